Context: an optimization exercise on an open-source flow, tuned for small area, a short achievable clock period and few clock cycles per item. The choices shown serve that exercise and are no tape-out recipe. The RTL was checked by simulation tests, not by an equivalence proof against the original design. The runs stand in the order in which they began. Some may have run side by side, so a run need not build on the results above it, and the first need not be the original design. Some runs may be left out. An edit can pass the tests and still lose a function that they never use. Power and IR drop assume default switching activity.

### flow/design.v
module insertion_sort
  (
   clk,
   rst,
   src_tvalid,
   src_tready,
   src_tdata,
   src_tlast,
   dest_tvalid,
   dest_tready,
   dest_tdata,
   dest_tlast,
   tlast_err
   );
   parameter DATA_WIDTH = 8;
   parameter ADDR_WIDTH = 6;
   input clk;
   input rst;
   input  src_tvalid;
   output src_tready;
   input  [DATA_WIDTH-1:0] src_tdata;
   input  src_tlast;
   output dest_tvalid;
   input  dest_tready;
   output [DATA_WIDTH-1:0] dest_tdata;
   output dest_tlast;
   output tlast_err;
   localparam SM_SORT = 1'b0;
   localparam SM_EJECT = 1'b1;
   reg [DATA_WIDTH-1:0] data_buf [2**ADDR_WIDTH-1:0];
   reg 	  sm;
   reg [ADDR_WIDTH:0] cnt;
   wire 	      tlast;
   integer 	      i;
   assign tlast = ((cnt == 2**ADDR_WIDTH-1) && (sm == SM_SORT))?src_tvalid : src_tlast;
   assign tlast_err = tlast && !src_tlast && src_tvalid && src_tready;
   assign src_tready = (sm == SM_SORT) && !rst ;
   assign dest_tvalid = (sm == SM_EJECT) && !rst;
   assign dest_tdata = data_buf[0];
   assign dest_tlast = (sm == SM_EJECT) && cnt == 1 && dest_tvalid;
   always @(posedge clk) begin
      if (src_tvalid && src_tready) begin
	 case (sm)
	   SM_SORT: begin
 	      data_buf[0] <= (cnt == 0)?src_tdata:
			    (data_buf[0] > src_tdata)?src_tdata : data_buf[0];
	      for (i = 1; i < 2**ADDR_WIDTH; i = i + 1) begin
		 if (i < cnt) begin
		    data_buf[i] <= (data_buf[i - 1] >= src_tdata)?data_buf[i-1]:
				   (data_buf[i] >= src_tdata)?src_tdata:
				   data_buf[i];
		 end else if (i == cnt) begin
		    data_buf[i] <= (data_buf[i - 1] >= src_tdata)?data_buf[i-1]:
				   src_tdata;
		 end else begin
		    data_buf[i] <= data_buf[i - 1];
		 end
	      end 
	   end 
	   SM_EJECT: begin
	      for (i = 1; i < 2**ADDR_WIDTH; i = i + 1) begin
		 data_buf[i] <= data_buf[i];
	      end
	   end    
	 endcase  
      end else if (dest_tvalid && dest_tready) begin
	 for (i = 0; i < 2**ADDR_WIDTH-1; i = i + 1) begin
	    data_buf[i] <= data_buf[i + 1];
	 end
      end else begin
	 for (i = 0; i < 2**ADDR_WIDTH; i = i + 1) begin
	    data_buf[i] <= data_buf[i];	 
	 end
      end
      if (src_tvalid && src_tready && !(dest_tvalid && dest_tready)) begin
	 cnt <= cnt + 1;
      end else if (!(src_tvalid && src_tready)
		   && dest_tvalid && dest_tready) begin
	 cnt <= (cnt == 0)?0:cnt - 1;
      end else begin
	 cnt <= cnt;
      end
      case (sm)
	SM_SORT: sm <= (src_tvalid && src_tready && tlast)? SM_EJECT:SM_SORT;
	SM_EJECT: sm <= (dest_tvalid && dest_tready && dest_tlast)? SM_SORT:
			SM_EJECT;
      endcase
      if (rst) begin
	 cnt <= 0;
	 sm <= SM_SORT;
      end
   end  
endmodule  
### flow/run.sh
#!/bin/bash
# synth_recipe.tcl (not shown) runs the flow's synth.tcl, then flattens the netlist and writes it again
# the make line also repeats each setting of config.mk as NAME=value (left out here)
make -C /OpenROAD-flow-scripts/flow DESIGN_CONFIG=/design/flow/config.mk WORK_HOME=/design/flow/orfs CLKGATE_MAP_FILE= SYNTH_SCRIPT=/design/flow/synth_recipe.tcl finish
### flow/config.mk
export PLATFORM = sky130hd
export DESIGN_NAME = insertion_sort
export DESIGN_NICKNAME = insertion_sort
export VERILOG_FILES = /design/flow/design.v
export SDC_FILE = /design/flow/constraint.sdc
export NUM_CORES = 4
export LEC_CHECK = 0
export CAP_MARGIN = 20
export CORE_MARGIN = 2
export CORE_UTILIZATION = 40
export SLEW_MARGIN = 20
### flow/constraint.sdc
create_clock -name core_clock -period 10.0 [get_ports {clk}]
set_input_delay 2.0000 -clock core_clock [delete_from_list [all_inputs] [get_ports {clk}]]
set_output_delay 2.0000 -clock core_clock [all_outputs]
set_load 0.01 [all_outputs]
==> impl_metrics.json, run 1 <==
{
  "std_cell_rows": 115,
  "setup_viol": 0,
  "ys_async_sr_fraction": 0,
  "use_met3": 0.0467,
  "grt_use_met1": 0.391,
  "critPathArrivalTime_ns": 5.00,
  "synth_flop_cell": "edfxtp_1",
  "timing.max_slew.rel_slack": 0.211,
  "cts_hold_buf": 0,
  "p_leak_uw": 0.0167,
  "hp-class": "reg2reg",
  "cts_tree": "built",
  "initial_core_util": 0.404,
  "viasPerCell": 6.67,
  "yosysUniqueCellTypes": 81,
  "wl_per_cell_um": 27.3,
  "htreeDepth": 3,
  "cp_slowest_cell": "or3b_4",
  "met2_usage": 0.418,
  "reg2reg_from": "sm",
  "place_hpwl_mm": 94.9,
  "power.internal_uw": 4480,
  "worst_r2r_endpoint": "data_buf[30][2]",
  "path_buf_inv": 2,
  "seq_power_share": 0.411,
  "tightest_slew_ns": 1.18,
  "avgSynthCellArea_um2": 9.58,
  "path_clk_slew_ns": 0.06,
  "synth_largest_area_cell": "edfxtp_1",
  "powerDensity_nw_per_um2": 159,
  "coreArea_um2": 98600,
  "cpPeakStageDelay_ns": 0.82,
  "whs_endpoint": "data_buf[7][0]",
  "synth_area_um2": 39800,
  "antenna_left": 0,
  "pwr-share-comb": 0.259,
  "required_ns": 8.00,
  "finalHoldViolations": 0,
  "layout_common_cells": "ha_1 (518), edfxtp_1 (512), a21oi_1 (500)",
  "r2r_cells": 5,
  "fin_crit_ns": 7.00,
  "layout_commonest_cell": "ha_1",
  "post-route-util": 0.437,
  "die_h_um": 319,
  "drive_above_1_share": 0.0508,
  "clkLatencyLatePin_ns": 0.62,
  "regArea_um2": 15500,
  "hold_depth": 1,
  "crit_chain": "clkdlybuf4s50_1 > or3b_4 > nor3_1 > clkdlybuf4s50_1",
  "nFillCells": 9388,
  "critPathCaptureType": "output pin",
  "crit_type": "in2out",
  "cts_buffers": 66,
  "die_area_um2": 102000,
  "drc": 0,
  "area_growth_pct": 8.23,
  "rsz0062_at_grt": "false",
  "cp-start-kind": "input pin",
  "maxCapViolCount": 0,
  "slew_violations": 0,
  "power_frac_clock": 0.330,
  "dr.pass1.iters": 8,
  "gp_congestion": 0.947,
  "irDropWorstVdd_uv": 114,
  "die_x_um": 319,
  "grt_pass1_wl_mm": 217,
  "yosysWarningCount": 2,
  "cp_max_fo": 39,
  "routed_wl_mm": 146,
  "fin_nets": 4542,
  "path_delay_family": "buffers and inverters",
  "multi_input_area_um2": 22900,
  "place_inst": 5230,
  "drt_iter0_drc": 4569,
  "grt_pass1_vias": 33600,
  "hp-start": "data_buf[8][0]",
  "clockBufferDepth": 3,
  "fin_skew_ns": 0.0248,
  "gr-usage-all-layers": 0.277,
  "ys_seq_area_frac": 0.390,
  "min_period_over_period": 0.700,
  "synth-edff-count": 512,
  "post-cts-setup-buffers": 0,
  "ys_ff_latch": 520,
  "fin_cells": 5342,
  "synthCells": 4155,
  "r2r_slack_ns": 5.93,
  "root_buffer": "clkbuf_16",
  "dr_total_vias": 35700,
  "io_pins": 25,
  "synthesis.nets": 4686,
  "outcome": "finished clean",
  "clock.fmax_mhz": 143,
  "grt_max_degree": 190,
  "clock-sinks": 520,
  "final.setup.tns_ns": 0,
  "switching_share": 0.346,
  "synth_area_leaders": "edfxtp_1 (39%), ha_1 (16%), a21oi_1 (6.3%)",
  "cts_resized": 0,
  "hold_ws_ns": 0.585,
  "synth_top_area_frac": 0.386,
  "fin_area_um2": 43100,
  "antenna_found_initial": 1,
  "critical_path.most_common_cell": "clkdlybuf4s50_1",
  "p_sw_uw": 2370,
  "overflow": 0,
  "portBuffers": 24,
  "place_area_um2": 41100,
  "grt.busiest_layer": "met2"
}
[worst max path at each step]
stage | depth (start not counted) | slack (ns) | to | startpoint
4_1_cts | 4 | 3.07 | tlast_err | rst
5_1_grt | 4 | 2.95 | tlast_err | rst
3_3_place_gp | 4 | 3.10 | tlast_err | rst
3_5_place_dp | 4 | 3.09 | tlast_err | rst
2_1_floorplan | 6 | 4.44 | tlast_err | rst
6_report | 4 | 3.00 | tlast_err | rst
[per-stage QoR]
step           total power (µW)  worst slack (ns)
5_1_grt                    7110              2.95
3_3_place_gp               4540              3.10
4_1_cts                    6800              3.07
3_5_place_dp               4570              3.09
6_report                   6850              3.00
2_1_floorplan              3980              4.44
[layout make-up]
type	count	share of cell area
Antenna cell	2	0.000116
Clock inverter	34	0.00471
Timing Repair Buffer	84	0.0166
Clock buffer	76	0.0397
Multi-Input combinational cell	3253	0.533
Inverter	86	0.00790
Tap cell	1287	0.0374
Sequential cell	520	0.361
[metal layers]
layer | share of wire | vias to the layer above
met5 | 0 | -
met4 | 0.042 | 0
met3 | 0.10 | 353
met2 | 0.43 | 1989
met1 | 0.42 | 17300
li1 | - | 16000
[power by group through the flow]
stage | logic [µW] | clock network (µW) | registers (µW)
2_1_floorplan | 1220 | 0 | 2760
3_5_place_dp | 1720 | 0 | 2850
3_3_place_gp | 1690 | 0 | 2850
6_report | 1770 | 2260 | 2820
4_1_cts | 1730 | 2260 | 2810
5_1_grt | 1940 | 2340 | 2830
[synthesized netlist by cell type (8+ instances only)]
master,count
a2111oi_0,14
dfxtp_1,8
and2_1,30
a21oi_1,500
o31a_1,47
nor3_1,32
nor4_1,9
o21ai_1,15
buf_1,15
o21ai_0,173
and3_1,12
nand3_1,171
or4_1,31
a31oi_1,167
nor2b_1,11
o211ai_1,96
or3_1,39
a2111o_1,11
a21o_1,60
a22oi_1,16
a311oi_1,8
mux2i_1,60
inv_1,86
a221o_1,217
a41oi_1,12
edfxtp_1,512
o31ai_1,24
nand2b_1,68
clkbuf_1,248
nand4_1,23
buf_2,31
o21a_1,52
o311ai_0,8
nand2_1,418
ha_1,518
a211oi_1,30
o211a_1,9
nor2_1,286
[kinds of logic (layout without fill, tap and decap cells)]
logic type | Yosys count | in the layout | synth area share
other cells | 0 | 2 | 0
flops | 520 | 520 | 0.390
buf+inv | 382 | 280 | 0.0371
mux | 67 | 67 | 0.0171
compound gates | 1511 | 1511 | 0.259
simple gates | 1155 | 1155 | 0.133
xor+xnor | 2 | 2 | 0.000440
fa+ha+maj | 518 | 518 | 0.163
[sequential cells by signal, summed over array words and instances, names as in the netlist]
name,flops
cnt,7
data_buf,512
sm,1
Testbench counts, summed over its fixed seeds: cycles 20,714, items 10,357.
==> run 2, diff against run 1 <==
==> flow/design.v (replaced) <==
module insertion_sort
  (
   clk,
   rst,
   src_tvalid,
   src_tready,
   src_tdata,
   src_tlast,
   dest_tvalid,
   dest_tready,
   dest_tdata,
   dest_tlast,
   tlast_err
   );
   parameter DATA_WIDTH = 8;
   parameter ADDR_WIDTH = 6;
   localparam N = 2**ADDR_WIDTH;
   input clk;
   input rst;
   input  src_tvalid;
   output src_tready;
   input  [DATA_WIDTH-1:0] src_tdata;
   input  src_tlast;
   output dest_tvalid;
   input  dest_tready;
   output [DATA_WIDTH-1:0] dest_tdata;
   output dest_tlast;
   output tlast_err;
   reg [DATA_WIDTH-1:0] data [0:N-1];   
   reg [N-1:0]          mark;           
   reg [ADDR_WIDTH:0]   n;              
   reg [ADDR_WIDTH:0]   nc;             
   reg [ADDR_WIDTH-1:0] pos;            
   reg                  full;           
   reg                  have;           
   wire out = have && dest_tready && !rst;
   assign src_tready = !rst && (!full || (have && dest_tready));
   assign dest_tvalid = have && !rst;
   assign dest_tdata = data[0];
   assign dest_tlast = mark[0];
   wire ins = src_tvalid && src_tready;
   wire pos_max = &pos;
   assign tlast_err = ins && pos_max && !src_tlast;
   wire done = ins && (src_tlast || pos_max);
   function lt8;
      input [DATA_WIDTH-1:0] a, b;
      integer j;
      begin
         lt8 = 1'b0;
         for (j = 0; j < DATA_WIDTH; j = j + 1)
           lt8 = (!a[j] && b[j]) || (!a[j] && lt8) || (b[j] && lt8);
      end
   endfunction
   reg [N+1:0] L;
   reg [N:0]   V;
   reg [N-1:0] s_dn, s_up, s_x, s_h;
   reg [DATA_WIDTH-1:0] d_dn, d_up, d_next [0:N-1];
   function [N-1:0] therm;
      input [ADDR_WIDTH:0] v;
      reg [N-1:0] t;
      integer k, j;
      begin
         t = {N{1'b0}};
         t[0] = v[0];
         for (k = 1; k < ADDR_WIDTH; k = k + 1)
           for (j = 0; j < N/2; j = j + 1)
             if (j < (1 << k)) begin
                t[j+(1<<k)] = v[k] & t[j];
                t[j]        = v[k] | t[j];
             end
         therm = {N{v[ADDR_WIDTH]}} | t;
      end
   endfunction
   wire [N-1:0] Tn = therm(n);
   wire [N-1:0] Tc = therm(nc);
   integer i;
   always @* begin
      L[0] = 1'b1;
      L[N+1] = 1'b0;
      for (i = 0; i < N; i = i + 1)
        L[i+1] = !ins || Tc[i] || (Tn[i] && lt8(data[i], src_tdata));
      for (i = 0; i < N; i = i + 1)
        V[i] = Tn[i];
      V[N] = 1'b0;
      for (i = 0; i < N; i = i + 1) begin
         s_dn[i] = out && L[i+2];
         s_up[i] = !out && !L[i];
         s_x[i]  = out ? (L[i+1] && !L[i+2]) : (L[i] && !L[i+1]);
         s_h[i]  = out ? !L[i+1] : L[i+1];
         d_dn = (i < N-1) ? data[(i+1)%N] : {DATA_WIDTH{1'b0}};
         d_up = (i > 0) ? data[(i+N-1)%N] : {DATA_WIDTH{1'b0}};
         d_next[i] = ({DATA_WIDTH{s_dn[i]}} & d_dn)
                   | ({DATA_WIDTH{s_up[i]}} & d_up)
                   | ({DATA_WIDTH{s_x[i]}}  & src_tdata)
                   | ({DATA_WIDTH{s_h[i]}}  & data[i]);
      end
   end
   wire [ADDR_WIDTH:0] n_next = n + ins - out;
   always @(posedge clk) begin
      for (i = 0; i < N; i = i + 1)
        data[i] <= d_next[i];
      for (i = 0; i < N; i = i + 1) begin
         if (rst)
           mark[i] <= 1'b0;
         else if (done && (out ? (V[i] && !V[i+1]) : ((i == 0 || V[(i+N-1)%N]) && !V[i])))
           mark[i] <= 1'b1;
         else if (out)
           mark[i] <= (i < N-1) ? mark[(i+1)%N] : 1'b0;
      end
      n <= n_next;
      full <= (n_next == N);
      if (done) begin
         nc <= n_next;
         have <= 1'b1;
      end else if (out) begin
         nc <= nc - 1'b1;
         have <= (nc != 1);
      end
      if (done)     pos <= 0;
      else if (ins) pos <= pos + 1'b1;
      if (rst) begin
         n <= 0;
         nc <= 0;
         pos <= 0;
         full <= 1'b0;
         have <= 1'b0;
      end
   end
endmodule
==> impl_metrics.json, run 2 <==
{
  "hp-class": "reg2reg",
  "timing.max_slew.rel_slack": 0.296,
  "final.setup.tns_ns": 0,
  "synth_area_leaders": "dfxtp_1 (35%), a222oi_1 (15%), o21ai_0 (7.0%)",
  "die_h_um": 298,
  "grt_pass1_vias": 32000,
  "drt_iter0_drc": 6486,
  "pwr-share-comb": 0.380,
  "place_hpwl_mm": 90.0,
  "p_sw_uw": 5550,
  "tightest_slew_ns": 1.05,
  "cts_resized": 0,
  "antenna_left": 0,
  "overflow": 0,
  "viasPerCell": 7.02,
  "cp_max_fo": 20,
  "min_period_over_period": 0.657,
  "clock-sinks": 598,
  "setup_viol": 0,
  "multi_input_area_um2": 20400,
  "synth-edff-count": 0,
  "std_cell_rows": 107,
  "drive_above_1_share": 0.0794,
  "cts_hold_buf": 0,
  "maxCapViolCount": 0,
  "area_growth_pct": 8.34,
  "antenna_found_initial": 3,
  "fin_skew_ns": 0.0280,
  "avgSynthCellArea_um2": 8.64,
  "fin_nets": 3908,
  "cts_tree": "built",
  "synth_flop_cell": "dfxtp_1",
  "yosysWarningCount": 3,
  "path_clk_slew_ns": 0.06,
  "initial_core_util": 0.405,
  "crit_type": "in2out",
  "hold_ws_ns": 0.499,
  "routed_wl_mm": 133,
  "synth_top_area_frac": 0.346,
  "cts_buffers": 71,
  "synthCells": 4008,
  "p_leak_uw": 0.0137,
  "powerDensity_nw_per_um2": 344,
  "required_ns": 8.00,
  "power.internal_uw": 7370,
  "nFillCells": 8358,
  "die_area_um2": 89000,
  "htreeDepth": 3,
  "rsz0062_at_grt": "false",
  "coreArea_um2": 85500,
  "regMostFlops": "data",
  "irDropWorstVdd_uv": 152,
  "wl_per_cell_um": 26.9,
  "hold_depth": 2,
  "critPathCaptureType": "output pin",
  "post-route-util": 0.439,
  "largest_register_ffs": 512,
  "synth_area_um2": 34600,
  "yosysMostFrequentCell": "dfxtp_1",
  "switching_share": 0.429,
  "cp-start-kind": "input pin",
  "post-cts-setup-buffers": 0,
  "grt_max_degree": 110,
  "root_buffer": "clkbuf_16",
  "largestRegisters": "data x512, mark x64",
  "seq_power_share": 0.407,
  "drc": 0,
  "clock.fmax_mhz": 152,
  "die_x_um": 298,
  "critPathArrivalTime_ns": 4.57,
  "grt_pass1_wl_mm": 203,
  "synthesis.nets": 4170,
  "synth_largest_area_cell": "dfxtp_1",
  "r2r_slack_ns": 5.78,
  "slew_violations": 0,
  "clockBufferDepth": 3,
  "dr_total_vias": 34700,
  "r2r_cells": 9,
  "portBuffers": 24,
  "finalHoldViolations": 0,
  "gp_congestion": 0.930,
  "clkLatencyLatePin_ns": 0.65,
  "gr-usage-all-layers": 0.287,
  "power_frac_clock": 0.213,
  "yosysUniqueCellTypes": 100,
  "regArea_um2": 12000,
  "outcome": "finished clean",
  "ys_async_sr_fraction": 0,
  "dr.pass1.iters": 11,
  "fin_crit_ns": 6.57,
  "ys_ff_latch": 598,
  "io_pins": 25,
  "synth_commonest_cells": "dfxtp_1 (598), a222oi_1 (523), o21ai_0 (485)",
  "ys_seq_area_frac": 0.346,
  "layout_commonest_cell": "dfxtp_1",
  "layout_common_cells": "dfxtp_1 (598), a222oi_1 (523), o21ai_0 (485)"
}
-- run 2: cell families after synthesis --
| family | synth area share |
|---|---|
| AOI/OAI and AO/OA | 0.365 |
| and+or+nand+nor | 0.111 |
| DFF | 0.346 |
| buffers and inverters | 0.0674 |
| adders and majority gates | 0.106 |
| xor gates and xnor gates | 0.00354 |
| muxes | 0.000867 |
-- run 2: metal layers --
metal  vias up  share of wire  track usage
met5         -       0.000098            0
met4         2          0.040        0.113
met3       334          0.098       0.0548
met2      1926           0.44        0.444
met1     17100           0.42        0.393
li1      15400              -            -
-- run 2: power groups by stage --
stage | Sequential, µW | Combinational (µW) | Clock (µW)
after floorplan | 4510 | 3730 | 0
after CTS | 5170 | 4800 | 2780
after detailed placement | 5220 | 4780 | 0
after global routing | 5380 | 5400 | 2880
after global placement | 5220 | 4700 | 0
final | 5260 | 4900 | 2760
-- run 2: final timing paths --
kind | start | to
worst max-delay path | rst | tlast_err
worst min-delay path | mark[20] | mark[19]
worst max register to register | n[3] | data[44][2]
worst min register to register | mark[20] | mark[19]
-- run 2: layout make-up --
cell class | instances | area share
tap | 1144 | 0.0381
multi-input combinational | 2823 | 0.542
inverter | 180 | 0.0186
antenna | 2 | 0.000133
sequential | 598 | 0.319
timing repair buffer | 72 | 0.0161
clock inverter | 30 | 0.0100
clock buffer | 99 | 0.0555
-- run 2: through the flow --
| step | setup slack [ns] | std cells | total power [µW] | cell area [µm²] |
|---|---|---|---|---|
| after floorplan | 2.61 | 4008 | 8230 | 34600 |
| after global placement | 3.43 | 4817 | 9920 | 35100 |
| after detailed placement | 3.44 | 4817 | 10000 | 35100 |
| after CTS | 3.41 | 4946 | 12800 | 37500 |
| after global routing | 3.22 | 4946 | 13700 | 37500 |
| final | 3.43 | 4948 | 12900 | 37500 |
-- run 2: worst max-delay path: stages --
cell	delay, ns
clkdlybuf4s50_1	0.77
nand2b_1	0.34
nor2_1	0.39
inv_1	0.19
nor4_1	0.30
clkdlybuf4s50_1	0.58
Testbench counts for the RTL of run 2, summed over its fixed seeds: cycles 10,866, items 10,357.
==> run 3, diff against run 2 <==
--- a/flow/config.mk
+++ b/flow/config.mk
@@ -9,3 +9,4 @@
 export CORE_MARGIN = 2
 export CORE_UTILIZATION = 40
+export SETUP_SLACK_MARGIN = 5
 export SLEW_MARGIN = 20
==> impl_metrics.json, run 3 <==
{
  "outcome": "finished clean",
  "synth_commonest_cells": "dfxtp_1 (598), a222oi_1 (523), o21ai_0 (485)",
  "dr_total_vias": 34900,
  "path_clk_slew_ns": 0.06,
  "cts_buffers": 71,
  "portBuffers": 24,
  "tightest_slew_ns": 1.11,
  "wl_met1_mm": 54.6,
  "fin_skew_ns": 0.0310,
  "clock-sinks": 598,
  "rsz0062_at_grt": "true",
  "yosysUniqueCellTypes": 100,
  "ys_async_sr_fraction": 0,
  "drive_above_1_share": 0.0827,
  "nFillCells": 8393,
  "synth_area_leaders": "dfxtp_1 (35%), a222oi_1 (15%), o21ai_0 (7.0%)",
  "fin_nets": 3917,
  "place_inst": 4815,
  "top_layer_used": "met4",
  "wl_per_cell_um": 27.2,
  "r2r_slack_ns": 5.68,
  "cts_tree": "built",
  "routed-wl-met2_mm": 59.8,
  "clockBufferDepth": 3,
  "clock.fmax_mhz": 203,
  "timing.max_slew.rel_slack": 0.257,
  "gr-usage-all-layers": 0.286,
  "cp-start-kind": "input pin",
  "largestRegisters": "data x512, mark x64",
  "initial_core_util": 0.405,
  "ys_seq_area_frac": 0.346,
  "hold_depth": 2,
  "p_total_uw": 12900,
  "layout_commonest_cell": "dfxtp_1",
  "dr.pass1.iters": 13,
  "maxCapViolCount": 0,
  "gp_congestion": 0.949,
  "r2r_cells": 9,
  "grt_pass1_vias": 32300,
  "min_period_over_period": 0.493,
  "critPathCaptureType": "output pin",
  "synth_top_area_frac": 0.346,
  "startpoint": "rst",
  "yosysMostFrequentCell": "dfxtp_1",
  "io_pins": 25,
  "setup_viol": 0,
  "cp_max_fo": 20,
  "area_growth_pct": 9.00,
  "reg2reg_from": "n[3]",
  "yosysWarningCount": 3,
  "crit_type": "in2out",
  "hp-class": "reg2reg",
  "viasPerCell": 7.04,
  "die_area_um2": 89000,
  "std_cell_rows": 107,
  "slew_violations": 0,
  "htreeDepth": 3,
  "pre_cts_slack_ns": 3.56,
  "powerDensity_nw_per_um2": 341,
  "layout_common_cells": "dfxtp_1 (598), a222oi_1 (523), o21ai_0 (484)",
  "antenna_left": 0,
  "die_x_um": 298,
  "drt_iter0_drc": 6572,
  "regMostFlops": "data",
  "ys_ff_latch": 598,
  "p_leak_uw": 0.0138,
  "antenna_found_initial": 1,
  "synth_area_um2": 34600,
  "wl_met3_mm": 13.3,
  "grt_max_degree": 93,
  "required_ns": 8.00,
  "final.setup.tns_ns": 0,
  "finalHoldViolations": 0,
  "cp_slowest_cell": "nor4_2",
  "synth-edff-count": 0,
  "irDropWorstVdd_uv": 153,
  "cts_hold_buf": 0,
  "synth_flop_cell": "dfxtp_1",
  "largest_register_ffs": 512,
  "endpoint": "tlast_err",
  "place_hpwl_mm": 89.5,
  "synthCells": 4008,
  "coreArea_um2": 85500,
  "die_h_um": 298,
  "routed_wl_mm": 135,
  "clkLatencyLatePin_ns": 0.63,
  "worst_slack_ns": 5.07,
  "synth_largest_area_cell": "dfxtp_1",
  "fin_cells": 4954,
  "synthesis.nets": 4170,
  "drc": 0,
  "critPathArrivalTime_ns": 2.93,
  "overflow": 0,
  "root_buffer": "clkbuf_16",
  "hp-start": "mark[46]",
  "cpPeakStageDelay_ns": 0.22,
  "grt_pass1_wl_mm": 203,
  "crit_chain": "buf_4 > nand2b_4 > nor2_4 > inv_2 > nor4_2 > buf_2",
  "avgSynthCellArea_um2": 8.64,
  "fin_crit_ns": 4.93,
  "worst_r2r_endpoint": "data[44][0]"
}
run 3: repair_timing:
action | CTS | global route
endpoints found under the setup margin | 398 | 264
gates resized for setup | 38 | 34
buffers inserted | 5 | 1
pin swaps | 2 | 1
cloned | 2 | 3
run 3: kinds of logic (layout without fill, tap and decap cells):
group	count (synthesis)	count (layout)	share of synthesized area
AO/OA/AOI/OAI	1704	1704	0.365
XOR/XNOR	14	14	0.00354
adder cells (fa/ha/maj)	327	327	0.106
buffers and inverters	587	386	0.0674
flip-flops	598	598	0.346
multiplexers	3	3	0.000867
other	0	1	0
AND/OR/NAND/NOR	775	777	0.111
run 3: how the worst min path moves through the flow:
| stage | endpoint | slack (ns) |
|---|---|---|
| floorplan | mark[63] | 0.46 |
| global placement | mark[41] | 0.47 |
| detailed placement | mark[47] | 0.49 |
| CTS | mark[45] | 0.48 |
| global route | mark[19] | 0.51 |
| finish | mark[45] | 0.49 |
run 3: layout make-up:
class / instances / area (µm²) / share of cell area
multi-input cells: 2825 / 20500 / 0.542
flip-flops and latches: 598 / 12000 / 0.317
clock buffers: 102 / 2050 / 0.0544
well taps: 1144 / 1430 / 0.0379
repair buffers: 77 / 757 / 0.0200
inverters: 180 / 742 / 0.0196
clock inverters: 25 / 328 / 0.00868
repair inverters: 2 / 17.5 / 0.000464
diodes: 1 / 2.50 / 0.0000663
run 3: report_power, final:
part | total, µW | internal, µW | switching [µW]
Clock | 2700 | 1610 | 1090
Sequential | 5260 | 3550 | 1720
Combinational | 4930 | 2210 | 2710
run 3: routing by layer:
metal	vias up	GRT usage
li1	15400	-
met1	17000	0.378
met2	2006	0.444
met3	418	0.0530
met4	0	0.147
met5	-	0
run 3: metrics by stage:
| stage | hold slack, ns | util | area, µm² |
|---|---|---|---|
| after detailed placement | 0.486 | 0.410 | 35100 |
| after CTS | 0.484 | 0.439 | 37600 |
| after global routing | 0.512 | 0.441 | 37800 |
| final | 0.494 | 0.441 | 37800 |
| after floorplan | 0.455 | - | 34700 |
| after global placement | 0.473 | 0.410 | 35100 |
run 3: critical path: cells and delay by family:
kind | cells | cell delay (ns)
and+or+nand+nor | 3 | 0.50
buffers and inverters | 3 | 0.41
==> run 4, diff against run 3 <==
--- a/flow/design.v
+++ b/flow/design.v
@@ -34,13 +34,17 @@
    reg                  full;           
    reg                  have;           
+   reg [DATA_WIDTH-1:0] x;              
+   reg                  xv;             
+   reg                  xlast;          
    wire out = have && dest_tready && !rst;
-   assign src_tready = !rst && (!full || (have && dest_tready));
+   wire ins = xv && (!full || out);     
+   assign src_tready = !rst && (!xv || !full || (have && dest_tready));
    assign dest_tvalid = have && !rst;
    assign dest_tdata = data[0];
    assign dest_tlast = mark[0];
-   wire ins = src_tvalid && src_tready;
+   wire acc = src_tvalid && src_tready;
    wire pos_max = &pos;
-   assign tlast_err = ins && pos_max && !src_tlast;
-   wire done = ins && (src_tlast || pos_max);
+   assign tlast_err = acc && pos_max && !src_tlast;
+   wire done = ins && xlast;
    function lt8;
       input [DATA_WIDTH-1:0] a, b;
@@ -52,8 +56,4 @@
       end
    endfunction
-   reg [N+1:0] L;
-   reg [N:0]   V;
-   reg [N-1:0] s_dn, s_up, s_x, s_h;
-   reg [DATA_WIDTH-1:0] d_dn, d_up, d_next [0:N-1];
    function [N-1:0] therm;
       input [ADDR_WIDTH:0] v;
@@ -74,4 +74,8 @@
    wire [N-1:0] Tn = therm(n);
    wire [N-1:0] Tc = therm(nc);
+   reg [N+1:0] L;
+   reg [N:0]   V;
+   reg [N-1:0] s_dn, s_up, s_x, s_h;
+   reg [DATA_WIDTH-1:0] d_dn, d_up, d_next [0:N-1];
    integer i;
    always @* begin
@@ -79,5 +83,5 @@
       L[N+1] = 1'b0;
       for (i = 0; i < N; i = i + 1)
-        L[i+1] = !ins || Tc[i] || (Tn[i] && lt8(data[i], src_tdata));
+        L[i+1] = !ins || Tc[i] || (Tn[i] && lt8(data[i], x));
       for (i = 0; i < N; i = i + 1)
         V[i] = Tn[i];
@@ -92,5 +96,5 @@
          d_next[i] = ({DATA_WIDTH{s_dn[i]}} & d_dn)
                    | ({DATA_WIDTH{s_up[i]}} & d_up)
-                   | ({DATA_WIDTH{s_x[i]}}  & src_tdata)
+                   | ({DATA_WIDTH{s_x[i]}}  & x)
                    | ({DATA_WIDTH{s_h[i]}}  & data[i]);
       end
@@ -108,4 +112,9 @@
            mark[i] <= (i < N-1) ? mark[(i+1)%N] : 1'b0;
       end
+      if (acc) begin
+         x <= src_tdata;
+         xlast <= src_tlast || pos_max;
+      end
+      xv <= acc || (xv && !ins);
       n <= n_next;
       full <= (n_next == N);
@@ -117,6 +126,5 @@
          have <= (nc != 1);
       end
-      if (done)     pos <= 0;
-      else if (ins) pos <= pos + 1'b1;
+      if (acc) pos <= (src_tlast || pos_max) ? 0 : pos + 1'b1;
       if (rst) begin
          n <= 0;
@@ -125,4 +133,5 @@
          full <= 1'b0;
          have <= 1'b0;
+         xv <= 1'b0;
       end
    end
==> impl_metrics.json, run 4 <==
{
  "ys_seq_area_frac": 0.355,
  "regMostFlops": "data",
  "routed_wl_mm": 123,
  "setup_viol": 0,
  "irDropWorstVdd_uv": 158,
  "die_area_um2": 88700,
  "critPathArrivalTime_ns": 2.93,
  "synth_area_leaders": "dfxtp_1 (35%), a222oi_1 (14%), o21ai_0 (7.2%)",
  "gr-usage-all-layers": 0.267,
  "whs_endpoint": "pos[5]",
  "worst_r2r_endpoint": "data[40][7]",
  "wl_per_cell_um": 25.5,
  "synth-edff-count": 9,
  "antenna_found_initial": 2,
  "final.setup.tns_ns": 0,
  "hold_depth": 2,
  "synth_top_area_frac": 0.347,
  "hold_ws_ns": 0.486,
  "viasPerCell": 6.91,
  "fin_skew_ns": 0.0145,
  "timing.max_slew.rel_slack": 0.205,
  "drc": 0,
  "initial_core_util": 0.405,
  "fin_nets": 3804,
  "synthesis.nets": 4047,
  "std_cell_rows": 107,
  "min_period_over_period": 0.493,
  "reg2reg_from": "x[7]",
  "clockBufferDepth": 3,
  "ys_async_sr_fraction": 0,
  "yosysWarningCount": 3,
  "synth_commonest_cells": "dfxtp_1 (599), o21ai_0 (499), a222oi_1 (495)",
  "cp-start-kind": "input pin",
  "clock.fmax_mhz": 203,
  "path_clk_slew_ns": 0.06,
  "critPathCaptureType": "output pin",
  "grt_pass1_wl_mm": 193,
  "fin_crit_ns": 4.93,
  "clkLatencyLatePin_ns": 0.62,
  "r2r_slack_ns": 5.39,
  "finalHoldViolations": 0,
  "layout_commonest_cell": "dfxtp_1",
  "r2r_cells": 10,
  "coreArea_um2": 85300,
  "antenna_left": 0,
  "largestRegisters": "data x512, mark x64, x x8",
  "drt_iter0_drc": 5598,
  "portBuffers": 24,
  "synth_area_um2": 34500,
  "largest_register_ffs": 512,
  "gp_congestion": 0.972,
  "synth_largest_area_cell": "dfxtp_1",
  "rsz0062_at_grt": "true",
  "ys_ff_latch": 608,
  "avgSynthCellArea_um2": 8.89,
  "layout_common_cells": "dfxtp_1 (599), o21ai_0 (498), a222oi_1 (495)",
  "required_ns": 8.00,
  "p_leak_uw": 0.0136,
  "grt_pass1_vias": 31400,
  "cts_hold_buf": 0,
  "synth_flop_cell": "dfxtp_1",
  "crit_type": "in2out",
  "dr_total_vias": 33400,
  "die_h_um": 298,
  "area_growth_pct": 8.59,
  "tightest_slew_ns": 1.19,
  "diodes": 0,
  "hp-start": "pos[5]",
  "htreeDepth": 3,
  "cts_buffers": 71,
  "yosysMostFrequentCell": "dfxtp_1",
  "yosysUniqueCellTypes": 99,
  "overflow": 0,
  "grt_max_degree": 145,
  "dr.pass1.iters": 11,
  "die_x_um": 298,
  "hp-class": "reg2reg",
  "cp_max_fo": 6,
  "slew_violations": 0,
  "drive_above_1_share": 0.0861,
  "clock-sinks": 608,
  "outcome": "finished clean",
  "synthCells": 3885,
  "powerDensity_nw_per_um2": 340,
  "cts_tree": "built",
  "maxCapViolCount": 0,
  "io_pins": 25,
  "place_hpwl_mm": 84.5,
  "root_buffer": "clkbuf_16"
}
run 4: cell types whose count changed after synthesis, sizes merged, moves of 14 or more:
cell and delta:
a21oi -20, a221o +29, a222oi -28, a22o +31
inv -33, nand2 -76, nand2b +17, nand3 -14
nor2b -24, o21ai +23, o22ai -14
run 4: how the worst max path moves through the flow:
stage                      startpoint     endpoint  slack, ns  cells past startpoint
final                      src_tvalid    tlast_err       5.07                      4
after global routing              rst  data[62][4]       4.91                     10
after CTS                 dest_tready    tlast_err       5.00                      6
after detailed placement          rst        nc[6]       3.88                     18
after global placement            rst        nc[6]       3.85                     18
after floorplan                   rst   data[0][1]       5.14                      8
run 4: worst max-delay path: stages:
cell             delay [ns]
clkdlybuf4s50_1        0.54
nand2_4                0.09
nor3_2                 0.14
buf_2                  0.15
run 4: metrics by stage:
step           setup slack (ns)  power (µW)  instances  area (µm²)  utilization
6_report                   5.07       12700       4839       37500        0.440
5_1_grt                    4.91       13500       4839       37500        0.440
4_1_cts                    5.00       12600       4838       37400        0.439
3_5_place_dp               3.88        9950       4711       35000        0.411
3_3_place_gp               3.85        9880       4711       35000        0.411
2_1_floorplan              5.14        8310       3885       34500            -
run 4: power breakdown:
group          leakage (µW)  total, µW  switching [µW]  internal, µW
logic               0.00731       4810            2560          2250
clock network       0.00115       2660            1090          1560
registers           0.00511       5280            1670          3610
total                0.0136      12700            5320          7420
run 4: timing repair:
item / CTS / global route
endpoints found under the setup margin: 365 / 23
buffers inserted: 0 / 1
gates cloned: 1 / 0
gates resized for setup: 22 / 10
pin swaps: 0 / 1
run 4: layer usage:
layer	global-route usage	routed length [µm]	up-vias
li1	-	-	15100
met1	0.363	52600	16400
met2	0.428	56200	1650
met3	0.0391	10500	232
met4	0.0958	3940	2
met5	0	13	-
run 4: cell families after synthesis:
kind of cell,after synthesis,synth area share
adders and majority gates,323,0.106
muxes,7,0.00279
AOI/OAI and AO/OA,1726,0.374
and+or+nand+nor,663,0.0968
buffers and inverters,545,0.0625
xor gates and xnor gates,13,0.00330
DFF,608,0.355
run 4: layout make-up:
type / count / area [µm²]
clock inverter: 24 / 236
inverter: 150 / 596
tap: 1144 / 1430
fill: 8295 / 47800
timing repair buffer: 79 / 692
sequential: 608 / 12300
multi-input combinational: 2732 / 20200
clock buffer: 102 / 2100
Testbench counts for the RTL of run 4, summed over its fixed seeds: cycles 10,874, items 10,357.
==> run 5, diff against run 4 <==
--- a/flow/design.v
+++ b/flow/design.v
@@ -37,7 +37,9 @@
    reg                  xv;             
    reg                  xlast;          
+   reg                  rdy;            
+   reg                  rdy_max;        
    wire out = have && dest_tready && !rst;
    wire ins = xv && (!full || out);     
-   assign src_tready = !rst && (!xv || !full || (have && dest_tready));
+   assign src_tready = !rst && rdy;
    assign dest_tvalid = have && !rst;
    assign dest_tdata = data[0];
@@ -45,5 +47,5 @@
    wire acc = src_tvalid && src_tready;
    wire pos_max = &pos;
-   assign tlast_err = acc && pos_max && !src_tlast;
+   assign tlast_err = src_tvalid && !src_tlast && !rst && rdy_max;
    wire done = ins && xlast;
    function lt8;
@@ -101,4 +103,7 @@
    end
    wire [ADDR_WIDTH:0] n_next = n + ins - out;
+   wire xv_next = acc || (xv && !ins);
+   wire [ADDR_WIDTH-1:0] pos_next = !acc ? pos : (src_tlast || pos_max) ? 0 : pos + 1'b1;
+   wire rdy_next = !(xv_next && n_next == N);
    always @(posedge clk) begin
       for (i = 0; i < N; i = i + 1)
@@ -116,5 +121,7 @@
          xlast <= src_tlast || pos_max;
       end
-      xv <= acc || (xv && !ins);
+      xv <= xv_next;
+      rdy <= rdy_next;
+      rdy_max <= rdy_next && (&pos_next);
       n <= n_next;
       full <= (n_next == N);
@@ -126,5 +133,5 @@
          have <= (nc != 1);
       end
-      if (acc) pos <= (src_tlast || pos_max) ? 0 : pos + 1'b1;
+      pos <= pos_next;
       if (rst) begin
          n <= 0;
@@ -134,4 +141,6 @@
          have <= 1'b0;
          xv <= 1'b0;
+         rdy <= 1'b1;
+         rdy_max <= 1'b0;
       end
    end
==> impl_metrics.json, run 5 <==
{
  "outcome": "finished clean",
  "clock.fmax_mhz": 205,
  "synth_area_leaders": "dfxtp_1 (35%), a222oi_1 (14%), ha_1 (5.3%)",
  "viasPerCell": 6.93,
  "dr_total_vias": 34000,
  "synth_top_area_frac": 0.347,
  "cp_max_fo": 2,
  "r2r_cells": 12,
  "final.setup.tns_ns": 0,
  "synth_area_um2": 34600,
  "htreeDepth": 3,
  "yosysUniqueCellTypes": 101,
  "hp-class": "reg2reg",
  "cp-start-kind": "input pin",
  "synthCells": 3962,
  "hp-start": "data[63][0]",
  "gr-usage-all-layers": 0.272,
  "powerDensity_nw_per_um2": 322,
  "irDropWorstVdd_uv": 140,
  "hold_depth": 2,
  "antenna_found_initial": 1,
  "synth_flop_cell": "dfxtp_1",
  "p_leak_uw": 0.0134,
  "path_clk_slew_ns": 0.06,
  "finalHoldViolations": 0,
  "largest_register_ffs": 512,
  "drc": 0,
  "ys_seq_area_frac": 0.355,
  "cts_tree": "built",
  "io_pins": 25,
  "regArea_um2": 12300,
  "grt_max_degree": 89,
  "crit_type": "in2out",
  "die_area_um2": 88900,
  "layout_commonest_cell": "dfxtp_1",
  "timing.max_slew.rel_slack": 0.304,
  "synth_commonest_cells": "dfxtp_1 (601), a222oi_1 (491), o21ai_0 (305)",
  "maxCapViolCount": 0,
  "min_period_over_period": 0.488,
  "critPathArrivalTime_ns": 2.88,
  "synth-edff-count": 9,
  "grt_pass1_vias": 31800,
  "tightest_slew_ns": 1.03,
  "drive_above_1_share": 0.0781,
  "die_h_um": 298,
  "synth_largest_area_cell": "dfxtp_1",
  "dr.pass1.iters": 14,
  "hold_ws_ns": 0.486,
  "gp_congestion": 0.950,
  "antenna_left": 0,
  "coreArea_um2": 85400,
  "required_ns": 8.00,
  "fin_crit_ns": 4.88,
  "rsz0062_at_grt": "false",
  "critPathCaptureType": "output pin",
  "std_cell_rows": 107,
  "fin_skew_ns": 0.0282,
  "initial_core_util": 0.405,
  "largestRegisters": "data x512, mark x64, x x8",
  "root_buffer": "clkbuf_16",
  "overflow": 0,
  "place_hpwl_mm": 84.9,
  "clockBufferDepth": 3,
  "yosysWarningCount": 3,
  "cts_buffers": 70,
  "setup_viol": 0,
  "drt_iter0_drc": 6096,
  "ys_async_sr_fraction": 0,
  "die_x_um": 298,
  "multi_input_area_um2": 20200,
  "synthesis.nets": 4124,
  "layout_common_cells": "dfxtp_1 (601), a222oi_1 (491), o21ai_0 (305)",
  "portBuffers": 24,
  "wl_per_cell_um": 25.8,
  "fin_nets": 3878,
  "grt_pass1_wl_mm": 195,
  "yosysMostFrequentCell": "dfxtp_1",
  "nFillCells": 8526,
  "clock-sinks": 610,
  "reg2reg_from": "x[7]",
  "clkLatencyLatePin_ns": 0.63,
  "slew_violations": 0,
  "area_growth_pct": 8.61,
  "regMostFlops": "data",
  "routed_wl_mm": 127,
  "avgSynthCellArea_um2": 8.74,
  "startpoint": "src_tlast",
  "ys_ff_latch": 610
}
[run 5: layer usage]
layer / GRT usage / wire length (µm)
met5: 0 / 0
met2: 0.429 / 57000
met4: 0.0972 / 4430
met3: 0.0540 / 11100
met1: 0.368 / 54300
[run 5: cell families (layout without fill, tap and decap cells)]
kind of cell	count (synthesis)	in the layout	synth area share
xor gates and xnor gates	14	14	0.00354
other	0	2	0
AOI/OAI and AO/OA	1738	1738	0.366
DFF	610	610	0.355
adders and majority gates	326	326	0.106
buffers and inverters	555	359	0.0629
muxes	8	8	0.00231
and+or+nand+nor	711	711	0.105
[run 5: stage by stage]
| step | util | area (µm²) | worst slack, ns | std cells | total power, µW |
|---|---|---|---|---|---|
| after floorplan | - | 34700 | 4.91 | 3962 | 7870 |
| after global placement | 0.411 | 35100 | 3.60 | 4779 | 9340 |
| after detailed placement | 0.411 | 35100 | 3.56 | 4779 | 9400 |
| after CTS | 0.439 | 37500 | 5.00 | 4903 | 12000 |
| after global routing | 0.440 | 37600 | 5.10 | 4912 | 12800 |
| final | 0.440 | 37600 | 5.12 | 4912 | 12100 |
[run 5: final cells by class]
type	instances	area share
well taps	1144	0.0381
repair inverters	1	0.000299
repair buffers	82	0.0208
inverters	154	0.0167
diodes	2	0.000133
flip-flops and latches	610	0.327
multi-input cells	2797	0.537
clock inverters	22	0.00482
clock buffers	100	0.0547
[run 5: repair_timing]
action	in CTS	in global routing
gates cloned	2	2
resized for setup	26	9
setup buffers	0	5
pin swaps	0	3
hold buffers	0	0
endpoints found under the setup margin	264	124
[run 5: final timing paths]
check	end	slack [ns]
worst max-delay path	tlast_err	5.12
worst min-delay path	data[63][0]	0.49
worst max register to register	data[27][6]	5.77
worst min register to register	data[63][0]	0.49
[run 5: critical path, cell delays in order]
cell and delay, ns:
clkdlybuf4s50_1 0.43, nor4bb_2 0.27, buf_2 0.18
[run 5: report_power, final]
group / switching [µW] / internal (µW)
sequential: 1710 / 3580
clock: 1080 / 1480
combinational: 2200 / 2040
total: 4990 / 7110
Testbench counts for the RTL of run 5, summed over its fixed seeds: cycles 10,876, items 10,357.
==> run 6, diff against run 5 <==
==> flow/flow/run.sh (new file) <==
#!/bin/bash
set -euo pipefail
bash standard.sh SETUP_SLACK_MARGIN=5.6 finish > standard.log 2>&1
==> flow/standard.sh (new file) <==
#!/bin/bash
# synth_recipe.tcl (not shown) runs the flow's synth.tcl, then flattens the netlist and writes it again
# the make line also repeats each setting of config.mk as NAME=value (left out here)
make -C /OpenROAD-flow-scripts/flow DESIGN_CONFIG=/design/flow/config.mk WORK_HOME=/design/flow/orfs CLKGATE_MAP_FILE= SYNTH_SCRIPT=/design/flow/synth_recipe.tcl "${@:-finish}"
--- a/flow/config.mk
+++ b/flow/config.mk
@@ -9,4 +9,3 @@
 export CORE_MARGIN = 2
 export CORE_UTILIZATION = 40
-export SETUP_SLACK_MARGIN = 5
 export SLEW_MARGIN = 20
removed: flow/run.sh
==> impl_metrics.json, run 6 <==
{
  "outcome": "finished clean",
  "cts_buffers": 71,
  "p_leak_uw": 0.0138,
  "clkLatencyLatePin_ns": 0.63,
  "final.setup.tns_ns": 0,
  "powerDensity_nw_per_um2": 320,
  "cp-start-kind": "input pin",
  "dr_total_vias": 34500,
  "synthMuxAreaShare": 0.00231,
  "ys_ff_latch": 610,
  "critPathCaptureType": "output pin",
  "synth-edff-count": 9,
  "synth_compound_area_frac": 0.366,
  "cts_hold_buf": 0,
  "yosysUniqueCellTypes": 101,
  "antenna_left": 0,
  "regMostFlops": "data",
  "tightest_slew_ns": 1.13,
  "cp_max_fo": 4,
  "largest_register_ffs": 512,
  "required_ns": 8.00,
  "viasPerCell": 6.97,
  "crit_chain": "buf_8 > buf_12 > nor4bb_1 > buf_2",
  "pre_cts_slack_ns": 3.30,
  "avgSynthCellArea_um2": 8.74,
  "coreArea_um2": 85400,
  "fin_crit_ns": 4.62,
  "place_area_um2": 35200,
  "layout_common_cells": "dfxtp_1 (601), a222oi_1 (491), o21ai_1 (295)",
  "fin_area_um2": 38900,
  "p_total_uw": 12500,
  "synthCells": 3962,
  "synthSimpleGateAreaFrac": 0.105,
  "min_period_over_period": 0.462,
  "setup_viol": 0,
  "synth_commonest_cells": "dfxtp_1 (601), a222oi_1 (491), o21ai_0 (305)",
  "synth_largest_area_cell": "dfxtp_1",
  "die_h_um": 298,
  "path_delay_family": "buffers and inverters",
  "layout_commonest_cell": "dfxtp_1",
  "hold_depth": 2,
  "synth_area_leaders": "dfxtp_1 (35%), a222oi_1 (14%), ha_1 (5.3%)",
  "worst_slack_ns": 5.38,
  "path_clk_slew_ns": 0.06,
  "cpPeakStageDelay_ns": 0.24,
  "synth_top_area_frac": 0.347,
  "antenna_found_initial": 3,
  "finalHoldViolations": 0,
  "synth-xor-area-share": 0.00354,
  "drt_iter0_drc": 6201,
  "wl_per_cell_um": 26.1,
  "portBuffers": 24,
  "fin_nets": 3921,
  "clock-sinks": 610,
  "r2r_cells": 9,
  "cp_slowest_cell": "nor4bb_1",
  "htreeDepth": 3,
  "clock.fmax_mhz": 216,
  "hp-start": "pos[1]",
  "crit_type": "in2out",
  "grt_pass1_wl_mm": 197,
  "ys_async_sr_fraction": 0,
  "die_area_um2": 88900,
  "nFillCells": 8310,
  "place_hpwl_mm": 84.8,
  "dr.pass1.iters": 11,
  "hp-class": "reg2reg",
  "std_cell_rows": 107,
  "initial_core_util": 0.405,
  "diodes": 0,
  "grt_max_degree": 88,
  "die_x_um": 298,
  "drc": 0,
  "whs_endpoint": "pos[1]",
  "fin_skew_ns": 0.0242,
  "path_buf_inv": 3,
  "gr-usage-all-layers": 0.276,
  "synth_flop_cell": "dfxtp_1",
  "drive_above_1_share": 0.118,
  "grt_pass1_vias": 32000,
  "io_pins": 25,
  "routed_wl_mm": 130,
  "slew_violations": 0,
  "largestRegisters": "data x512, mark x64, x x8",
  "maxCapViolCount": 0,
  "reg2reg_from": "nc[1]",
  "yosysWarningCount": 3,
  "synthesis.nets": 4124,
  "root_buffer": "clkbuf_16",
  "fin_cells": 4953,
  "cts_tree": "built",
  "rsz0062_at_grt": "true",
  "gp_congestion": 0.936,
  "synth_top_family_by_area": "compound AO/OA/AOI/OAI gates",
  "yosysMostFrequentCell": "dfxtp_1",
  "timing.max_slew.rel_slack": 0.241,
  "overflow": 0,
  "irDropWorstVdd_uv": 151,
  "r2r_slack_ns": 5.71,
  "critPathArrivalTime_ns": 2.62,
  "ys_seq_area_frac": 0.355,
  "worst_r2r_endpoint": "data[60][7]",
  "area_growth_pct": 12.4,
  "clockBufferDepth": 3,
  "synth_area_um2": 34600,
  "synth_fa_ha_area_frac": 0.106,
  "place_inst": 4777
}
==> run 6: worst max path at each step <==
stage              start        end  slack, ns  depth (start not counted)
4_1_cts        src_tlast  tlast_err       5.38                          3
3_3_place_gp         rst    rdy_max       3.33                         19
3_5_place_dp         rst    rdy_max       3.30                         19
2_1_floorplan        rst    rdy_max       5.26                         19
5_1_grt              rst  tlast_err       5.32                          4
6_report             rst  tlast_err       5.38                          4
==> run 6: final cells by class <==
type | instances | area (µm²) | share of cell area
timing repair buffer | 123 | 1180 | 0.0304
sequential | 610 | 12300 | 0.316
clock inverter | 17 | 243 | 0.00624
inverter | 154 | 629 | 0.0162
multi-input combinational | 2797 | 20900 | 0.538
tap | 1144 | 1430 | 0.0368
timing repair inverter | 2 | 27.5 | 0.000707
clock buffer | 106 | 2180 | 0.0561
==> run 6: cell families (layout without fill, tap and decap cells) <==
family | Yosys count | count (layout)
AND/OR/NAND/NOR | 711 | 711
buffers and inverters | 555 | 402
flip-flops | 610 | 610
adder cells (fa/ha/maj) | 326 | 326
XOR/XNOR | 14 | 14
multiplexers | 8 | 8
AO/OA/AOI/OAI | 1738 | 1738
==> run 6: timing repair <==
| item | 4_1_cts | 5_1_grt |
|---|---|---|
| resized for setup | 64 | 176 |
| pin swaps | 6 | 56 |
| setup endpoints to repair | 535 | 363 |
| setup buffers | 16 | 30 |
| cloned | 5 | 2 |
==> run 6: worst min-delay path: stages (launching register included) <==
cell	delay, ns
dfxtp_1	0.32
nand2_1	0.07
a21oi_1	0.06
==> run 6: per-stage QoR <==
step,hold slack [ns],util
finish,0.500,0.456
global route,0.524,0.456
CTS,0.499,0.445
detailed placement,0.483,0.412
global placement,0.476,0.412
floorplan,0.450,-
==> run 6: power breakdown <==
part           internal (µW)  switching, µW  total (µW)
combinational           2130           2290        4420
sequential              3580           1720        5300
clock                   1660           1090        2750
==> run 6: per-layer routing <==
| metal | GRT usage | part of all wire | up-vias |
|---|---|---|---|
| met1 | 0.370 | 0.42 | 17000 |
| met3 | 0.0512 | 0.090 | 338 |
| met5 | 0 | 0.00039 | - |
| met4 | 0.110 | 0.043 | 5 |
| li1 | - | - | 15400 |
| met2 | 0.436 | 0.45 | 1732 |
==> run 7, diff against run 6 <==
==> flow/flow/run.sh (replaced) <==
#!/bin/bash
# The standard layout (standard.sh: the standard synthesis and ORFS flow,
# unchanged) with two changes of settings:
# - timing repair aims at a larger setup margin than config.mk accepts, so
#   that repair works the design below the fixed clock period;
# - clock tree synthesis clusters at most 12 flip-flops within 50 um per
#   clkbuf_8 leaf buffer and inserts no dummy loads, which makes a smaller
#   tree than the default clkbuf_16 one while keeping clock-pin slew low.
# make's whole output goes to standard.log; ORFS keeps each step's log under
# orfs/logs.
set -euo pipefail
bash standard.sh SETUP_SLACK_MARGIN=5.6 \
  "CTS_ARGS=-sink_clustering_enable -repair_clock_nets -dont_use_dummy_load -buf_list sky130_fd_sc_hd__clkbuf_8 -sink_clustering_size 12 -sink_clustering_max_diameter 50" \
  finish > standard.log 2>&1
==> impl_metrics.json, run 7 <==
{
  "outcome": "finished clean",
  "synth_area_leaders": "dfxtp_1 (35%), a222oi_1 (14%), ha_1 (5.3%)",
  "gp_congestion": 0.936,
  "r2r_slack_ns": 5.79,
  "synth_commonest_cells": "dfxtp_1 (601), a222oi_1 (491), o21ai_0 (305)",
  "die_h_um": 298,
  "clock-sinks": 610,
  "grt_pass1_wl_mm": 195,
  "pwr-share-comb": 0.382,
  "ys_ff_latch": 610,
  "largest_register_ffs": 512,
  "synth_top_area_frac": 0.347,
  "yosysMostFrequentCell": "dfxtp_1",
  "cts_hold_buf": 0,
  "viasPerCell": 7.00,
  "powerDensity_nw_per_um2": 305,
  "yosysUniqueCellTypes": 101,
  "clockBufferDepth": 3,
  "regArea_um2": 12300,
  "worst_r2r_endpoint": "data[4][4]",
  "setup_viol": 0,
  "power_frac_clock": 0.146,
  "post-route-util": 0.431,
  "std_cell_rows": 107,
  "fin_skew_ns": 0.0685,
  "synthesis.nets": 4124,
  "fin_area_um2": 36800,
  "largestRegisters": "data x512, mark x64, x x8",
  "drt_iter0_drc": 5838,
  "cp-start-kind": "input pin",
  "fin_crit_ns": 4.62,
  "die_x_um": 298,
  "p_leak_uw": 0.0130,
  "final.setup.tns_ns": 0,
  "switching_share": 0.433,
  "dr.pass1.iters": 13,
  "critPathArrivalTime_ns": 2.62,
  "whs_endpoint": "mark[1]",
  "htreeDepth": 3,
  "ys_seq_area_frac": 0.355,
  "overflow": 0,
  "finalHoldViolations": 0,
  "hp-start": "mark[2]",
  "synthCells": 3962,
  "top_layer_used": "met5",
  "rsz0062_at_grt": "true",
  "yosysWarningCount": 3,
  "power.internal_uw": 6360,
  "hp-class": "reg2reg",
  "coreArea_um2": 85400,
  "pre_cts_slack_ns": 3.30,
  "multi_input_area_um2": 20400,
  "routed-wl-met2_mm": 57.7,
  "layout_commonest_cell": "dfxtp_1",
  "area_growth_pct": 6.40,
  "clkLatencyLatePin_ns": 0.71,
  "timing.max_slew.rel_slack": 0.284,
  "required_ns": 8.00,
  "antenna_found_initial": 2,
  "reg2reg_from": "nc[1]",
  "worst_slack_ns": 5.38,
  "nFillCells": 8521,
  "io_pins": 25,
  "min_period_over_period": 0.462,
  "synth-edff-count": 9,
  "avgSynthCellArea_um2": 8.74,
  "root_buffer": "clkbuf_8",
  "antenna_left": 0,
  "synth_largest_area_cell": "dfxtp_1",
  "tightest_slew_ns": 1.06,
  "p_sw_uw": 4860,
  "fin_nets": 3901,
  "grt_max_degree": 88,
  "initial_core_util": 0.405,
  "path_clk_slew_ns": 0.08,
  "place_area_um2": 35200,
  "drive_above_1_share": 0.0891,
  "hold_depth": 2,
  "layout_common_cells": "dfxtp_1 (601), a222oi_1 (491), o21ai_0 (303)",
  "routed_wl_mm": 128,
  "die_area_um2": 88900,
  "portBuffers": 24,
  "wl_met1_mm": 54.1,
  "seq_power_share": 0.472,
  "slew_violations": 0,
  "regMostFlops": "data",
  "synth_flop_cell": "dfxtp_1",
  "critPathCaptureType": "output pin",
  "maxCapViolCount": 0,
  "place_hpwl_mm": 84.8,
  "wl_per_cell_um": 26.2,
  "ys_async_sr_fraction": 0,
  "cts_tree": "built",
  "gr-usage-all-layers": 0.274,
  "grt_pass1_vias": 32000,
  "dr_total_vias": 34200,
  "irDropWorstVdd_uv": 123,
  "crit_type": "in2out",
  "synth_area_um2": 34600,
  "drc": 0,
  "r2r_cells": 12,
  "cts_buffers": 80,
  "wl_met3_mm": 11.1,
  "cp_max_fo": 3,
  "clock.fmax_mhz": 216,
  "hold_ws_ns": 0.493
}
[run 7: area by class of cell]
| class | count | share of cell area |
|---|---|---|
| clock buffer | 80 | 0.0299 |
| timing repair inverter | 1 | 0.000441 |
| sequential | 610 | 0.334 |
| tap | 1144 | 0.0388 |
| timing repair buffer | 95 | 0.0254 |
| antenna | 1 | 0.0000679 |
| inverter | 154 | 0.0171 |
| multi-input combinational | 2797 | 0.554 |
[run 7: through the flow]
stage / power [µW] / instances
2_1_floorplan: 7880 / 3962
3_3_place_gp: 9340 / 4777
3_5_place_dp: 9400 / 4777
4_1_cts: 11100 / 4872
5_1_grt: 11900 / 4882
6_report: 11200 / 4882
[run 7: logic make-up after synthesis]
group           count (synthesis)  synth area share
buf+inv                       555            0.0629
xor+xnor                       14           0.00354
flops                         610             0.355
simple gates                  711             0.105
mux                             8           0.00231
fa+ha+maj                     326             0.106
compound gates               1738             0.366
[run 7: worst max path at each step]
stage / slack (ns) / startpoint / cells after the start / to
6_report: 5.38 / rst / 4 / tlast_err
5_1_grt: 5.32 / rst / 4 / tlast_err
4_1_cts: 5.38 / src_tlast / 3 / tlast_err
3_5_place_dp: 3.30 / rst / 19 / rdy_max
3_3_place_gp: 3.33 / rst / 19 / rdy_max
2_1_floorplan: 5.26 / rst / 19 / rdy_max
[run 7: metal layers]
metal	global-route usage	vias to the layer above
met4	0.110	2
met1	0.367	16900
met3	0.0506	313
met5	0	-
met2	0.433	1654
li1	-	15300
[run 7: worst max-delay path, cell delays in order]
cell	delay (ns)
buf_8	0.10
buf_12	0.11
nor4bb_1	0.24
buf_2	0.17
[run 7: timing repair]
action | in CTS | in global routing
buffers inserted | 11 | 8
endpoints found under the hold margin | 0 | 0
resized for setup | 59 | 43
setup endpoints to repair | 532 | 336
cloned | 4 | 1
pin swaps | 6 | 13
[run 7: power groups by stage]
stage / combinational (µW) / clock, µW / sequential, µW
final: 4290 / 1640 / 5290
after global routing: 4750 / 1740 / 5430
after CTS: 4180 / 1660 / 5220
after floorplan: 3320 / 0 / 4560
after detailed placement: 4130 / 0 / 5260
after global placement: 4070 / 0 / 5270
==> run 8, diff against run 7 <==
==> flow/flow/run.sh (replaced) <==
#!/bin/bash
# The standard layout (standard.sh: the standard synthesis and ORFS flow,
# unchanged) with two changes of settings:
# - timing repair aims at a larger setup margin than config.mk accepts, so
#   that repair works the design below the fixed clock period;
# - clock tree synthesis clusters at most 10 flip-flops within 40 um per
#   clkbuf_4 leaf buffer and inserts no dummy loads, which makes a smaller
#   tree than the default clkbuf_16 one while keeping clock-pin slew low.
# make's whole output goes to standard.log; ORFS keeps each step's log under
# orfs/logs.
set -euo pipefail
bash standard.sh SETUP_SLACK_MARGIN=5.6 \
  "CTS_ARGS=-sink_clustering_enable -repair_clock_nets -dont_use_dummy_load -buf_list sky130_fd_sc_hd__clkbuf_4 -sink_clustering_size 10 -sink_clustering_max_diameter 40" \
  finish > standard.log 2>&1
==> impl_metrics.json, run 8 <==
{
  "crit_chain": "buf_8 > buf_12 > nor4bb_1 > buf_2",
  "min_period_over_period": 0.462,
  "wl_met1_mm": 53.8,
  "synthesis.nets": 4124,
  "hp-start": "mark[27]",
  "io_pins": 25,
  "pwr-share-comb": 0.390,
  "area_growth_pct": 4.99,
  "synth_flop_cell": "dfxtp_1",
  "cp_slowest_cell": "nor4bb_1",
  "synth_compound_area_frac": 0.366,
  "power_frac_clock": 0.127,
  "synth_top_family_by_area": "compound AO/OA/AOI/OAI gates",
  "regMostFlops": "data",
  "outcome": "finished clean",
  "synthSimpleGateAreaFrac": 0.105,
  "irDropWorstVdd_uv": 124,
  "grt_pass1_wl_mm": 195,
  "tightest_slew_ns": 1.14,
  "final.setup.tns_ns": 0,
  "cp_max_fo": 4,
  "std_cell_rows": 107,
  "yosysMostFrequentCell": "dfxtp_1",
  "drt_iter0_drc": 6212,
  "power.internal_uw": 6120,
  "hp-class": "reg2reg",
  "yosysWarningCount": 3,
  "fin_nets": 3922,
  "dr.pass1.iters": 9,
  "clkLatencyLatePin_ns": 1.00,
  "top_layer_used": "met5",
  "layout_common_cells": "dfxtp_1 (601), a222oi_1 (491), o21ai_0 (305)",
  "drive_above_1_share": 0.0846,
  "die_h_um": 298,
  "synth_area_leaders": "dfxtp_1 (35%), a222oi_1 (14%), ha_1 (5.3%)",
  "wl_per_cell_um": 26.0,
  "switching_share": 0.441,
  "seq_power_share": 0.483,
  "htreeDepth": 3,
  "p_leak_uw": 0.0128,
  "die_x_um": 298,
  "overflow": 0,
  "initial_core_util": 0.405,
  "ys_seq_area_frac": 0.355,
  "wl_met3_mm": 11.4,
  "yosysUniqueCellTypes": 101,
  "maxCapViolCount": 0,
  "dr_total_vias": 34300,
  "path_buf_inv": 3,
  "clock.fmax_mhz": 216,
  "regArea_um2": 12300,
  "synth_top_area_frac": 0.347,
  "path_delay_family": "buffers and inverters",
  "cts_hold_buf": 0,
  "synthMuxAreaShare": 0.00231,
  "nFillCells": 8602,
  "powerDensity_nw_per_um2": 301,
  "ys_ff_latch": 610,
  "clock-sinks": 610,
  "synth-xor-area-share": 0.00354,
  "root_buffer": "clkbuf_4",
  "ys_async_sr_fraction": 0,
  "synthCells": 3962,
  "largest_register_ffs": 512,
  "place_hpwl_mm": 84.8,
  "crit_type": "in2out",
  "clockBufferDepth": 3,
  "critPathCaptureType": "output pin",
  "synth_fa_ha_area_frac": 0.106,
  "antenna_left": 0,
  "required_ns": 8.00,
  "cts_tree": "built",
  "startpoint": "rst",
  "viasPerCell": 7.00,
  "p_sw_uw": 4820,
  "reg2reg_from": "nc[1]",
  "routed_wl_mm": 127,
  "gp_congestion": 0.936,
  "synth_largest_area_cell": "dfxtp_1",
  "coreArea_um2": 85400,
  "drc": 0,
  "die_area_um2": 88900,
  "portBuffers": 24,
  "gr-usage-all-layers": 0.273,
  "synth-edff-count": 9,
  "grt_max_degree": 88,
  "cp-start-kind": "input pin",
  "antenna_found_initial": 4,
  "cts_buffers": 106,
  "critPathArrivalTime_ns": 2.62,
  "grt_pass1_vias": 32100,
  "cpPeakStageDelay_ns": 0.24,
  "layout_commonest_cell": "dfxtp_1",
  "fin_skew_ns": 0.128,
  "slew_violations": 0,
  "largestRegisters": "data x512, mark x64, x x8",
  "post-route-util": 0.426,
  "synth_commonest_cells": "dfxtp_1 (601), a222oi_1 (491), o21ai_0 (305)",
  "avgSynthCellArea_um2": 8.74,
  "fin_crit_ns": 4.62,
  "synth_area_um2": 34600,
  "finalHoldViolations": 0,
  "multi_input_area_um2": 20300,
  "routed-wl-met2_mm": 57.4,
  "setup_viol": 0,
  "rsz0062_at_grt": "true",
  "timing.max_slew.rel_slack": 0.229,
  "path_clk_slew_ns": 0.11
}
run 8: logic make-up after synthesis:
group | count (synthesis)
muxes | 8
xor gates and xnor gates | 14
adders and majority gates | 326
DFF | 610
AOI/OAI and AO/OA | 1738
buffers and inverters | 555
and+or+nand+nor | 711
run 8: stage by stage:
stage | worst slack, ns | cell area, µm² | hold slack (ns) | std cells | power (µW)
5_1_grt | 5.32 | 36400 | 0.480 | 4906 | 11700
3_3_place_gp | 3.33 | 35200 | 0.476 | 4777 | 9340
6_report | 5.38 | 36400 | 0.461 | 4906 | 10900
4_1_cts | 5.38 | 36200 | 0.464 | 4891 | 10800
3_5_place_dp | 3.30 | 35200 | 0.483 | 4777 | 9400
2_1_floorplan | 5.26 | 34800 | 0.450 | 3962 | 7880
run 8: final timing paths:
kind / end / slack, ns / depth (start not counted)
hold reg to reg: mark[26] / 0.46 / 2
setup / recovery: tlast_err / 5.38 / 4
setup reg to reg: data[4][3] / 5.66 / 12
hold / removal: mark[26] / 0.46 / 2
run 8: layout make-up:
class                           count  area share
Multi-Input combinational cell   2797       0.558
Sequential cell                   610       0.338
Tap cell                         1144      0.0394
Timing Repair Buffer               90      0.0240
Clock buffer                      106      0.0219
Inverter                          154      0.0174
Timing Repair inverter              1    0.000447
Antenna cell                        4    0.000275
run 8: power by group through the flow:
| stage | combinational, µW | clock [µW] | sequential [µW] |
|---|---|---|---|
| after floorplan | 3320 | 0 | 4560 |
| after global placement | 4070 | 0 | 5270 |
| after detailed placement | 4130 | 0 | 5260 |
| after CTS | 4160 | 1410 | 5210 |
| after global routing | 4720 | 1510 | 5420 |
| final | 4260 | 1390 | 5290 |
run 8: worst min-delay path: stages, from the launching register on:
cell and delay, ns:
dfxtp_1 0.30, a21oi_1 0.07, o22ai_1 0.12
run 8: layer usage:
metal,vias to the layer above,GRT usage
met2,1736,0.431
met4,4,0.111
met5,-,0
met3,324,0.0516
met1,16900,0.365
li1,15400,-
run 8: repair_timing:
action                                  4_1_cts  5_1_grt
endpoints found under the setup margin      529      193
resized for setup                            47       15
cloned                                        2        3
pin swaps                                     2        6
buffers inserted                              6        8
==> run 9, diff against run 8 <==
--- a/flow/flow/run.sh
+++ b/flow/flow/run.sh
@@ -1,5 +1,8 @@
 #!/bin/bash
-# The standard layout (standard.sh: the standard synthesis and ORFS flow,
-# unchanged) with two changes of settings:
+# The standard layout (standard.sh and the ORFS flow) with these changes:
+# - synthesis is the standard one (synth_recipe.tcl) except that ABC maps the
+#   logic with flow/abc_area.script: one area-oriented mapping pass (delay
+#   relaxed, after two rounds of &dc2 restructuring) and no buffering or gate sizing, which the layout's repair
+#   steps do later where timing needs it;
 # - timing repair aims at a larger setup margin than config.mk accepts, so
 #   that repair works the design below the fixed clock period;
@@ -10,5 +13,8 @@
 # orfs/logs.
 set -euo pipefail
-bash standard.sh SETUP_SLACK_MARGIN=5.6 \
+here=$PWD
+export MY_ABC_SCRIPT=$here/flow/abc_area.script
+export FLOW_REF_SYNTH=$here/synth_recipe.tcl
+bash standard.sh SYNTH_SCRIPT=$here/flow/synth.tcl SETUP_SLACK_MARGIN=5.6 \
   "CTS_ARGS=-sink_clustering_enable -repair_clock_nets -dont_use_dummy_load -buf_list sky130_fd_sc_hd__clkbuf_4 -sink_clustering_size 10 -sink_clustering_max_diameter 40" \
   finish > standard.log 2>&1
==> flow/flow/abc_area.script (new file) <==
&get -n
&st
&dc2
&dc2
&dch
&nf -R 1000 -p
&put
topo
==> flow/flow/synth.tcl (new file) <==
# The standard synthesis (synth_recipe.tcl, sourced unchanged), except that
# ABC's technology mapping runs the script in $MY_ABC_SCRIPT in place of
# ORFS's abc_speed.script.  Only the combinational mapping changes: the
# registers, their names and cells come out as in the standard synthesis.
proc abc {args} {
  set i [lsearch -exact $args -script]
  if {$i >= 0 && [string match *abc_speed.script [lindex $args [expr {$i + 1}]]]} {
    lset args [expr {$i + 1}] $::env(MY_ABC_SCRIPT)
  }
  yosys abc {*}$args
}
source $::env(FLOW_REF_SYNTH)
==> impl_metrics.json, run 9 <==
{
  "p_sw_uw": 4450,
  "die_x_um": 279,
  "pwr-share-comb": 0.356,
  "setup_viol": 0,
  "synth_largest_area_cell": "dfxtp_1",
  "r2r_cells": 10,
  "root_buffer": "clkbuf_4",
  "yosysMostFrequentCell": "dfxtp_1",
  "yosysUniqueCellTypes": 49,
  "largestRegisters": "data x512, mark x64, x x8",
  "multi_input_area_um2": 17900,
  "cts_buffers": 109,
  "p_leak_uw": 0.0113,
  "synth_area_um2": 30200,
  "rsz0062_at_grt": "true",
  "viasPerCell": 7.42,
  "coreArea_um2": 74600,
  "synth_area_leaders": "dfxtp_1 (40%), a222oi_1 (16%), o21ai_0 (9.7%)",
  "clock-sinks": 610,
  "gp_congestion": 0.943,
  "synth_flop_cell": "dfxtp_1",
  "tightest_slew_ns": 1.18,
  "io_pins": 25,
  "routed_wl_mm": 110,
  "die_h_um": 279,
  "grt_max_degree": 106,
  "layout_common_cells": "dfxtp_1 (601), o21ai_0 (576), a222oi_1 (496)",
  "yosysWarningCount": 3,
  "timing.max_slew.rel_slack": 0.207,
  "p_total_uw": 10300,
  "cp-start-kind": "input pin",
  "regMostFlops": "data",
  "fin_skew_ns": 0.125,
  "avgSynthCellArea_um2": 9.41,
  "hp-class": "reg2reg",
  "cp_slowest_cell": "nor4bb_4",
  "crit_chain": "buf_16 > nor4bb_4 > buf_2",
  "drc": 0,
  "gr-usage-all-layers": 0.267,
  "synthCells": 3204,
  "fin_nets": 3564,
  "min_period_over_period": 0.467,
  "antenna_left": 0,
  "ys_seq_area_frac": 0.408,
  "initial_core_util": 0.404,
  "powerDensity_nw_per_um2": 307,
  "cts_hold_buf": 0,
  "layout_commonest_cell": "dfxtp_1",
  "seq_power_share": 0.509,
  "finalHoldViolations": 0,
  "drt_iter0_drc": 5946,
  "nFillCells": 7295,
  "r2r_slack_ns": 5.89,
  "clockBufferDepth": 3,
  "synth_top_area_frac": 0.399,
  "cts_tree": "built",
  "crit_type": "in2out",
  "place_hpwl_mm": 73.8,
  "path_clk_slew_ns": 0.06,
  "critPathArrivalTime_ns": 2.67,
  "dr.pass1.iters": 12,
  "power.internal_uw": 5840,
  "critPathCaptureType": "output pin",
  "dr_total_vias": 32400,
  "drive_above_1_share": 0.0715,
  "cp_num_cells": 3,
  "irDropWorstVdd_uv": 133,
  "path_buf_inv": 2,
  "cp_max_fo": 2,
  "die_area_um2": 77600,
  "synthesis.nets": 3366,
  "slew_violations": 0,
  "outcome": "finished clean",
  "htreeDepth": 3,
  "wl_per_cell_um": 25.1,
  "fin_crit_ns": 4.67,
  "overflow": 0,
  "cpPeakStageDelay_ns": 0.36,
  "clkLatencyLatePin_ns": 0.92,
  "synth-edff-count": 9,
  "final.setup.tns_ns": 0,
  "std_cell_rows": 100,
  "required_ns": 8.00,
  "clock.fmax_mhz": 214,
  "regArea_um2": 12300,
  "hold_depth": 2,
  "synth_commonest_cells": "dfxtp_1 (601), o21ai_0 (582), a222oi_1 (496)",
  "ys_ff_latch": 610,
  "portBuffers": 24,
  "switching_share": 0.433,
  "path_delay_family": "simple AND/OR/NAND/NOR gates",
  "power_frac_clock": 0.135,
  "antenna_found_initial": 2,
  "area_growth_pct": 11.1,
  "largest_register_ffs": 512,
  "ys_async_sr_fraction": 0,
  "maxCapViolCount": 0,
  "grt_pass1_vias": 29900,
  "grt_pass1_wl_mm": 173
}
==> run 9: timing repair <==
action                                  in CTS  in global routing
buffers inserted                             7                 20
cloned                                       4                  3
endpoints found under the setup margin     539                261
gates resized for setup                     49                 29
pin swaps                                    4                  3
==> run 9: worst paths after layout <==
check / startpoint / to
max: rst / tlast_err
min: mark[28] / mark[27]
max reg2reg: n[3] / data[60][2]
min reg2reg: mark[28] / mark[27]
==> run 9: power groups by stage <==
stage / clock network, µW / logic (µW) / registers [µW]
2_1_floorplan: 0 / 2760 / 4680
3_3_place_gp: 0 / 3470 / 5210
3_5_place_dp: 0 / 3570 / 5220
4_1_cts: 1420 / 3600 / 5180
5_1_grt: 1520 / 4080 / 5410
6_report: 1390 / 3670 / 5240
==> run 9: through the flow <==
step | hold slack [ns] | worst slack (ns) | cells | area, µm² | util
floorplan | 0.466 | 4.78 | 3204 | 30500 | -
global placement | 0.475 | 3.51 | 4226 | 32200 | 0.432
detailed placement | 0.489 | 3.35 | 4226 | 32200 | 0.432
CTS | 0.439 | 5.32 | 4346 | 33200 | 0.446
global route | 0.483 | 5.32 | 4370 | 33500 | 0.449
finish | 0.422 | 5.33 | 4370 | 33500 | 0.449
==> run 9: final cells by class <==
cell class	count	share of cell area
antenna	1	0.0000747
clock buffer	109	0.0244
inverter	110	0.0141
multi-input combinational	2488	0.534
sequential	610	0.367
tap	969	0.0362
timing repair buffer	81	0.0234
timing repair inverter	2	0.000672
==> run 9: worst reg2reg max path: stages (launching register included) <==
cell and delay, ns:
dfxtp_1 0.76, clkinv_1 0.56, nor4_2 0.80, buf_4 0.24
nor2_1 0.04, nor2_1 0.20, o21ai_0 0.15, o221ai_2 0.36
ha_1 0.41, a222oi_1 0.37, o21ai_0 0.15
==> run 9: routing by layer <==
layer / global-route usage / share of wire / up-vias
met2: 0.426 / 0.46 / 1659
met1: 0.365 / 0.43 / 16000
met3: 0.0393 / 0.078 / 222
met4: 0.100 / 0.032 / 2
li1: - / - / 14600
met5: 0 / 0.00012 / -
==> run 9: cell families after synthesis <==
logic type               synth area share
adder cells (fa/ha/maj)            0.0621
buffers and inverters              0.0137
AO/OA/AOI/OAI                       0.462
AND/OR/NAND/NOR                    0.0508
flip-flops                          0.408
XOR/XNOR                          0.00349
==> run 10, diff against run 9 <==
--- a/flow/flow/run.sh
+++ b/flow/flow/run.sh
@@ -2,6 +2,6 @@
 # The standard layout (standard.sh and the ORFS flow) with these changes:
 # - synthesis is the standard one (synth_recipe.tcl) except that ABC maps the
-#   logic with flow/abc_area.script: one area-oriented mapping pass (delay
-#   relaxed, after two rounds of &dc2 restructuring) and no buffering or gate sizing, which the layout's repair
+#   logic with flow/abc_area.script: two rounds of &dc2 restructuring, one
+#   mapping pass and no buffering or gate sizing, which the layout's repair
 #   steps do later where timing needs it;
 # - timing repair aims at a larger setup margin than config.mk accepts, so
==> flow/flow/abc_area.script (replaced) <==
&get -n
&st
&dc2
&dc2
&dch
&nf -p
&put
topo
==> impl_metrics.json, run 10 <==
{
  "dr.pass1.iters": 14,
  "fin_area_um2": 34300,
  "gr-usage-all-layers": 0.266,
  "synth_area_um2": 30900,
  "met2_usage": 0.412,
  "regMostFlops": "data",
  "area_growth_pct": 11.1,
  "gp_congestion": 0.967,
  "wl_per_cell_um": 25.0,
  "synth_flop_cell": "dfxtp_1",
  "synth-edff-count": 9,
  "synth_fa_ha_area_frac": 0.0607,
  "fin_nets": 3613,
  "place_area_um2": 32900,
  "clock-sinks": 610,
  "synthMuxAreaShare": 0,
  "routed_wl_mm": 112,
  "clkLatencyLatePin_ns": 0.96,
  "clock.fmax_mhz": 209,
  "hp-class": "reg2reg",
  "layout_common_cells": "dfxtp_1 (599), o21ai_0 (503), a222oi_1 (450)",
  "dr_total_vias": 32200,
  "synth_top_family_by_area": "compound AO/OA/AOI/OAI gates",
  "die_x_um": 282,
  "cts_tree": "built",
  "place_hpwl_mm": 74.5,
  "tightest_slew_ns": 1.18,
  "synth_top_area_frac": 0.390,
  "portBuffers": 24,
  "grt_use_met1": 0.381,
  "ys_seq_area_frac": 0.399,
  "fin_skew_ns": 0.0958,
  "antenna_found_initial": 3,
  "irDropWorstVdd_uv": 157,
  "cts_buffers": 105,
  "clockBufferDepth": 3,
  "synthesis.nets": 3410,
  "critPathCaptureType": "output pin",
  "grt_pass1_vias": 28700,
  "drt_iter0_drc": 5806,
  "grt_pass1_wl_mm": 173,
  "required_ns": 8.00,
  "use_met3": 0.0404,
  "crit_type": "in2out",
  "root_buffer": "clkbuf_4",
  "yosysWarningCount": 3,
  "grt.busiest_layer": "met2",
  "synthCells": 3248,
  "drc": 0,
  "ys_ff_latch": 610,
  "min_period_over_period": 0.479,
  "largest_register_ffs": 512,
  "yosysUniqueCellTypes": 54,
  "slew_violations": 0,
  "critPathArrivalTime_ns": 2.79,
  "coreArea_um2": 76200,
  "overflow": 0,
  "grt_max_degree": 117,
  "final.setup.tns_ns": 0,
  "path_clk_slew_ns": 0.09,
  "cp-start-kind": "input pin",
  "fin_crit_ns": 4.79,
  "viasPerCell": 7.18,
  "p_leak_uw": 0.0119,
  "synth_largest_area_cell": "dfxtp_1",
  "synth_compound_area_frac": 0.470,
  "rsz0062_at_grt": "true",
  "setup_viol": 0,
  "antenna_left": 0,
  "worst_slack_ns": 5.21,
  "io_pins": 25,
  "htreeDepth": 3,
  "synth-xor-area-share": 0.00341,
  "avgSynthCellArea_um2": 9.50,
  "die_h_um": 282,
  "ys_async_sr_fraction": 0,
  "layout_commonest_cell": "dfxtp_1",
  "initial_core_util": 0.405,
  "outcome": "finished clean",
  "finalHoldViolations": 0,
  "cp_max_fo": 3,
  "die_area_um2": 79400,
  "pre_cts_slack_ns": 3.70,
  "timing.max_slew.rel_slack": 0.204,
  "synth_area_leaders": "dfxtp_1 (39%), a222oi_1 (15%), o21ai_0 (8.3%)",
  "synthSimpleGateAreaFrac": 0.0532,
  "powerDensity_nw_per_um2": 302,
  "largestRegisters": "data x512, mark x64, x x8",
  "synth_commonest_cells": "dfxtp_1 (601), o21ai_0 (509), a222oi_1 (450)",
  "drive_above_1_share": 0.0687,
  "std_cell_rows": 101,
  "yosysMostFrequentCell": "dfxtp_1",
  "maxCapViolCount": 0
}
run 10: cell types whose count changed after synthesis, sizes merged, moves of 28 or more:
cell / change
o22ai: +28
nor2: +28
a22o: +117
a221o: +42
o21bai: +61
a222oi: -46
nand2: -120
nor2b: +73
a221oi: -62
o21ai: -73
run 10: stage by stage:
step	hold slack, ns	cells	util	power, µW
floorplan	0.468	3248	-	7510
global placement	0.478	4335	0.432	8800
CTS	0.458	4461	0.446	10200
finish	0.467	4485	0.450	10300
global route	0.518	4485	0.450	11000
detailed placement	0.485	4335	0.432	8840
run 10: power by group:
part | total [µW] | switching [µW] | internal [µW]
combinational | 3690 | 1830 | 1860
sequential | 5270 | 1680 | 3590
clock | 1380 | 907 | 476
total | 10300 | 4420 | 5930
run 10: metal layers:
layer	vias up	wire (µm)	part of all wire
met2	1382	50000	0.45
met3	227	8510	0.076
met1	15900	50400	0.45
met4	2	3000	0.027
li1	14700	-	-
met5	-	8	0.000071
run 10: worst max-delay path, cell delays in order:
cell	delay [ns]
buf_8	0.10
buf_12	0.12
nor4bb_4	0.35
buf_4	0.20
run 10: area by class of cell:
class / count / area, µm²
clock buffers: 105 / 788
flip-flops and latches: 610 / 12300
fillers: 7595 / 41900
diodes: 6 / 15.0
inverters: 112 / 499
repair inverters: 2 / 22.5
well taps: 1030 / 1290
multi-input cells: 2529 / 18400
repair buffers: 91 / 923
run 10: cell families (layout without fill, tap and decap cells):
kind of cell / after synthesis / after routing
compound gates: 2024 / 2024
flops: 610 / 610
simple gates: 341 / 344
fa+ha+maj: 149 / 149
buf+inv: 112 / 310
xor+xnor: 12 / 12
other cells: 0 / 6
run 10: path summary, 6_finish.rpt:
kind	depth (start not counted)	slack [ns]	end	startpoint
setup / recovery	4	5.21	tlast_err	rst
hold / removal	2	0.47	mark[3]	mark[4]
setup reg to reg	11	5.87	data[58][7]	x[1]
hold reg to reg	2	0.47	mark[3]	mark[4]
run 10: what timing repair did:
| action | 4_1_cts | 5_1_grt |
|---|---|---|
| resized for setup | 47 | 22 |
| pin swaps | 3 | 6 |
| cloned | 5 | 5 |
| setup endpoints to repair | 531 | 251 |
| hold buffers | 0 | 0 |
| setup buffers | 16 | 13 |
==> run 11, diff against run 10 <==
--- a/flow/design.v
+++ b/flow/design.v
@@ -34,11 +34,7 @@
    reg                  full;           
    reg                  have;           
-   reg [DATA_WIDTH-1:0] x;              
-   reg                  xv;             
-   reg                  xlast;          
    reg                  rdy;            
    reg                  rdy_max;        
    wire out = have && dest_tready && !rst;
-   wire ins = xv && (!full || out);     
    assign src_tready = !rst && rdy;
    assign dest_tvalid = have && !rst;
@@ -46,7 +42,9 @@
    assign dest_tlast = mark[0];
    wire acc = src_tvalid && src_tready;
+   wire ins = acc;
+   wire [DATA_WIDTH-1:0] x = src_tdata;
    wire pos_max = &pos;
    assign tlast_err = src_tvalid && !src_tlast && !rst && rdy_max;
-   wire done = ins && xlast;
+   wire done = acc && (src_tlast || pos_max);
    function lt8;
       input [DATA_WIDTH-1:0] a, b;
@@ -103,7 +101,6 @@
    end
    wire [ADDR_WIDTH:0] n_next = n + ins - out;
-   wire xv_next = acc || (xv && !ins);
    wire [ADDR_WIDTH-1:0] pos_next = !acc ? pos : (src_tlast || pos_max) ? 0 : pos + 1'b1;
-   wire rdy_next = !(xv_next && n_next == N);
+   wire rdy_next = !(n_next == N);
    always @(posedge clk) begin
       for (i = 0; i < N; i = i + 1)
@@ -117,9 +114,4 @@
            mark[i] <= (i < N-1) ? mark[(i+1)%N] : 1'b0;
       end
-      if (acc) begin
-         x <= src_tdata;
-         xlast <= src_tlast || pos_max;
-      end
-      xv <= xv_next;
       rdy <= rdy_next;
       rdy_max <= rdy_next && (&pos_next);
@@ -140,5 +132,4 @@
          full <= 1'b0;
          have <= 1'b0;
-         xv <= 1'b0;
          rdy <= 1'b1;
          rdy_max <= 1'b0;
--- a/flow/flow/run.sh
+++ b/flow/flow/run.sh
@@ -2,6 +2,6 @@
 # The standard layout (standard.sh and the ORFS flow) with these changes:
 # - synthesis is the standard one (synth_recipe.tcl) except that ABC maps the
-#   logic with flow/abc_area.script: two rounds of &dc2 restructuring, one
-#   mapping pass and no buffering or gate sizing, which the layout's repair
+#   logic with flow/abc_area.script: one area-oriented mapping pass (delay
+#   relaxed, after two rounds of &dc2 restructuring) and no buffering or gate sizing, which the layout's repair
 #   steps do later where timing needs it;
 # - timing repair aims at a larger setup margin than config.mk accepts, so
==> flow/flow/abc_area.script (replaced) <==
&get -n
&st
&dc2
&dc2
&dch
&nf -R 1000 -p
&put
topo
==> impl_metrics.json, run 11 <==
{
  "gp_congestion": 0.907,
  "r2r_slack_ns": 6.02,
  "grt_max_degree": 94,
  "worst_r2r_endpoint": "data[53][2]",
  "ys_ff_latch": 599,
  "synth_area_um2": 29800,
  "routed-wl-met2_mm": 56.6,
  "r2r_cells": 10,
  "cts_tree": "built",
  "critPathArrivalTime_ns": 5.24,
  "synth_flop_cell": "dfxtp_1",
  "root_buffer": "clkbuf_4",
  "wl_met3_mm": 14.8,
  "reg2reg_from": "nc[1]",
  "min_period_over_period": 0.442,
  "ys_seq_area_frac": 0.402,
  "hp-class": "reg2reg",
  "seq_power_share": 0.461,
  "cts_hold_buf": 0,
  "dr_total_vias": 33800,
  "required_ns": 10.82,
  "cts_buffers": 111,
  "die_area_um2": 76700,
  "hp-start": "mark[5]",
  "fin_nets": 3590,
  "io_pins": 25,
  "yosysMostFrequentCell": "dfxtp_1",
  "coreArea_um2": 74100,
  "initial_core_util": 0.402,
  "slew_violations": 0,
  "synthSimpleGateAreaFrac": 0.0552,
  "synthCells": 3206,
  "p_sw_uw": 5330,
  "dr.pass1.iters": 12,
  "cp_max_fo": 23,
  "gr-usage-all-layers": 0.300,
  "ys_async_sr_fraction": 0,
  "largest_register_ffs": 512,
  "yosysUniqueCellTypes": 48,
  "clock.fmax_mhz": 226,
  "clockBufferDepth": 3,
  "hold_depth": 2,
  "tightest_slew_ns": 0.991,
  "die_h_um": 277,
  "critPathCaptureType": "flip-flop",
  "outcome": "finished clean",
  "cp-start-kind": "input pin",
  "maxCapViolCount": 0,
  "synth_area_leaders": "dfxtp_1 (40%), a222oi_1 (17%), o21ai_0 (9.6%)",
  "layout_commonest_cell": "dfxtp_1",
  "pwr-share-comb": 0.418,
  "die_x_um": 277,
  "std_cell_rows": 100,
  "top_layer_used": "met5",
  "fin_crit_ns": 4.42,
  "antenna_left": 0,
  "synthesis.nets": 3368,
  "switching_share": 0.462,
  "avgSynthCellArea_um2": 9.30,
  "p_leak_uw": 0.0116,
  "place_hpwl_mm": 73.2,
  "whs_endpoint": "mark[4]",
  "htreeDepth": 3,
  "synth-edff-count": 0,
  "synth_top_family_by_area": "compound AO/OA/AOI/OAI gates",
  "crit_type": "in2reg",
  "power_frac_clock": 0.121,
  "synth_top_area_frac": 0.402,
  "power.internal_uw": 6200,
  "grt_pass1_wl_mm": 187,
  "final.setup.tns_ns": 0,
  "layout_common_cells": "dfxtp_1 (599), o21ai_0 (546), a222oi_1 (496)",
  "fin_skew_ns": 0.0859,
  "synth_fa_ha_area_frac": 0.0628,
  "hold_ws_ns": 0.460,
  "finalHoldViolations": 0,
  "area_growth_pct": 13.7,
  "powerDensity_nw_per_um2": 340,
  "drive_above_1_share": 0.0893,
  "timing.max_slew.rel_slack": 0.338,
  "regMostFlops": "data",
  "drc": 0,
  "viasPerCell": 7.67,
  "synth_commonest_cells": "dfxtp_1 (599), o21ai_0 (571), a222oi_1 (496)",
  "routed_wl_mm": 128,
  "overflow": 0,
  "path_clk_slew_ns": 0.10,
  "portBuffers": 24,
  "synth_largest_area_cell": "dfxtp_1",
  "grt_pass1_vias": 31200,
  "clock-sinks": 599,
  "synthMuxAreaShare": 0.000336,
  "synth-xor-area-share": 0.00382,
  "wl_met1_mm": 50.9,
  "setup_viol": 0,
  "antenna_found_initial": 4,
  "clkLatencyLatePin_ns": 0.96,
  "drt_iter0_drc": 6861,
  "largestRegisters": "data x512, mark x64",
  "yosysWarningCount": 3,
  "rsz0062_at_grt": "true",
  "wl_per_cell_um": 29.1,
  "synth_compound_area_frac": 0.461,
  "irDropWorstVdd_uv": 99.7
}
==> run 11: cell types whose count changed after synthesis, moves of 27 or more <==
cell and change:
nor2b_1 -75, o21ai_0 +62, a222oi_1 +46, a22o_1 -117, a221oi_1 +62, o21bai_1 -63, a21oi_1 -29, nand2_1 +135
o22ai_1 -27, a221o_1 -41
==> run 11: what timing repair did <==
item                       4_1_cts  5_1_grt
gates resized for setup         93      118
gates cloned                    16       10
hold endpoints to repair         0        0
setup buffers                    7       25
setup endpoints to repair      531      490
pin swaps                        3       23
==> run 11: cells by family (layout without fill, tap and decap cells) <==
logic type,count (synthesis),count (layout)
buffers and inverters,112,329
AOI/OAI and AO/OA,1932,1932
xor gates and xnor gates,13,13
other,0,5
muxes,1,1
and+or+nand+nor,400,403
DFF,599,599
adders and majority gates,149,149
==> run 11: metrics by stage <==
stage	area, µm²	worst slack [ns]	std cells	total power (µW)	utilization
global route	33900	5.53	4399	12200	0.457
detailed placement	31700	3.44	4226	9720	0.429
CTS	33100	5.54	4360	11200	0.447
global placement	31700	3.47	4226	9580	0.429
floorplan	30100	4.99	3206	8020	-
finish	33900	5.58	4400	11500	0.457
==> run 11: area by class of cell <==
type | instances | area, µm²
Tap cell | 969 | 1210
Fill cell | 7186 | 40200
Multi-Input combinational cell | 2498 | 17900
Inverter | 112 | 632
Antenna cell | 5 | 12.5
Sequential cell | 599 | 12000
Clock buffer | 111 | 833
Timing Repair inverter | 20 | 364
Timing Repair Buffer | 86 | 886
==> run 11: critical path: stages <==
cell and delay (ns):
clkdlybuf4s50_1 0.45, buf_12 0.22, inv_16 0.22, a22oi_1 0.12, a21oi_1 0.20, a221oi_1 0.08, o21ai_1 0.24, o221ai_2 0.19
a2111oi_4 0.44, clkinv_1 0.18, ha_2 0.38, a222oi_1 0.34, o21ai_0 0.15
==> run 11: how the worst max path moves through the flow <==
stage	startpoint	endpoint	slack, ns	depth (start not counted)
4_1_cts	src_tdata[2]	data[4][2]	5.54	13
3_5_place_dp	rst	rdy_max	3.44	20
3_3_place_gp	src_tdata[0]	data[4][0]	3.47	12
6_report	src_tdata[2]	data[4][2]	5.58	13
2_1_floorplan	rst	rdy	4.99	19
5_1_grt	src_tdata[2]	data[25][0]	5.53	14
==> run 11: power by group through the flow <==
stage               Clock (µW)  Combinational [µW]  Sequential [µW]
finish                    1400                4820             5310
global route              1510                5290             5430
CTS                       1410                4570             5210
detailed placement           0                4470             5250
global placement             0                4340             5240
floorplan                    0                3370             4660
==> run 11: routing by layer <==
layer,vias to the layer above,GRT usage
li1,14600,-
met1,16600,0.397
met2,2195,0.477
met3,393,0.0630
met4,2,0.124
met5,-,0
Testbench counts for the RTL of run 11, summed over its fixed seeds: cycles 10,868, items 10,357.
==> run 12, diff against run 11 <==
--- a/flow/design.v
+++ b/flow/design.v
@@ -34,7 +34,11 @@
    reg                  full;           
    reg                  have;           
+   reg [DATA_WIDTH-1:0] x;              
+   reg                  xv;             
+   reg                  xlast;          
    reg                  rdy;            
    reg                  rdy_max;        
    wire out = have && dest_tready && !rst;
+   wire ins = xv && (!full || out);     
    assign src_tready = !rst && rdy;
    assign dest_tvalid = have && !rst;
@@ -42,9 +46,7 @@
    assign dest_tlast = mark[0];
    wire acc = src_tvalid && src_tready;
-   wire ins = acc;
-   wire [DATA_WIDTH-1:0] x = src_tdata;
    wire pos_max = &pos;
    assign tlast_err = src_tvalid && !src_tlast && !rst && rdy_max;
-   wire done = acc && (src_tlast || pos_max);
+   wire done = ins && xlast;
    function lt8;
       input [DATA_WIDTH-1:0] a, b;
@@ -101,6 +103,7 @@
    end
    wire [ADDR_WIDTH:0] n_next = n + ins - out;
+   wire xv_next = acc || (xv && !ins);
    wire [ADDR_WIDTH-1:0] pos_next = !acc ? pos : (src_tlast || pos_max) ? 0 : pos + 1'b1;
-   wire rdy_next = !(n_next == N);
+   wire rdy_next = !(xv_next && n_next == N);
    always @(posedge clk) begin
       for (i = 0; i < N; i = i + 1)
@@ -114,4 +117,9 @@
            mark[i] <= (i < N-1) ? mark[(i+1)%N] : 1'b0;
       end
+      if (acc) begin
+         x <= src_tdata;
+         xlast <= src_tlast || pos_max;
+      end
+      xv <= xv_next;
       rdy <= rdy_next;
       rdy_max <= rdy_next && (&pos_next);
@@ -132,4 +140,5 @@
          full <= 1'b0;
          have <= 1'b0;
+         xv <= 1'b0;
          rdy <= 1'b1;
          rdy_max <= 1'b0;
--- a/flow/flow/run.sh
+++ b/flow/flow/run.sh
@@ -16,5 +16,5 @@
 export MY_ABC_SCRIPT=$here/flow/abc_area.script
 export FLOW_REF_SYNTH=$here/synth_recipe.tcl
-bash standard.sh SYNTH_SCRIPT=$here/flow/synth.tcl SETUP_SLACK_MARGIN=5.6 \
+bash standard.sh SYNTH_SCRIPT=$here/flow/synth.tcl SETUP_SLACK_MARGIN=5.3 \
   "CTS_ARGS=-sink_clustering_enable -repair_clock_nets -dont_use_dummy_load -buf_list sky130_fd_sc_hd__clkbuf_4 -sink_clustering_size 10 -sink_clustering_max_diameter 40" \
   finish > standard.log 2>&1
==> impl_metrics.json, run 12 <==
{
  "outcome": "finished clean",
  "fin_skew_ns": 0.162,
  "path_delay_family": "buffers and inverters",
  "die_x_um": 279,
  "overflow": 0,
  "synth_largest_area_cell": "dfxtp_1",
  "critPathArrivalTime_ns": 2.67,
  "coreArea_um2": 74600,
  "regMostFlops": "data",
  "htreeDepth": 3,
  "power_frac_clock": 0.134,
  "synth_area_um2": 30200,
  "largestRegisters": "data x512, mark x64, x x8",
  "yosysWarningCount": 3,
  "p_sw_uw": 4470,
  "std_cell_rows": 100,
  "dr_total_vias": 32400,
  "pwr-share-comb": 0.353,
  "p_leak_uw": 0.0113,
  "viasPerCell": 7.43,
  "grt_pass1_vias": 30500,
  "initial_core_util": 0.404,
  "pre_cts_slack_ns": 3.64,
  "grt_max_degree": 115,
  "fin_crit_ns": 4.67,
  "avgSynthCellArea_um2": 9.41,
  "clock.fmax_mhz": 214,
  "cp_max_fo": 8,
  "power.internal_uw": 5840,
  "ys_seq_area_frac": 0.408,
  "largest_register_ffs": 512,
  "hp-class": "reg2reg",
  "critPathCaptureType": "output pin",
  "synthesis.nets": 3366,
  "finalHoldViolations": 0,
  "root_buffer": "clkbuf_4",
  "drive_above_1_share": 0.0635,
  "synthCells": 3204,
  "timing.max_slew.rel_slack": 0.173,
  "required_ns": 8.00,
  "switching_share": 0.434,
  "layout_commonest_cell": "dfxtp_1",
  "cp-start-kind": "input pin",
  "clkLatencyLatePin_ns": 0.98,
  "powerDensity_nw_per_um2": 310,
  "gr-usage-all-layers": 0.274,
  "gp_congestion": 0.940,
  "clock-sinks": 610,
  "synth_flop_cell": "dfxtp_1",
  "synth_commonest_cells": "dfxtp_1 (601), o21ai_0 (582), a222oi_1 (496)",
  "yosysUniqueCellTypes": 49,
  "crit_chain": "buf_8 > buf_12 > nor4bb_4 > buf_2",
  "maxCapViolCount": 0,
  "dr.pass1.iters": 10,
  "synth_area_leaders": "dfxtp_1 (40%), a222oi_1 (16%), o21ai_0 (9.7%)",
  "cp_slowest_cell": "nor4bb_4",
  "place_hpwl_mm": 75.5,
  "hold_ws_ns": 0.414,
  "drt_iter0_drc": 5472,
  "cts_buffers": 110,
  "seq_power_share": 0.513,
  "path_buf_inv": 3,
  "synth-edff-count": 9,
  "antenna_left": 0,
  "yosysMostFrequentCell": "dfxtp_1",
  "rsz0062_at_grt": "true",
  "path_clk_slew_ns": 0.08,
  "antenna_found_initial": 2,
  "p_total_uw": 10300,
  "ys_async_sr_fraction": 0,
  "worst_slack_ns": 5.33,
  "layout_common_cells": "dfxtp_1 (601), o21ai_0 (577), a222oi_1 (496)",
  "drc": 0,
  "area_growth_pct": 10.4,
  "final.setup.tns_ns": 0,
  "wl_per_cell_um": 25.3,
  "crit_type": "in2out",
  "die_area_um2": 77600,
  "synth_top_area_frac": 0.399,
  "slew_violations": 0,
  "fin_nets": 3551,
  "portBuffers": 24,
  "clockBufferDepth": 3,
  "cpPeakStageDelay_ns": 0.26,
  "cts_tree": "built",
  "setup_viol": 0,
  "routed_wl_mm": 110,
  "io_pins": 25,
  "ys_ff_latch": 610,
  "irDropWorstVdd_uv": 151,
  "tightest_slew_ns": 1.23,
  "grt_pass1_wl_mm": 176,
  "min_period_over_period": 0.467,
  "die_h_um": 279
}
==> run 12: area by class of cell <==
class	instances	area (µm²)
fill	7328	41300
inverter	110	485
clock buffer	110	826
tap	969	1210
multi-input combinational	2487	17800
timing repair buffer	70	649
antenna	6	15.0
sequential	610	12300
==> run 12: layer usage <==
layer | vias to the layer above | part of all wire | GRT usage
met3 | 217 | 0.081 | 0.0462
li1 | 14600 | - | -
met2 | 1650 | 0.46 | 0.443
met5 | - | 0 | 0
met1 | 16000 | 0.43 | 0.372
met4 | 0 | 0.027 | 0.0917
==> run 12: timing repair <==
action,in CTS,in global routing
pin swaps,2,1
cloned,4,0
gates resized for setup,31,16
buffers inserted,2,16
endpoints found under the setup margin,492,293
hold buffers,0,0
==> run 12: logic make-up after synthesis <==
logic type               count (synthesis)  synth area share
buffers and inverters                  110            0.0137
AO/OA/AOI/OAI                         1957             0.462
AND/OR/NAND/NOR                        366            0.0508
adder cells (fa/ha/maj)                149            0.0621
flip-flops                             610             0.408
XOR/XNOR                                12           0.00349
==> run 12: worst reg2reg max path, stage by stage (launching register included) <==
cell and delay [ns]:
edfxtp_1 0.72, bufinv_8 0.56, buf_6 0.52, a22oi_1 0.24, a21oi_1 0.22, a221oi_1 0.06
o21ai_0 0.24, o221ai_1 0.25, a221o_1 0.47, ha_1 0.34, a222oi_1 0.39, o21ai_0 0.17
==> run 12: final timing paths <==
kind | from | end | slack (ns) | cells past startpoint
setup / recovery | rst | tlast_err | 5.33 | 4
hold / removal | mark[26] | mark[25] | 0.41 | 2
setup reg to reg | x[2] | data[26][1] | 5.54 | 11
hold reg to reg | mark[26] | mark[25] | 0.41 | 2
==> run 12: through the flow <==
stage                     utilization  area, µm²  instances
after detailed placement        0.431      32200       4224
final                           0.446      33300       4362
after global routing            0.446      33300       4362
after CTS                       0.444      33100       4340
after floorplan                     -      30500       3204
after global placement          0.431      32100       4224
==> run 12: power by group through the flow <==
stage | Combinational (µW) | Sequential [µW] | Clock, µW
after floorplan | 2750 | 4680 | 0
after global placement | 3460 | 5250 | 0
after detailed placement | 3560 | 5260 | 0
after CTS | 3580 | 5210 | 1410
after global routing | 4070 | 5450 | 1510
final | 3640 | 5280 | 1380
Testbench counts for the RTL of run 12, summed over its fixed seeds: cycles 10,876, items 10,357.
==> run 13, diff against run 12 <==
--- a/flow/flow/run.sh
+++ b/flow/flow/run.sh
@@ -3,6 +3,7 @@
 # - synthesis is the standard one (synth_recipe.tcl) except that ABC maps the
 #   logic with flow/abc_area.script: one area-oriented mapping pass (delay
-#   relaxed, after two rounds of &dc2 restructuring) and no buffering or gate sizing, which the layout's repair
-#   steps do later where timing needs it;
+#   relaxed, after two rounds of &dc2 restructuring), no buffering or gate
+#   sizing, which the layout's repair steps do later where timing needs it,
+#   and no 4-input NOR cells (see flow/synth.tcl);
 # - timing repair aims at a larger setup margin than config.mk accepts, so
 #   that repair works the design below the fixed clock period;
@@ -16,5 +17,5 @@
 export MY_ABC_SCRIPT=$here/flow/abc_area.script
 export FLOW_REF_SYNTH=$here/synth_recipe.tcl
-bash standard.sh SYNTH_SCRIPT=$here/flow/synth.tcl SETUP_SLACK_MARGIN=5.3 \
+bash standard.sh SYNTH_SCRIPT=$here/flow/synth.tcl SETUP_SLACK_MARGIN=5.6 \
   "CTS_ARGS=-sink_clustering_enable -repair_clock_nets -dont_use_dummy_load -buf_list sky130_fd_sc_hd__clkbuf_4 -sink_clustering_size 10 -sink_clustering_max_diameter 40" \
   finish > standard.log 2>&1
==> flow/flow/synth.tcl (replaced) <==
# The standard synthesis (synth_recipe.tcl, sourced unchanged), except that
# ABC's technology mapping runs the script in $MY_ABC_SCRIPT in place of
# ORFS's abc_speed.script, and may not use the 4-input NOR cells (their four
# stacked p-transistors make them slow on the short port-to-port paths).
# Only the combinational mapping changes: the registers, their names and
# cells come out as in the standard synthesis.
proc abc {args} {
  set i [lsearch -exact $args -script]
  if {$i >= 0 && [string match *abc_speed.script [lindex $args [expr {$i + 1}]]]} {
    lset args [expr {$i + 1}] $::env(MY_ABC_SCRIPT)
    foreach c {nor4_1 nor4_2 nor4_4 nor4b_1 nor4b_2 nor4b_4 nor4bb_1 nor4bb_2 nor4bb_4} {
      lappend args -dont_use sky130_fd_sc_hd__$c
    }
  }
  yosys abc {*}$args
}
source $::env(FLOW_REF_SYNTH)
==> impl_metrics.json, run 13 <==
{
  "outcome": "finished clean",
  "antenna_found_initial": 2,
  "largestRegisters": "data x512, mark x64, x x8",
  "critPathArrivalTime_ns": 2.61,
  "avgSynthCellArea_um2": 9.40,
  "finalHoldViolations": 0,
  "std_cell_rows": 100,
  "grt_pass1_wl_mm": 175,
  "crit_chain": "buf_8 > buf_12 > nor2b_4 > nand2_2 > nor2_1 > buf_2",
  "fin_skew_ns": 0.123,
  "cp_slowest_cell": "nor2b_4",
  "wl_met3_mm": 9.76,
  "tightest_slew_ns": 1.03,
  "routed_wl_mm": 112,
  "area_growth_pct": 11.1,
  "synth_area_leaders": "dfxtp_1 (40%), a222oi_1 (16%), o21ai_0 (9.6%)",
  "layout_common_cells": "dfxtp_1 (601), o21ai_0 (578), a222oi_1 (496)",
  "irDropWorstVdd_uv": 154,
  "clockBufferDepth": 3,
  "reg2reg_from": "x[1]",
  "synth_area_um2": 30200,
  "synthesis.nets": 3372,
  "maxCapViolCount": 0,
  "synth-edff-count": 9,
  "overflow": 0,
  "synth_top_area_frac": 0.399,
  "grt_pass1_vias": 29700,
  "powerDensity_nw_per_um2": 308,
  "fin_crit_ns": 4.61,
  "final.setup.tns_ns": 0,
  "die_area_um2": 77700,
  "wl_met1_mm": 47.9,
  "timing.max_slew.rel_slack": 0.307,
  "setup_viol": 0,
  "cpPeakStageDelay_ns": 0.13,
  "startpoint": "rst",
  "layout_commonest_cell": "dfxtp_1",
  "synth_largest_area_cell": "dfxtp_1",
  "clock-sinks": 610,
  "hp-class": "reg2reg",
  "die_x_um": 279,
  "critPathCaptureType": "output pin",
  "cts_tree": "built",
  "place_inst": 4241,
  "yosysWarningCount": 3,
  "io_pins": 25,
  "coreArea_um2": 74600,
  "viasPerCell": 7.42,
  "wl_per_cell_um": 25.7,
  "min_period_over_period": 0.461,
  "cts_buffers": 101,
  "fin_nets": 3569,
  "place_hpwl_mm": 75.3,
  "path_clk_slew_ns": 0.10,
  "dr.pass1.iters": 11,
  "yosysUniqueCellTypes": 47,
  "routed-wl-met2_mm": 50.4,
  "antenna_left": 0,
  "p_leak_uw": 0.0114,
  "r2r_slack_ns": 5.74,
  "required_ns": 8.00,
  "hp-start": "mark[54]",
  "crit_type": "in2out",
  "initial_core_util": 0.405,
  "grt_max_degree": 126,
  "hold_ws_ns": 0.444,
  "synth_commonest_cells": "dfxtp_1 (601), o21ai_0 (580), a222oi_1 (496)",
  "cts_hold_buf": 0,
  "yosysMostFrequentCell": "dfxtp_1",
  "largest_register_ffs": 512,
  "ys_seq_area_frac": 0.408,
  "rsz0062_at_grt": "true",
  "clock.fmax_mhz": 217,
  "cp_max_fo": 4,
  "ys_ff_latch": 610,
  "drive_above_1_share": 0.0702,
  "htreeDepth": 3,
  "clkLatencyLatePin_ns": 0.95,
  "drc": 0,
  "portBuffers": 24,
  "gr-usage-all-layers": 0.273,
  "cp-start-kind": "input pin",
  "gp_congestion": 0.936,
  "regMostFlops": "data",
  "synth_flop_cell": "dfxtp_1",
  "slew_violations": 0,
  "drt_iter0_drc": 5771,
  "fin_cells": 4376,
  "dr_total_vias": 32500,
  "root_buffer": "clkbuf_4",
  "ys_async_sr_fraction": 0,
  "synthCells": 3210,
  "die_h_um": 279,
  "top_layer_used": "met5"
}
[run 13: worst paths after layout]
path	end	cells after the start
max	tlast_err	6
min	mark[53]	2
min reg2reg	mark[53]	2
max reg2reg	data[57][1]	12
[run 13: area by class of cell]
cell class	instances	area (µm²)
repair buffers	88	862
clock buffers	101	758
inverters	112	498
diodes	2	5.00
fillers	7246	41000
well taps	969	1210
repair inverters	2	22.5
flip-flops and latches	610	12300
multi-input cells	2492	17900
[run 13: kinds of logic (layout without fill, tap and decap cells)]
logic type,after synthesis,in the layout,share of synthesized area
flip-flops,610,610,0.408
AO/OA/AOI/OAI,1958,1958,0.462
other,0,2,0
XOR/XNOR,12,12,0.00348
buffers and inverters,112,303,0.0139
adder cells (fa/ha/maj),149,149,0.0620
AND/OR/NAND/NOR,369,373,0.0506
[run 13: through the flow]
| step | area [µm²] | worst slack [ns] | power (µW) | util |
|---|---|---|---|---|
| after CTS | 33300 | 5.38 | 10200 | 0.446 |
| after floorplan | 30500 | 4.86 | 7450 | - |
| after detailed placement | 32300 | 3.95 | 8870 | 0.433 |
| final | 33500 | 5.39 | 10300 | 0.450 |
| after global routing | 33500 | 5.33 | 11000 | 0.450 |
| after global placement | 32300 | 4.02 | 8740 | 0.433 |
[run 13: critical path: cells and delay by family]
family / cells / cell delay [ns]
buffers and inverters: 3 / 0.35
AND/OR/NAND/NOR: 3 / 0.27
[run 13: per-layer routing]
| layer | up-vias | GRT usage |
|---|---|---|
| met5 | - | 0 |
| met4 | 2 | 0.110 |
| met3 | 216 | 0.0445 |
| met2 | 1732 | 0.430 |
| met1 | 15900 | 0.372 |
| li1 | 14600 | - |
[run 13: timing repair]
action | CTS | global route
setup endpoints to repair | 518 | 260
pin swaps | 5 | 5
buffers inserted | 12 | 13
gates resized for setup | 38 | 23
gates cloned | 5 | 2
[run 13: report_power, final]
group	total, µW	switching (µW)	internal, µW
combinational	3690	1920	1770
clock	1320	863	458
sequential	5310	1720	3590
total	10300	4500	5830
==> run 14, diff against run 13 <==
--- a/flow/design.v
+++ b/flow/design.v
@@ -34,11 +34,7 @@
    reg                  full;           
    reg                  have;           
-   reg [DATA_WIDTH-1:0] x;              
-   reg                  xv;             
-   reg                  xlast;          
    reg                  rdy;            
    reg                  rdy_max;        
    wire out = have && dest_tready && !rst;
-   wire ins = xv && (!full || out);     
    assign src_tready = !rst && rdy;
    assign dest_tvalid = have && !rst;
@@ -46,7 +42,9 @@
    assign dest_tlast = mark[0];
    wire acc = src_tvalid && src_tready;
+   wire ins = acc;
+   wire [DATA_WIDTH-1:0] x = src_tdata;
    wire pos_max = &pos;
    assign tlast_err = src_tvalid && !src_tlast && !rst && rdy_max;
-   wire done = ins && xlast;
+   wire done = acc && (src_tlast || pos_max);
    function lt8;
       input [DATA_WIDTH-1:0] a, b;
@@ -103,7 +101,6 @@
    end
    wire [ADDR_WIDTH:0] n_next = n + ins - out;
-   wire xv_next = acc || (xv && !ins);
    wire [ADDR_WIDTH-1:0] pos_next = !acc ? pos : (src_tlast || pos_max) ? 0 : pos + 1'b1;
-   wire rdy_next = !(xv_next && n_next == N);
+   wire rdy_next = !(n_next == N);
    always @(posedge clk) begin
       for (i = 0; i < N; i = i + 1)
@@ -117,9 +114,4 @@
            mark[i] <= (i < N-1) ? mark[(i+1)%N] : 1'b0;
       end
-      if (acc) begin
-         x <= src_tdata;
-         xlast <= src_tlast || pos_max;
-      end
-      xv <= xv_next;
       rdy <= rdy_next;
       rdy_max <= rdy_next && (&pos_next);
@@ -140,5 +132,4 @@
          full <= 1'b0;
          have <= 1'b0;
-         xv <= 1'b0;
          rdy <= 1'b1;
          rdy_max <= 1'b0;
==> impl_metrics.json, run 14 <==
{
  "outcome": "finished clean",
  "avgSynthCellArea_um2": 9.33,
  "overflow": 0,
  "cp-start-kind": "input pin",
  "rsz0062_at_grt": "true",
  "die_h_um": 277,
  "gr-usage-all-layers": 0.292,
  "die_x_um": 277,
  "grt_pass1_wl_mm": 183,
  "clkLatencyLatePin_ns": 0.96,
  "synth_largest_area_cell": "dfxtp_1",
  "worst_slack_ns": 5.56,
  "yosysMostFrequentCell": "dfxtp_1",
  "ys_async_sr_fraction": 0,
  "die_area_um2": 76700,
  "slew_violations": 0,
  "fin_cells": 4331,
  "synth_area_leaders": "dfxtp_1 (40%), a222oi_1 (17%), o21ai_0 (9.6%)",
  "irDropWorstVdd_uv": 127,
  "pre_cts_slack_ns": 3.31,
  "gp_congestion": 0.950,
  "synth_top_area_frac": 0.402,
  "ys_seq_area_frac": 0.402,
  "finalHoldViolations": 0,
  "crit_chain": "buf_12 > nand2_8 > nor3_2 > buf_2",
  "ys_ff_latch": 599,
  "coreArea_um2": 74100,
  "io_pins": 25,
  "crit_type": "in2out",
  "dr_total_vias": 32900,
  "required_ns": 8.00,
  "antenna_found_initial": 7,
  "root_buffer": "clkbuf_4",
  "initial_core_util": 0.402,
  "path_clk_slew_ns": 0.11,
  "wl_per_cell_um": 27.8,
  "cts_tree": "built",
  "yosysWarningCount": 3,
  "yosysUniqueCellTypes": 44,
  "fin_skew_ns": 0.101,
  "grt_max_degree": 187,
  "hold_ws_ns": 0.472,
  "p_leak_uw": 0.0112,
  "drc": 0,
  "layout_common_cells": "dfxtp_1 (599), o21ai_0 (570), a222oi_1 (497)",
  "timing.max_slew.rel_slack": 0.257,
  "htreeDepth": 3,
  "regMostFlops": "data",
  "synthesis.nets": 3354,
  "hp-class": "reg2reg",
  "synth_area_um2": 29800,
  "synthCells": 3192,
  "critPathArrivalTime_ns": 2.44,
  "final.setup.tns_ns": 0,
  "clock.fmax_mhz": 225,
  "synth_commonest_cells": "dfxtp_1 (599), o21ai_0 (574), a222oi_1 (497)",
  "clock-sinks": 599,
  "grt_pass1_vias": 30400,
  "cp_slowest_cell": "buf_2",
  "fin_nets": 3524,
  "post-route-util": 0.444,
  "path_delay_family": "buffers and inverters",
  "largestRegisters": "data x512, mark x64",
  "area_growth_pct": 10.4,
  "fin_crit_ns": 4.44,
  "routed_wl_mm": 120,
  "cpPeakStageDelay_ns": 0.15,
  "synth_flop_cell": "dfxtp_1",
  "path_buf_inv": 2,
  "critPathCaptureType": "output pin",
  "std_cell_rows": 100,
  "portBuffers": 24,
  "drt_iter0_drc": 6492,
  "cts_hold_buf": 0,
  "layout_commonest_cell": "dfxtp_1",
  "antenna_left": 0,
  "viasPerCell": 7.60,
  "powerDensity_nw_per_um2": 342,
  "min_period_over_period": 0.444,
  "drive_above_1_share": 0.0604,
  "clockBufferDepth": 3,
  "place_inst": 4202,
  "tightest_slew_ns": 1.11,
  "synth-edff-count": 0,
  "maxCapViolCount": 0,
  "dr.pass1.iters": 13,
  "cts_buffers": 105,
  "setup_viol": 0,
  "place_hpwl_mm": 73.5,
  "cp_max_fo": 2,
  "largest_register_ffs": 512
}
==> run 14: tightest hold or removal path, stage by stage, from the launching register on <==
cell,delay (ns)
dfxtp_1,0.31
a31oi_1,0.05
o22ai_1,0.12
==> run 14: report_power, final <==
part           total [µW]  switching, µW  internal, µW  leakage [µW]
clock network        1360            888           476      0.000483
registers            5270           1700          3580       0.00502
logic                4620           2570          2050       0.00567
==> run 14: worst paths after layout <==
| check | start | end | slack, ns | depth (start not counted) |
|---|---|---|---|---|
| worst min register to register | mark[16] | mark[15] | 0.47 | 2 |
| worst max register to register | n[3] | data[59][0] | 5.92 | 11 |
| worst min-delay path | mark[16] | mark[15] | 0.47 | 2 |
| worst max-delay path | src_tvalid | tlast_err | 5.56 | 4 |
==> run 14: kinds of logic after synthesis <==
| kind of cell | count (synthesis) | synth area share |
|---|---|---|
| simple gates | 373 | 0.0520 |
| mux | 1 | 0.000336 |
| buf+inv | 115 | 0.0145 |
| flops | 599 | 0.402 |
| fa+ha+maj | 149 | 0.0628 |
| compound gates | 1941 | 0.464 |
| xor+xnor | 14 | 0.00412 |
==> run 14: layer usage <==
layer | part of all wire | global-route usage | wire length [µm] | up-vias
met5 | 0.00048 | 0 | 58 | -
li1 | - | - | - | 14400
met1 | 0.42 | 0.391 | 50000 | 16200
met4 | 0.044 | 0.129 | 5250 | 8
met3 | 0.10 | 0.0609 | 12200 | 326
met2 | 0.44 | 0.453 | 52800 | 1977
==> run 14: area by class of cell <==
type,instances,area [µm²]
Multi-Input combinational cell,2483,17600
Tap cell,969,1210
Sequential cell,599,12000
Timing Repair inverter,13,193
Timing Repair Buffer,45,417
Fill cell,7244,41200
Clock buffer,105,788
Inverter,115,643
Antenna cell,2,5.00
==> run 14: timing repair <==
action / in CTS / in global routing
pin swaps: 2 / 1
setup endpoints to repair: 548 / 464
resized for setup: 96 / 30
cloned: 13 / 5
buffers inserted: 3 / 1
==> run 14: stage by stage <==
step	cell area [µm²]	total power (µW)
CTS	32800	11100
floorplan	30100	8030
finish	32900	11300
global route	32900	12000
detailed placement	31700	9660
global placement	31700	9530
Testbench counts for the RTL of run 14, summed over its fixed seeds: cycles 10,868, items 10,357.
==> run 15, diff against run 14 <==
--- a/flow/flow/run.sh
+++ b/flow/flow/run.sh
@@ -17,5 +17,5 @@
 export MY_ABC_SCRIPT=$here/flow/abc_area.script
 export FLOW_REF_SYNTH=$here/synth_recipe.tcl
-bash standard.sh SYNTH_SCRIPT=$here/flow/synth.tcl SETUP_SLACK_MARGIN=5.6 \
+bash standard.sh SYNTH_SCRIPT=$here/flow/synth.tcl SETUP_SLACK_MARGIN=5.5 \
   "CTS_ARGS=-sink_clustering_enable -repair_clock_nets -dont_use_dummy_load -buf_list sky130_fd_sc_hd__clkbuf_4 -sink_clustering_size 10 -sink_clustering_max_diameter 40" \
   finish > standard.log 2>&1
==> impl_metrics.json, run 15 <==
{
  "largestRegisters": "data x512, mark x64",
  "root_buffer": "clkbuf_4",
  "die_x_um": 277,
  "worst_r2r_endpoint": "data[14][7]",
  "yosysWarningCount": 3,
  "slew_violations": 0,
  "die_area_um2": 76700,
  "startpoint": "rst",
  "synth_area_leaders": "dfxtp_1 (40%), a222oi_1 (17%), o21ai_0 (9.6%)",
  "drc": 0,
  "ys_seq_area_frac": 0.402,
  "wl_per_cell_um": 29.2,
  "cts_buffers": 105,
  "post-route-util": 0.454,
  "synth_largest_area_cell": "dfxtp_1",
  "critPathArrivalTime_ns": 2.48,
  "worst_slack_ns": 5.52,
  "ys_async_sr_fraction": 0,
  "powerDensity_nw_per_um2": 341,
  "setup_viol": 0,
  "reg2reg_from": "n[5]",
  "cts_tree": "built",
  "rsz0062_at_grt": "true",
  "maxCapViolCount": 0,
  "p_leak_uw": 0.0114,
  "viasPerCell": 7.66,
  "place_hpwl_mm": 72.5,
  "cp-start-kind": "input pin",
  "clockBufferDepth": 3,
  "synth_top_area_frac": 0.402,
  "largest_register_ffs": 512,
  "clock.fmax_mhz": 223,
  "r2r_cells": 10,
  "fin_skew_ns": 0.0828,
  "cp_max_fo": 15,
  "grt_pass1_vias": 31000,
  "initial_core_util": 0.402,
  "clkLatencyLatePin_ns": 0.93,
  "yosysMostFrequentCell": "dfxtp_1",
  "antenna_found_initial": 4,
  "regMostFlops": "data",
  "final.setup.tns_ns": 0,
  "timing.max_slew.rel_slack": 0.137,
  "grt_max_degree": 94,
  "antenna_left": 0,
  "synth_flop_cell": "dfxtp_1",
  "finalHoldViolations": 0,
  "dr_total_vias": 33500,
  "cts_hold_buf": 0,
  "die_h_um": 277,
  "coreArea_um2": 74100,
  "std_cell_rows": 100,
  "endpoint": "dest_tvalid",
  "fin_crit_ns": 4.48,
  "drt_iter0_drc": 6158,
  "r2r_slack_ns": 5.75,
  "io_pins": 25,
  "dr.pass1.iters": 13,
  "clock-sinks": 599,
  "drive_above_1_share": 0.0810,
  "required_ns": 8.00,
  "min_period_over_period": 0.448,
  "synth-edff-count": 0,
  "ys_ff_latch": 599,
  "path_clk_slew_ns": 0.10,
  "critPathCaptureType": "output pin",
  "overflow": 0,
  "fin_nets": 3557,
  "routed_wl_mm": 127,
  "grt_pass1_wl_mm": 187,
  "irDropWorstVdd_uv": 95.0,
  "synth_area_um2": 29800,
  "outcome": "finished clean",
  "gp_congestion": 0.924,
  "crit_type": "in2out",
  "synthCells": 3192,
  "layout_common_cells": "dfxtp_1 (599), o21ai_0 (554), a222oi_1 (497)",
  "gr-usage-all-layers": 0.302,
  "htreeDepth": 3,
  "avgSynthCellArea_um2": 9.33,
  "hp-class": "reg2reg",
  "tightest_slew_ns": 1.30,
  "area_growth_pct": 12.8,
  "layout_commonest_cell": "dfxtp_1",
  "synthesis.nets": 3354,
  "synth_commonest_cells": "dfxtp_1 (599), o21ai_0 (574), a222oi_1 (497)",
  "portBuffers": 24,
  "yosysUniqueCellTypes": 44,
  "pre_cts_slack_ns": 3.35
}
==> run 15: worst min path at each step <==
stage,cells past startpoint,slack [ns],from,to
after floorplan,2,0.47,mark[1],mark[0]
after global placement,2,0.48,mark[15],mark[14]
after detailed placement,2,0.49,mark[15],mark[14]
after CTS,2,0.47,mark[51],mark[50]
after global routing,2,0.49,mark[51],mark[50]
final,2,0.48,mark[51],mark[50]
==> run 15: timing repair <==
| action | CTS | global route |
|---|---|---|
| gates resized for setup | 67 | 114 |
| buffers inserted | 2 | 25 |
| pin swaps | 3 | 10 |
| setup endpoints to repair | 530 | 516 |
| gates cloned | 16 | 10 |
==> run 15: cell type report <==
| class | count | area (µm²) |
|---|---|---|
| diodes | 4 | 10.0 |
| clock buffers | 105 | 788 |
| well taps | 969 | 1210 |
| multi-input cells | 2483 | 17900 |
| repair buffers | 73 | 734 |
| flip-flops and latches | 599 | 12000 |
| repair inverters | 18 | 333 |
| fillers | 7117 | 40500 |
| inverters | 115 | 643 |
==> run 15: per-stage QoR <==
step / power [µW] / hold slack, ns / area [µm²] / cells
CTS: 11100 / 0.471 / 32800 / 4327
global route: 12200 / 0.493 / 33600 / 4363
finish: 11400 / 0.477 / 33600 / 4366
global placement: 9570 / 0.476 / 31600 / 4204
floorplan: 8030 / 0.468 / 30000 / 3192
detailed placement: 9700 / 0.486 / 31600 / 4204
==> run 15: cells by family (layout without fill, tap and decap cells) <==
logic type,after synthesis,count (layout),synth area share
AO/OA/AOI/OAI,1941,1941,0.464
XOR/XNOR,14,14,0.00412
adder cells (fa/ha/maj),149,149,0.0628
buffers and inverters,115,311,0.0145
flip-flops,599,599,0.402
multiplexers,1,1,0.000336
other,0,4,0
AND/OR/NAND/NOR,373,378,0.0520
==> run 15: routing by layer <==
metal,share of wire,global-route usage,vias up
li1,-,-,14500
met1,0.40,0.399,16500
met2,0.45,0.469,2100
met3,0.11,0.0580,362
met4,0.044,0.154,2
met5,0.00011,0,-
==> run 15: worst max-delay path, stage by stage <==
cell and delay, ns:
buf_6 0.14, nor2b_4 0.17, clkbuf_2 0.15
==> run 15: report_power, final <==
group	switching [µW]	total (µW)	internal (µW)
clock network	890	1370	476
registers	1740	5310	3580
logic	2670	4770	2100
total	5300	11400	6150

[afterwards: timing with drivers on the ports]
No port has a modelled driver above. Below, the same layouts with a new extraction and two added sets of constraints.
Step 1 assumes that a clkbuf_16 drives the clock port and a buf_2 every other input.
Step 2 adds t to the input delays and takes it off the output delays; t is the mean of the earliest and latest rising clock arrival at the registers after step 1. Input paths then give back, and output paths get back, about the clock's delay inside the block.
Slacks: ideal ports / drivers / drivers and shift; pairs: ideal ports / drivers.
run	shift t [ns]	setup WS [ns]	worst register clock-pin slew, ns
run 1	0.679	3.004 / 2.975 / 2.975	0.06 / 0.06
run 2	0.702	3.427 / 3.402 / 3.402	0.07 / 0.07
run 3	0.677	5.070 / 5.039 / 4.495	0.06 / 0.06
run 4	0.689	5.075 / 5.040 / 4.533	0.06 / 0.06
run 5	0.680	5.123 / 5.098 / 4.691	0.06 / 0.06
run 6	0.690	5.380 / 5.333 / 4.880	0.06 / 0.06
run 7	0.742	5.380 / 5.332 / 4.892	0.09 / 0.09
run 8	1.001	5.379 / 5.333 / 4.642	0.11 / 0.11
run 9	0.938	5.333 / 5.223 / 4.730	0.11 / 0.11
run 10	0.988	5.213 / 5.143 / 4.649	0.12 / 0.12
run 11	0.981	5.575 / 5.539 / 4.630	0.11 / 0.11
run 12	0.972	5.335 / 5.295 / 4.544	0.11 / 0.11
run 13	0.959	5.387 / 5.349 / 4.774	0.11 / 0.11
run 14	0.961	5.557 / 5.494 / 4.723	0.12 / 0.12
run 15	0.952	5.523 / 5.486 / 4.644	0.12 / 0.12
After both steps setup and hold are still met in every run listed. The setup slack of run 11, which loses most, moves by -0.036 ns with the drivers and by -0.945 ns with both steps.
